This design comes from an exercise in tuning for small area on the open sky130 flow, not from production work. Function was checked by simulation only, so behaviour that the tests miss may differ from the original. Runs are listed by start time; runs that overlapped did not see each other's results, and the first one shown may already differ from the original design. Some runs may be left out. An edit can pass the tests and still lose a function that they never use. Power is estimated from default activity; no workload was simulated. The flow treats the clock pin as an ideal source, which a real chip does not have.

==> design.v <==
module sync_fifo 
#(
	parameter FIFO_DEPTH = 256,
	parameter DATA_WIDTH =  32,
	parameter WIDTH      = 9
) (
	input                         i_clk            ,  
	input                         i_rst_n          ,  
	input                         i_valid_s        ,  
	input                         i_ready_m        ,  
	input        [WIDTH-1:0]      i_almostempty_lvl,  
	input        [WIDTH-1:0]      i_almostfull_lvl ,  
	input        [DATA_WIDTH-1:0] i_datain         ,  
	output logic                  o_almostfull     ,  
	output logic                  o_full           ,  
	output logic                  o_ready_s        ,  
	output logic                  o_valid_m        ,  
	output logic                  o_almostempty    ,  
	output logic                  o_empty          ,  
	output logic [DATA_WIDTH-1:0] o_dataout           
);
logic [DATA_WIDTH-1:0] fifo [FIFO_DEPTH-1:0];
logic [WIDTH-1:0] ptr;
assign o_dataout = fifo[0];
assign o_almostfull = (ptr >= i_almostfull_lvl);
assign o_full       = (ptr == FIFO_DEPTH);
assign o_valid_m    = !o_empty;
assign o_empty      = (!(|ptr));
assign o_ready_s    = !o_full;
assign o_almostempty= (ptr <= i_almostempty_lvl);
always_ff @(posedge i_clk or negedge i_rst_n) begin
	if(~i_rst_n) begin
		ptr <= 0;
	end else begin
		case ({i_ready_m, i_valid_s})
			2'b01: begin
				ptr <= o_full ? ptr : ptr + 1;
			end
			2'b10: begin 
				ptr <= o_empty ? ptr : ptr - 1;
			end
			2'b11: begin
				ptr <= o_empty ? ptr + 1 : ptr;
			end
			default: begin 
				ptr <= ptr;
			end
		endcase
	end
end
always_ff @(posedge i_clk or negedge i_rst_n) begin
	if(~i_rst_n) begin
		for (int i = 0; i < FIFO_DEPTH; i++) begin
			fifo[i] <= {DATA_WIDTH{1'b0}};
		end
	end else begin
		case ({i_ready_m, i_valid_s})
			2'b01: begin 
				if (o_ready_s) begin
					fifo[ptr] <= i_datain;					
				end
			end
			2'b10: begin 
				fifo[FIFO_DEPTH-1] <= {DATA_WIDTH{1'b0}};
				for (int i = 0; i < FIFO_DEPTH-1; i++) begin
					fifo[i] <= fifo[i+1];
				end				
			end
			2'b11: begin 
				fifo[FIFO_DEPTH-1] <= o_full ? i_datain : {DATA_WIDTH{1'b0}};
				fifo[0] <= (o_empty || (ptr == 1)) ? i_datain : fifo[1];
				for (int i = 1; i < FIFO_DEPTH-1; i++) begin
					if (i == (ptr-1)) begin
						fifo[i] <= i_datain;
					end
					else begin 
						fifo[i] <= fifo[i+1];
					end
				end
			end
		endcase
	end
end
endmodule
==> run.sh <==
#!/bin/bash
# synth_recipe.tcl (not shown) runs the flow's synth.tcl, then flattens the netlist and writes it again
# the make line also repeats each setting of config.mk as NAME=value (left out here)
make -C /OpenROAD-flow-scripts/flow DESIGN_CONFIG=/design/flow/config.mk WORK_HOME=/design/flow/orfs CLKGATE_MAP_FILE= SYNTH_SCRIPT=/design/flow/synth_recipe.tcl finish
==> config.mk <==
export PLATFORM = sky130hd
export DESIGN_NAME = sync_fifo
export DESIGN_NICKNAME = sync_fifo
export VERILOG_FILES = /design/flow/design.v
export SDC_FILE = /design/flow/constraint.sdc
export NUM_CORES = 8
export LEC_CHECK = 0
export CAP_MARGIN = 20
export CORE_MARGIN = 2
export CORE_UTILIZATION = 40
export SLEW_MARGIN = 20
==> constraint.sdc <==
create_clock -name core_clock -period 10.0 [get_ports {i_clk}]
set_input_delay 2.0000 -clock core_clock [delete_from_list [all_inputs] [get_ports {i_clk}]]
set_output_delay 2.0000 -clock core_clock [all_outputs]
set_load 0.01 [all_outputs]
==> results of run 1 <==
## how the worst max path moves through the flow
stage,to,slack [ps],depth (start not counted)
4_1_cts,o_full,2870,8
3_5_place_dp,o_almostempty,3730,10
2_1_floorplan,o_almostempty,4720,8
5_1_grt,o_full,2610,8
6_report,o_full,2610,8
3_3_place_gp,o_almostempty,3490,10
## tightest hold or removal path, cell delays in order (launching register included)
cell and delay, ps:
dfrtp_1 350, a22oi_1 70, o31ai_1 60
## metal layers
metal,global-route usage [%],wire length (microns)
met1,44.90,714500
met5,0.5125,1750
met2,46.57,748800
met4,21.37,132400
met3,10.92,227400
## registers in the layout, indices dropped and copies added (netlist names)
name	cells
fifo	8192
ptr	9
## layout by cell type (no fill, tap or decap), types with 57 or more instances in the layout
cell	count
mux2i_1	1178
a21oi_1	750
a211oi_1	4287
buf_12	123
buf_4	1132
clkbuf_8	242
mux2_2	67
nand3_1	128
o31ai_1	460
clkinv_2	143
a32oi_1	211
nor2_1	1816
a221o_1	2015
a22oi_1	671
o311ai_0	308
nor2_4	145
dfrtp_1	8194
bufinv_16	57
clkbuf_1	214
nand2_1	9107
nor3_2	135
a31oi_1	3837
nor2b_1	2730
nor3_1	1230
o21ai_0	898
diode_2	149
and3_1	904
clkbuf_16	905
## report_power, final
group          switching [mW]  internal [mW]
registers                5.62           39.8
clock network            15.1           19.9
logic                    16.5           7.83
total                    37.3           67.5
## synth_stat cells (all sizes together), types with 21 or more instances
cell type / n / share of area [%]
o311ai: 308 / 0.65
a22oi: 674 / 1.2
ha: 25 / 0.075
mux2i: 1178 / 2.8
o311a: 56 / 0.14
dfrtp: 8201 / 49
nor3: 1381 / 1.7
mux2: 67 / 0.18
and3: 908 / 1.4
a221o: 2015 / 4.9
a211oi: 4291 / 7.8
nor2b: 2734 / 4.1
clkbuf: 4979 / 4.5
or3: 24 / 0.036
nor2: 1990 / 1.8
a32oi: 213 / 0.45
a21oi: 810 / 0.98
a31oi: 3892 / 5.9
o31ai: 478 / 0.87
nor4: 47 / 0.11
inv: 46 / 0.042
nand3: 183 / 0.23
buf: 648 / 0.70
o21ai: 943 / 1.1
o211ai: 21 / 0.040
and2: 21 / 0.032
a22o: 37 / 0.078
nand4: 31 / 0.048
nand2: 9171 / 8.3
## metrics by stage
step	cells	area, sq um	hold slack [ps]
final	56820	459100	460.2
after global routing	56690	458800	496.2
after CTS	56640	457800	466.1
after detailed placement	55000	427400	465.8
after global placement	54980	426700	463.4
after floorplan	45550	414800	449.2
## cells by family after synthesis
kind of cell               count (synthesis)  synth area share [%]
buffers and inverters                   5685                 5.262
adders and majority gates                 25               0.07540
AOI/OAI and AO/OA                      13840                 24.29
xor gates and xnor gates                   7               0.01478
muxes                                   1245                 3.024
and+or+nand+nor                        16540                 17.86
DFF                                     8201                 49.47
## area by class of cell
class / instances / area (sq um) / area share, %
antenna: 149 / 372.9 / 0.08121
clock buffer: 1361 / 26780 / 5.833
clock inverter: 276 / 3691 / 0.8040
inverter: 58 / 465.4 / 0.1014
multi-input combinational: 31660 / 192500 / 41.92
sequential: 8201 / 205200 / 44.70
tap: 13720 / 17170 / 3.740
timing repair buffer: 1388 / 12910 / 2.813
==> implementation parameters, run 1 <==
Parameter                              Value

Detailed routing
  Antenna Violating Nets Remaining    0
  Post-detailed-route wirelength per cell    32.12 microns
  Initial detailed-routing violation count    56,410
  Residual DRC count    0
  DR vias    377,200
  Number of detailed-route iterations in the first pass    8
  Vias per std cell    6.638
  Wire length reported by the detailed router    1,825,000 microns

Hold path
  Cell depth of the worst hold path    2
  Path type of the worst min-delay path    flop to flop
  Worst Hold Launch    fifo[246][25]
  Worst-case hold path end point    fifo[245][25]

Worst setup path
  Cell count of the worst reg-to-reg path    12
  Startpoint of the lowest-slack register-to-register path    ptr[1]
  Largest delay contributor family on the critical path    buffers and inverters
  Max stage delay cell, worst path    inv_1
  Setup slack of the most critical reg-to-reg path    3590 ps
  Critical path cell sequence    inv_1 -> ha_1 -> buf_4 -> nor3b_4 -> buf_4 -> nand3_1 -> inv_1 -> clkdlybuf4s50_1
  Arrival @ worst endpoint    5390 ps
  Start point of the critical path    ptr[0]
  Critical path fanouts, max    21
  Sort of element at the end of the critical path    output pin
  WS Path Type    flop to output pin
  Critical Path Start Type    flop
  Combined buffer and inverter count along the critical path    5
  Capture point of the worst reg-to-reg path    fifo[134][22]
  Critical path required time    8000 ps
  Largest stage delay on the critical path    700 ps

Placed design
  DP HPWL    1,103,000 microns
  Final estimated routing congestion in global placement    1.001
  Buffers added on ports    91
  Worst-case setup slack after placement    3728 ps

Power
  Cell leakage power    182.1 nW
  Final Power    104.8 mW
  Peak supply drop    0.0003126 V
  Power density relative to cell area    228.3 mW/mm^2

STA
  Accumulated negative setup slack    0 ps
  Fmax achieved    0.1353 GHz
  Worst clock skew on the final layout    101.0 ps
  Slew at the pin closest to its max-slew limit    1438 ps
  Final period util    73.92%
  Final Max Tran Viols    0
  Post-layout min period    7392 ps
  PnR worst setup slack    2608 ps
  Final hold violations    0
  RSZ-0062 raised after global routing    no
  Number of setup violations in the final report    0
  Headroom to the max-slew limit    4.134%

Logic synthesis
  Yosys synthesis warning count    2
  Share of the yosys chip area belonging to registers    49.47%
  Number of flops mapped to enable cells by yosys    0
  Dominant synthesized flop cell    dfrtp_1
  Post-Syn Instances    45,550
  Mapped Nets    45,630
  Unique masters post-synth    92
  Synth Area per Inst    9.108 sq um
  Netlist Area Pre-Place    0.4148 sq mm
  Async set or reset register ratio after synthesis    100.0%
  Post-synthesis register bit count    8,201

Clock network
  Number of levels in the clock H-tree    6
  Clock-pin slew on the worst setup and hold paths    60 ps
  Clock buffers created by TritonCTS    899
  Clock tree sinks    8,201
  Maximum buffer depth of the clock tree    5
  Worst skew pair latency    1370 ps
  Master cell of the clock root buffer    clkbuf_16
  Resized Gates After CTS    0
  Quantity of hold-fixing buffers added after cts    0
  Number of post-CTS setup repair buffers    0
  CTS tree    yes

Finish
  Fraction of final layout cells sized beyond drive strength 1    8.432%
  End-of-flow core utilization    44.33%
  Area growth from synthesis to layout    10.67%
  Post-layout net count    42,290
  Fill count    98,040

GRT
  Total congestion overflow after global routing    0
  Global-route wire length before repair    2,613,000 microns
  GRT Total Usage    33.55%
  Initial antenna violation count    166
  Pin count of the biggest net entering global routing    269
  Via count of the first global-routing pass    349,100

Job
  Number of violations of the max-capacitance limit    0

Floorplanning
  Cell row count    374
  Width of the die    1022 microns
  Die area    1.045 sq mm
  Placeable core region    1.036 sq mm
  Height of the die    1022 microns
  Number of I/O pins    92
  Starting Density    40.06%

Outcome
  Outcome    complete, no violations
==> run 2, diff against run 1 <==
==> design.v (replaced) <==
module sync_fifo
#(
	parameter FIFO_DEPTH = 256,
	parameter DATA_WIDTH =  32,
	parameter WIDTH      = 9
) (
	input                         i_clk            ,
	input                         i_rst_n          ,
	input                         i_valid_s        ,
	input                         i_ready_m        ,
	input        [WIDTH-1:0]      i_almostempty_lvl,
	input        [WIDTH-1:0]      i_almostfull_lvl ,
	input        [DATA_WIDTH-1:0] i_datain         ,
	output logic                  o_almostfull     ,
	output logic                  o_full           ,
	output logic                  o_ready_s        ,
	output logic                  o_valid_m        ,
	output logic                  o_almostempty    ,
	output logic                  o_empty          ,
	output logic [DATA_WIDTH-1:0] o_dataout
);
localparam int LB = 3;                  
localparam int L  = 1 << LB;            
localparam int PC = L;                  
localparam int KC = L - 1;              
localparam int NR = (FIFO_DEPTH - PC) / L;  
localparam int RB = 5;                  
localparam int DW = DATA_WIDTH;
logic [WIDTH-1:0] count;
logic [3:0]       pcnt;    
logic [2:0]       kcnt;    
logic [LB-1:0]    phase;
logic [RB-1:0]    ra_r, wa_r;
logic [LB-1:0]    ra_s, wa_s;
assign o_empty       = (count == 0);
assign o_valid_m     = !o_empty;
assign o_full        = (count == FIFO_DEPTH);
assign o_ready_s     = !o_full;
assign o_almostfull  = (count >= i_almostfull_lvl);
assign o_almostempty = (count <= i_almostempty_lvl);
logic pop, push, pfree, s_zero, has_k, rd, src_p, src_s, kout, d2k, pin;
assign pop    = i_ready_m & !o_empty;
assign push   = i_valid_s & (!o_full | i_ready_m);
assign pfree  = !(pcnt == PC) | pop;
assign s_zero = (count == WIDTH'(pcnt) + WIDTH'(kcnt));
assign has_k  = (kcnt != 0);
assign rd     = !s_zero & (ra_s == phase) & pfree;
assign src_p  = s_zero & pfree & (has_k | push);
assign src_s  = !(s_zero & pfree) & (has_k | push) & (s_zero | (wa_s == phase));
assign kout   = has_k & (src_p | src_s);
assign d2k    = push & (has_k | !(src_p | src_s));
assign pin    = rd | src_p;
logic [RB-1:0] ra_rn, wa_rn;
assign ra_rn = (ra_r == NR-1) ? {RB{1'b0}} : ra_r + 1'b1;
assign wa_rn = (wa_r == NR-1) ? {RB{1'b0}} : wa_r + 1'b1;
always_ff @(posedge i_clk or negedge i_rst_n) begin
	if (~i_rst_n) begin
		count <= '0;
		pcnt  <= '0;
		kcnt  <= '0;
		phase <= '0;
		ra_r  <= '0;
		ra_s  <= '0;
		wa_r  <= '0;
		wa_s  <= '0;
	end else begin
		count <= count + WIDTH'(push) - WIDTH'(pop);
		pcnt  <= pcnt - 4'(pop) + 4'(pin);
		kcnt  <= kcnt - 3'(kout) + 3'(d2k);
		phase <= phase + 1'b1;
		if (src_s & s_zero) begin
			ra_r <= wa_r;
			ra_s <= phase;
			wa_s <= phase + 1'b1;
			if (phase == L-1) wa_r <= wa_rn;
		end else begin
			if (rd) begin
				ra_s <= ra_s + 1'b1;
				if (ra_s == L-1) ra_r <= ra_rn;
			end
			if (src_s) begin
				wa_s <= wa_s + 1'b1;
				if (wa_s == L-1) wa_r <= wa_rn;
			end
		end
	end
end
logic [DW-1:0] kq [KC];
logic [DW-1:0] pq [PC];
logic [DW-1:0] ring [NR][L];
logic [DW-1:0] src, ring_out, pin_data;
assign src = has_k ? kq[0] : i_datain;
always_comb begin
	ring_out = ring[0][L-1];
	for (int i = 1; i < NR; i++)
		if (ra_r == i) ring_out = ring[i][L-1];
end
assign pin_data  = rd ? ring_out : src;
assign o_dataout = pq[0];
for (genvar i = 0; i < NR; i++) begin : g_ring
	logic we;
	assign we = src_s & (wa_r == i);
	always_ff @(posedge i_clk) begin
		ring[i][0] <= we ? src : ring[i][L-1];
		for (int j = 1; j < L; j++)
			ring[i][j] <= ring[i][j-1];
	end
end
logic [3:0] pa;
assign pa = pcnt - 4'(pop);
for (genvar i = 0; i < PC; i++) begin : g_p
	always_ff @(posedge i_clk) begin
		if (pin && pa == 4'(i))
			pq[i] <= pin_data;
		else if (pop)
			pq[i] <= (i == PC-1) ? pq[i] : pq[(i+1) % PC];
	end
end
logic [2:0] ka;
assign ka = kcnt - 3'(kout);
for (genvar i = 0; i < KC; i++) begin : g_k
	always_ff @(posedge i_clk) begin
		if (d2k && ka == 3'(i))
			kq[i] <= i_datain;
		else if (kout)
			kq[i] <= (i == KC-1) ? kq[i] : kq[(i+1) % KC];
	end
end
endmodule
==> implementation parameters, run 2 <==
Parameter                              Value

Worst setup path
  Critical path cell sequence    clkdlybuf4s50_1 -> ha_1 -> nand2b_1 -> a21o_1 -> a21o_1 -> a21o_1 -> a211o_1 -> a21oi_1 -> o21ai_0 -> clkdlybuf4s50_1
  Largest stage delay on the critical path    490 ps (-210 ps)
  Critical path fanouts, max    1 (-95%)
  Critical path required time    8000 ps (about the same)
  Sort of element at the end of the critical path    output pin
  Max stage delay cell, worst path    clkdlybuf4s50_1
  Arrival @ worst endpoint    4400 ps (-990 ps)
  Most frequent cell on the critical path    a21o_1
  Critical Path Start Type    primary input
  WS Path Type    primary input to output pin

Clock network
  Quantity of hold-fixing buffers added after cts    0 (unchanged)
  Number of post-CTS setup repair buffers    0 (unchanged)
  Resized Gates After CTS    0 (unchanged)
  Master cell of the clock root buffer    clkbuf_16
  Worst skew pair latency    1070 ps (-300 ps)
  Clock-pin slew on the worst setup and hold paths    60 ps (about the same)
  Clock tree sinks    8,451 (+3.0%)
  CTS tree    yes
  Clock buffers created by TritonCTS    717 (-20%)
  Number of levels in the clock H-tree    6 (unchanged)
  Maximum buffer depth of the clock tree    4 (-1)

Floorplanning
  Placeable core region    0.5062 sq mm (-51%)
  Height of the die    717.3 microns (-30%)
  Number of I/O pins    92 (unchanged)
  Width of the die    717.3 microns (-30%)
  Cell row count    261 (-30%)
  Starting Density    40.21% (+0.15 points)
  Die area    0.5145 sq mm (-51%)

Logic synthesis
  Synth Area per Inst    14.91 sq um (+64%)
  Yosys top cell area share    78.06% (+29 points)
  Yosys synthesis warning count    4 (+2)
  Post-synthesis register bit count    8,451 (+3.0%)
  Netlist Area Pre-Place    0.2035 sq mm (-51%)
  Leading cell types by count after synthesis    dfxtp_1 (7,936), nor2_1 (732), a21oi_1 (707), nand2_1 (707), o21ai_0 (633)
  Leading post-synthesis cells by cell area    dfxtp_1 (78%), edfxtp_1 (7.1%), a21oi_1 (1.7%)
  Dominant synthesized flop cell    dfxtp_1
  Cell with the most instances after synthesis    dfxtp_1
  Number of flops mapped to enable cells by yosys    480 (+480)
  Share of the yosys chip area belonging to registers    85.58% (+36 points)
  Async set or reset register ratio after synthesis    0.4142% (-100 points)
  Unique masters post-synth    94 (+2.2%)
  Mapped Nets    13,760 (-70%)
  Leading area contributor after synthesis    dfxtp_1
  Post-Syn Instances    13,650 (-70%)

Finish
  Fraction of final layout cells sized beyond drive strength 1    11.83% (+3.4 points)
  Flip-flop count of the largest register after layout    7,936 (-3.1%)
  Layout Cell Area excl Fill    0.2372 sq mm (-48%)
  Commonest non-fill, non-tap cell in the layout    dfxtp_1
  Post-layout net count    14,220 (-66%)
  Registers with the most flip-flops    ring x7936, pq x256, kq x224
  Area growth from synthesis to layout    16.57%
  Most flops, register    ring
  Commonest non-fill, non-tap cells in the layout    dfxtp_1 (7,936), clkbuf_16 (743), nor2_1 (725)

GRT
  GRT Total Usage    16.29% (-17 points)
  Pin count of the biggest net entering global routing    65 (-76%)
  Initial antenna violation count    35 (-79%)
  Global-route wire length before repair    625,300 microns (-76%)
  Via count of the first global-routing pass    94,210 (-73%)
  Total congestion overflow after global routing    0 (unchanged)

STA
  PnR worst setup slack    3600 ps (+991.1 ps)
  Fmax achieved    0.1562 GHz (+15%)
  Slew at the pin closest to its max-slew limit    1234 ps (-204.1 ps)
  Final hold violations    0 (unchanged)
  Post-layout min period    6400 ps (-991.1 ps)
  Headroom to the max-slew limit    17.24% (+13 points)
  Accumulated negative setup slack    0 ps (unchanged)
  Final period util    64.00% (-9.9 points)
  Worst clock skew on the final layout    45.76 ps (-55.25 ps)
  Final-layout worst hold slack    292.0 ps (-168.2 ps)
  Final Max Tran Viols    0 (unchanged)
  Number of setup violations in the final report    0 (unchanged)
  RSZ-0062 raised after global routing    no

Outcome
  Outcome    complete, no violations

Detailed routing
  Antenna Violating Nets Remaining    0 (unchanged)
  Number of detailed-route iterations in the first pass    5 (-3)
  Residual DRC count    0 (unchanged)
  Initial detailed-routing violation count    7,043 (-88%)
  Post-detailed-route wirelength per cell    20.11 microns (-37%)
  DR vias    97,160 (-74%)
  Vias per std cell    4.537 (-32%)
  Wire length reported by the detailed router    430,600 microns (-76%)

Placed design
  Buffers added on ports    91 (unchanged)
  Worst-case setup slack after placement    3605 ps (-122.4 ps)
  Final estimated routing congestion in global placement    0.7912 (-21%)
  Post-detailed-placement cell area    0.2130 sq mm (-50%)
  DP HPWL    256,300 microns (-77%)

Job
  Number of violations of the max-capacitance limit    0 (unchanged)

Power
  Cell leakage power    92.68 nW (-49%)
  Peak supply drop    0.0002130 V (-32%)
  Power density relative to cell area    314.2 mW/mm^2 (+38%)

Hold path
  Path type of the worst min-delay path    flop to flop
[run 2: cell types whose count changed after synthesis, sizes merged, moves of 1293 or more]
| cell | before | now |
|---|---|---|
| dfxtp | 0 | 7936 |
| nor2b | 2734 | 29 |
| a221o | 2015 | 42 |
| dfrtp | 8201 | 35 |
| clkbuf | 4979 | 450 |
| nor3 | 1381 | 88 |
| a211oi | 4291 | 24 |
| a31oi | 3892 | 28 |
| nand2 | 9171 | 707 |
[run 2: final timing paths]
| kind | startpoint | endpoint | slack (ps) | cells past startpoint |
|---|---|---|---|---|
| max reg2reg | kcnt[0] | kq[1][24] | 4340 | 16 |
| max | i_almostfull_lvl[0] | o_almostfull | 3600 | 10 |
| max in group asynchronous | i_rst_n | ra_r[2] | 8180 | 1 |
| min in group asynchronous | i_rst_n | count[3] | 1090 | 1 |
| min | ring[13][5] | ring[14][5] | 290 | 0 |
| min reg2reg | ring[13][5] | ring[14][5] | 290 | 0 |
[run 2: power breakdown]
group | switching, mW | internal (mW)
clock network | 12.0 | 16.0
registers | 0.658 | 36.1
logic | 7.29 | 2.52
[run 2: through the flow]
stage          power [mW]  instances  utilization (%)
6_report            74.54      21420            46.87
5_1_grt             77.06      21400            46.86
4_1_cts             75.12      21400            46.86
3_5_place_dp        47.35      20100            42.07
3_3_place_gp        47.19      20090            42.06
2_1_floorplan       41.81      13650                -
[run 2: kinds of logic (layout without fill, tap and decap cells)]
logic type	Yosys count	count (layout)	share of synthesized area (%)
flops	8451	8451	85.58
compound gates	2056	2056	6.070
simple gates	1926	1926	4.316
buf+inv	721	1770	1.405
mux	409	409	2.144
fa+ha+maj	59	59	0.3701
xor+xnor	26	26	0.1193
other cells	0	13	0
[run 2: final cells by class]
cell class,count,area (sq um)
clock inverters,247,2848
inverters,140,525.5
multi-input cells,4476,27210
fillers,43500,268900
flip-flops and latches,8451,174200
well taps,6706,8391
diodes,13,32.53
repair buffers,325,2660
clock buffers,1058,21400
[run 2: worst max-delay path: cells and delay by family]
kind	cells	cell delay [ps]
compound gates	6	1090
buf+inv	2	900
fa+ha+maj	1	280
simple gates	1	140
[run 2: layer usage]
| metal | global-route usage [%] | share of wire (%) |
|---|---|---|
| met1 | 24.28 | 50 |
| met2 | 24.24 | 43 |
| met3 | 2.497 | 4.6 |
| met4 | 5.274 | 2.8 |
| met5 | 0 | 0.0026 |
==> run 3, diff against run 2 <==
==> design.v (replaced) <==
module sync_fifo
#(
	parameter FIFO_DEPTH = 256,
	parameter DATA_WIDTH =  32,
	parameter WIDTH      = 9
) (
	input                         i_clk            ,
	input                         i_rst_n          ,
	input                         i_valid_s        ,
	input                         i_ready_m        ,
	input        [WIDTH-1:0]      i_almostempty_lvl,
	input        [WIDTH-1:0]      i_almostfull_lvl ,
	input        [DATA_WIDTH-1:0] i_datain         ,
	output logic                  o_almostfull     ,
	output logic                  o_full           ,
	output logic                  o_ready_s        ,
	output logic                  o_valid_m        ,
	output logic                  o_almostempty    ,
	output logic                  o_empty          ,
	output logic [DATA_WIDTH-1:0] o_dataout
);
localparam int LB = 3;                       
localparam int L  = 1 << LB;                 
localparam int KC = L - 1;                   
localparam int NR = (FIFO_DEPTH - L) / L;    
localparam int RB = 5;                       
localparam int DW = DATA_WIDTH;
logic [WIDTH-1:0] count;   
logic [LB:0]      pcnt;    
logic [2:0]       kcnt;    
logic [LB-1:0]    phase;
logic [LB-1:0]    rp;      
logic [RB-1:0]    ra_r, wa_r;  
logic [LB-1:0]    ra_s, wa_s;
assign o_empty       = (count == 0);
assign o_valid_m     = !o_empty;
assign o_full        = (count == FIFO_DEPTH);
assign o_ready_s     = !o_full;
assign o_almostfull  = (count >= i_almostfull_lvl);
assign o_almostempty = (count <= i_almostempty_lvl);
logic pop, push;
logic [LB:0] pa;
logic pfull, s_zero, realign, has_k, rd, wr, wr_p, wr_s, kout, d2k, pin;
assign pop     = i_ready_m & !o_empty;
assign push    = i_valid_s & (!o_full | i_ready_m);
assign pa      = pcnt - pop;
assign pfull   = pa[LB];
assign s_zero  = (count == pcnt + kcnt);
assign realign = s_zero & (pa == 0);
assign has_k   = (kcnt != 0);
assign rd      = !s_zero & (ra_s == phase) & !pfull;
assign wr      = (has_k | push) & (realign | (wa_s == phase));
assign wr_p    = wr & s_zero & !pfull;
assign wr_s    = wr & !(s_zero & !pfull);
assign kout    = has_k & wr;
assign d2k     = push & (has_k | !wr);
assign pin     = rd | wr_p;
logic [RB-1:0] ra_rn, wa_rn;
assign ra_rn = (ra_r == NR-1) ? {RB{1'b0}} : ra_r + 1'b1;
assign wa_rn = (wa_r == NR-1) ? {RB{1'b0}} : wa_r + 1'b1;
always_ff @(posedge i_clk or negedge i_rst_n) begin
	if (~i_rst_n) begin
		count <= '0;
		pcnt  <= '0;
		kcnt  <= '0;
		phase <= '0;
		rp    <= '0;
		ra_r  <= '0;
		ra_s  <= '0;
		wa_r  <= '0;
		wa_s  <= '0;
	end else begin
		count <= count + push - pop;
		pcnt  <= pa + pin;
		kcnt  <= kcnt - kout + d2k;
		phase <= phase + 1'b1;
		if (realign & wr) begin
			rp   <= phase;
			ra_s <= phase + 1'b1;
			wa_s <= phase + 1'b1;
			if (phase == L-1) begin
				ra_r <= wa_rn;
				wa_r <= wa_rn;
			end
		end else begin
			rp <= rp + pop;
			if (pin) begin
				ra_s <= ra_s + 1'b1;
				if (ra_s == L-1) ra_r <= ra_rn;
			end
			if (wr) begin
				wa_s <= wa_s + 1'b1;
				if (wa_s == L-1) wa_r <= wa_rn;
			end
		end
	end
end
logic [DW-1:0] kq [KC];
logic [DW-1:0] pr [L];
logic [DW-1:0] ring [NR][L];
logic [DW-1:0] src, ring_out, pin_data;
assign src = has_k ? kq[0] : i_datain;
always_comb begin
	ring_out = ring[0][L-1];
	for (int i = 1; i < NR; i++)
		if (ra_r == i) ring_out = ring[i][L-1];
end
assign pin_data = rd ? ring_out : src;
for (genvar i = 0; i < NR; i++) begin : g_ring
	logic we;
	assign we = wr_s & (wa_r == i);
	always_ff @(posedge i_clk) begin
		ring[i][0] <= we ? src : ring[i][L-1];
		for (int j = 1; j < L; j++)
			ring[i][j] <= ring[i][j-1];
	end
end
always_ff @(posedge i_clk) begin
	pr[0] <= pin ? pin_data : pr[L-1];
	for (int j = 1; j < L; j++)
		pr[j] <= pr[j-1];
end
logic [LB-1:0] hsel;
assign hsel = phase - rp - 1'b1;
assign o_dataout = pr[hsel];
logic [2:0] ka;
assign ka = kcnt - kout;
for (genvar i = 0; i < KC; i++) begin : g_k
	always_ff @(posedge i_clk) begin
		if (d2k && ka == i)
			kq[i] <= i_datain;
		else if (kout)
			kq[i] <= (i == KC-1) ? kq[i] : kq[(i+1) % KC];
	end
end
endmodule
==> implementation parameters, run 3 <==
Parameter                              Value

Outcome
  Outcome    complete, no violations

Clock network
  Master cell of the clock root buffer    clkbuf_16
  CTS tree    yes
  Clock buffers created by TritonCTS    718 (+0.14%)
  Number of post-CTS setup repair buffers    0 (unchanged)
  Number of levels in the clock H-tree    6 (unchanged)
  Maximum buffer depth of the clock tree    4 (unchanged)
  Resized Gates After CTS    0 (unchanged)
  Clock tree sinks    8,454 (+0.035%)
  Clock-pin slew on the worst setup and hold paths    70 ps (about the same)
  Quantity of hold-fixing buffers added after cts    0 (unchanged)
  Worst skew pair latency    1090 ps (+20 ps)

GRT
  Total congestion overflow after global routing    0 (unchanged)
  Via count of the first global-routing pass    92,080 (-2.3%)
  Initial antenna violation count    49 (+40%)
  GRT Total Usage    15.77% (-0.52 points)
  Pin count of the biggest net entering global routing    75 (+15%)
  Global-route wire length before repair    597,100 microns (-4.5%)

Detailed routing
  Antenna Violating Nets Remaining    0 (unchanged)
  Routed wire length on met2    170,100 microns (-7.0%)
  Number of detailed-route iterations in the first pass    5 (unchanged)
  Top routing layer in use    met5
  DR vias    93,600 (-3.7%)
  Vias per std cell    4.445 (-2.0%)
  Residual DRC count    0 (unchanged)
  Post-detailed-route wirelength per cell    19.29 microns (-4.0%)
  Wire length the detailed router placed on met1    205,600 microns (-4.7%)
  Wire length on met3    19,060 microns (-3.9%)
  Initial detailed-routing violation count    6,274 (-11%)
  Wire length reported by the detailed router    406,300 microns (-5.6%)

Worst setup path
  Critical path fanouts, max    53 (+52)
  Startpoint of the lowest-slack register-to-register path    ra_r[0]
  Critical path required time    8000 ps (about the same)
  Max stage delay cell, worst path    nor2_1
  Sort of element at the end of the critical path    output pin
  Setup slack of the most critical reg-to-reg path    4230 ps (-110 ps)
  Arrival @ worst endpoint    5860 ps (+1460 ps)
  Largest stage delay on the critical path    790 ps (+300 ps)
  Critical Path Start Type    flop
  WS Path Type    flop to output pin
  Capture point of the worst reg-to-reg path    pr[0][21]
  Cell count of the worst reg-to-reg path    11 (-5)
  Critical path cell sequence    ha_4 -> inv_1 -> fa_4 -> xnor2_1 -> xor2_4 -> buf_4 -> nand3b_1 -> buf_4 -> nor2_1 -> nor2_1 -> clkdlybuf4s50_1

Finish
  Post-layout net count    13,900 (-2.3%)
  Post-Layout Cell Count    21,060 (-1.7%)
  Area growth from synthesis to layout    17.05%
  Commonest non-fill, non-tap cell in the layout    dfxtp_1
  Fill count    42,640 (-2.0%)
  Registers with the most flip-flops    ring x7936, pr x256, kq x224
  Flip-flop count of the largest register after layout    7,936 (unchanged)
  Commonest non-fill, non-tap cells in the layout    dfxtp_1 (8,192), o21ai_0 (780), clkbuf_16 (731)
  Most flops, register    ring
  Fraction of final layout cells sized beyond drive strength 1    11.78% (-0.050 points)

Job
  Number of violations of the max-capacitance limit    0 (unchanged)

Logic synthesis
  Dominant synthesized flop cell    dfxtp_1
  Async set or reset register ratio after synthesis    0.4495% (+0.035 points)
  Netlist Area Pre-Place    0.1992 sq mm (-2.1%)
  Yosys top cell area share    82.35% (+4.3 points)
  Synth Area per Inst    14.92 sq um (about the same)
  Cell with the most instances after synthesis    dfxtp_1
  Number of flops mapped to enable cells by yosys    224 (-53%)
  Post-Syn Instances    13,350 (-2.2%)
  Yosys synthesis warning count    4 (unchanged)
  Leading cell types by count after synthesis    dfxtp_1 (8,192), o21ai_0 (781), nor2_1 (707)
  Share of the yosys chip area belonging to registers    86.20% (+0.63 points)
  Leading post-synthesis cells by cell area    dfxtp_1 (82%), edfxtp_1 (3.4%), o21ai_0 (2.0%)
  Post-synthesis register bit count    8,454 (+0.035%)
  Mapped Nets    13,470 (-2.1%)
  Leading area contributor after synthesis    dfxtp_1
  Unique masters post-synth    89 (-5.3%)

Placed design
  DP HPWL    243,700 microns (-4.9%)
  Worst-case setup slack after placement    3065 ps (-540.8 ps)
  Placed cell count    19,710 (-1.9%)
  Final estimated routing congestion in global placement    0.7718 (-2.5%)
  Buffers added on ports    91 (unchanged)

STA
  Slew at the pin closest to its max-slew limit    1245 ps (+11.32 ps)
  RSZ-0062 raised after global routing    no
  Number of setup violations in the final report    0 (unchanged)
  Post-layout min period    7856 ps (+1455 ps)
  Accumulated negative setup slack    0 ps (unchanged)
  Final Max Tran Viols    0 (unchanged)
  Worst clock skew on the final layout    46.62 ps (+0.8603 ps)
  Fmax achieved    0.1273 GHz (-19%)
  PnR worst setup slack    2144 ps (-1455 ps)
  Final hold violations    0 (unchanged)
  Final period util    78.56% (+15 points)
  Headroom to the max-slew limit    16.98% (-0.26 points)

Floorplanning
  Placeable core region    0.4968 sq mm (-1.9%)
  Number of I/O pins    92 (unchanged)
  Die area    0.5035 sq mm (-2.1%)
  Width of the die    709.6 microns (-1.1%)
  Cell row count    259 (-0.77%)
  Height of the die    709.6 microns (-1.1%)
  Starting Density    40.09% (-0.12 points)

Power
  Peak supply drop    0.0002977 V (+40%)
  Power density relative to cell area    318.3 mW/mm^2 (+1.3%)
  Cell leakage power    90.94 nW (-1.9%)

Hold path
  Cell depth of the worst hold path    0 (unchanged)
  Worst Hold Launch    ring[211][17]
  Worst-case hold path end point    ring[212][17]
  Path type of the worst min-delay path    flop to flop
==> run 3: worst max path at each step <==
stage	from	to	slack, ps	cells past startpoint
floorplan	i_ready_m	kq[0][0]	2780	15
CTS	phase[0]	o_dataout[5]	1950	11
finish	phase[0]	o_dataout[5]	2140	11
detailed placement	i_ready_m	kq[1][19]	3060	19
global placement	i_ready_m	kq[1][1]	2980	19
global route	phase[0]	o_dataout[5]	1960	11
==> run 3: cell families after synthesis <==
family / share of synthesized area, %
mux: 1.909
compound gates: 6.184
fa+ha+maj: 0.4071
xor+xnor: 0.1527
simple gates: 3.832
flops: 86.20
buf+inv: 1.312
==> run 3: cell type report <==
cell class,instances,area [sq um],area share [%]
flip-flops and latches,8454,171700,73.65
multi-input cells,4258,25560,10.97
clock buffers,1063,21340,9.156
well taps,6655,8327,3.572
clock inverters,263,3567,1.530
repair buffers,280,2327,0.9984
inverters,68,255.2,0.1095
diodes,18,45.04,0.01932
==> run 3: per-stage QoR <==
stage	total power, mW	hold slack, ps	util (%)	instance area, sq um
floorplan	41.59	309.6	-	199200
global placement	46.33	309.5	41.89	208100
detailed placement	46.40	312.1	41.90	208100
CTS	74.75	295.4	46.91	233000
global route	76.78	300.6	46.91	233100
finish	74.19	291.0	46.92	233100
==> run 3: where the power goes <==
group / switching [mW] / internal, mW
combinational: 6.22 / 2.77
sequential: 0.762 / 35.9
clock: 12.1 / 16.4
total: 19.1 / 55.1
==> run 3: worst max-delay path, delay by kind of cell, from the launching register on <==
kind	cells	cell delay (ps)
XOR/XNOR	2	670
AND/OR/NAND/NOR	3	1410
adder cells (fa/ha/maj)	2	580
flip-flops	1	490
buffers and inverters	4	1450
==> run 3: per-layer routing <==
metal / global-route usage [%] / up-vias
met2: 23.32 / 2049
met5: 0 / -
met3: 2.576 / 685
met1: 23.52 / 45650
li1: - / 45200
met4: 5.087 / 8
==> run 4, diff against run 3 <==
--- a/config.mk
+++ b/config.mk
@@ -9,3 +9,6 @@
 export CORE_MARGIN = 2
 export CORE_UTILIZATION = 40
+export CTS_BUF_LIST = sky130_fd_sc_hd__clkbuf_16
+export CTS_CLUSTER_DIAMETER = 80
+export CTS_CLUSTER_SIZE = 28
 export SLEW_MARGIN = 20
==> implementation parameters, run 4 <==
Parameter                              Value

Power
  Cell leakage power    83.29 nW (-8.4%)
  Power density relative to cell area    283.5 mW/mm^2 (-11%)
  Peak supply drop    0.0002488 V (-16%)
  Final Power    61.67 mW (-17%)

Logic synthesis
  Leading area contributor after synthesis    dfxtp_1
  Share of the yosys chip area belonging to registers    86.20% (unchanged)
  Post-Syn Instances    13,350 (unchanged)
  Number of flops mapped to enable cells by yosys    224 (unchanged)
  Post-synthesis register bit count    8,454 (unchanged)
  Async set or reset register ratio after synthesis    0.4495% (unchanged)
  Dominant synthesized flop cell    dfxtp_1
  Yosys top cell area share    82.35% (unchanged)
  Synth Area per Inst    14.92 sq um (unchanged)
  Netlist Area Pre-Place    0.1992 sq mm (unchanged)
  Leading post-synthesis cells by cell area    dfxtp_1 (82%), edfxtp_1 (3.4%), o21ai_0 (2.0%)
  Cell with the most instances after synthesis    dfxtp_1
  Unique masters post-synth    89 (unchanged)
  Mapped Nets    13,470 (unchanged)
  Yosys synthesis warning count    4 (unchanged)
  Leading cell types by count after synthesis    dfxtp_1 (8,192), o21ai_0 (781), nor2_1 (707)

GRT
  Pin count of the biggest net entering global routing    75 (unchanged)
  Via count of the first global-routing pass    86,920 (-5.6%)
  GRT Total Usage    15.28% (-0.50 points)
  Initial antenna violation count    43 (-12%)
  Total congestion overflow after global routing    0 (unchanged)
  Global-route wire length before repair    575,800 microns (-3.6%)

Worst setup path
  Critical Path Start Type    flop
  Critical path fanouts, max    54 (+1.9%)
  Largest stage delay on the critical path    730 ps (-60 ps)
  WS Path Type    flop to output pin
  Arrival @ worst endpoint    5760 ps (-100 ps)
  Critical path cell sequence    inv_1 -> ha_4 -> inv_1 -> fa_4 -> xnor2_1 -> xor2_4 -> buf_4 -> nand3b_1 -> buf_4 -> nor2_1 -> nor2_1 -> clkdlybuf4s50_1
  Critical path required time    8000 ps (about the same)
  Sort of element at the end of the critical path    output pin
  Max stage delay cell, worst path    nor2_1

Clock network
  Resized Gates After CTS    0 (unchanged)
  Quantity of hold-fixing buffers added after cts    0 (unchanged)
  Clock buffers created by TritonCTS    345 (-52%)
  Number of levels in the clock H-tree    5 (-1)
  CTS tree    yes
  Master cell of the clock root buffer    clkbuf_16
  Number of post-CTS setup repair buffers    0 (unchanged)
  Maximum buffer depth of the clock tree    4 (unchanged)
  Clock-pin slew on the worst setup and hold paths    110 ps (+40 ps)
  Worst skew pair latency    1000 ps (-90 ps)
  Clock tree sinks    8,454 (unchanged)

Floorplanning
  Die area    0.5035 sq mm (unchanged)
  Starting Density    40.09% (unchanged)
  Number of I/O pins    92 (unchanged)
  Placeable core region    0.4968 sq mm (unchanged)
  Width of the die    709.6 microns (unchanged)
  Cell row count    259 (unchanged)
  Height of the die    709.6 microns (unchanged)

Finish
  Flip-flop count of the largest register after layout    7,936 (unchanged)
  Area growth from synthesis to layout    9.214%
  Commonest non-fill, non-tap cell in the layout    dfxtp_1
  Post-layout net count    13,520 (-2.7%)
  Registers with the most flip-flops    ring x7936, pr x256, kq x224
  Commonest non-fill, non-tap cells in the layout    dfxtp_1 (8,192), o21ai_0 (780), nand2_1 (703)
  Most flops, register    ring
  Fill count    44,070 (+3.4%)
  Fraction of final layout cells sized beyond drive strength 1    6.701% (-5.1 points)

Detailed routing
  Antenna Violating Nets Remaining    0 (unchanged)
  Residual DRC count    0 (unchanged)
  DR vias    90,240 (-3.6%)
  Initial detailed-routing violation count    6,679 (+6.5%)
  Post-detailed-route wirelength per cell    19.55 microns (+1.3%)
  Vias per std cell    4.481 (+0.83%)
  Number of detailed-route iterations in the first pass    6 (+1)
  Wire length reported by the detailed router    393,700 microns (-3.1%)

STA
  Post-layout min period    7764 ps (-91.38 ps)
  Accumulated negative setup slack    0 ps (unchanged)
  Fmax achieved    0.1288 GHz (+1.2%)
  Final hold violations    0 (unchanged)
  RSZ-0062 raised after global routing    no
  Number of setup violations in the final report    0 (unchanged)
  Final period util    77.64% (-0.91 points)
  Final Max Tran Viols    0 (unchanged)
  Slew at the pin closest to its max-slew limit    1366 ps (+120.5 ps)
  Worst clock skew on the final layout    48.56 ps (+1.944 ps)
  Headroom to the max-slew limit    8.949% (-8.0 points)

Placed design
  Final estimated routing congestion in global placement    0.7718 (unchanged)
  Buffers added on ports    91 (unchanged)
  DP HPWL    243,700 microns (unchanged)

Hold path
  Path type of the worst min-delay path    flop to flop

Job
  Number of violations of the max-capacitance limit    0 (unchanged)

Outcome
  Outcome    complete, no violations
## run 4: cell counts after synthesis
Identical to the previous run, type by type.
## run 4: final timing paths
path,from,to,slack (ps),depth (start not counted)
worst min-delay path,ring[240][25],ring[241][25],310,0
worst min register to register,ring[240][25],ring[241][25],310,0
worst max register to register,count[4],kq[1][29],4270,22
worst max-delay path,rp[0],o_dataout[5],2240,12
max in group asynchronous,i_rst_n,ra_r[2],8460,2
min in group asynchronous,i_rst_n,count[0],1060,2
## run 4: final cells by class
cell class / instances / area (sq um) / share of cell area (%)
antenna: 21 / 52.55 / 0.02416
clock buffer: 352 / 8808 / 4.050
clock inverter: 49 / 501.7 / 0.2307
inverter: 68 / 255.2 / 0.1174
multi-input combinational: 4258 / 25560 / 11.75
sequential: 8454 / 171700 / 78.93
tap: 6655 / 8327 / 3.828
timing repair buffer: 279 / 2320 / 1.067
## run 4: metal layers
| metal | routed length, microns | vias to the layer above | GRT usage (%) |
|---|---|---|---|
| met5 | 46 | - | 0 |
| met4 | 10810 | 6 | 4.267 |
| met3 | 17470 | 586 | 2.022 |
| met2 | 164100 | 1578 | 22.77 |
| met1 | 201300 | 44200 | 23.18 |
| li1 | - | 43870 | - |
## run 4: worst max-delay path, delay by kind of cell, from the launching register on
kind | cells | cell delay (ps)
buf+inv | 5 | 1570
xor+xnor | 2 | 700
simple gates | 3 | 1370
flops | 1 | 410
fa+ha+maj | 2 | 550
## run 4: logic make-up after synthesis
| family | share of synthesized area [%] |
|---|---|
| fa+ha+maj | 0.4071 |
| mux | 1.909 |
| flops | 86.20 |
| xor+xnor | 0.1527 |
| buf+inv | 1.312 |
| simple gates | 3.832 |
| compound gates | 6.184 |
## run 4: through the flow
stage / area [sq um] / hold WS [ps] / worst slack [ps] / utilization, % / std cells
3_5_place_dp: 208100 / 312.1 / 3065 / 41.90 / 19710
6_report: 217500 / 307.3 / 2236 / 43.78 / 20140
4_1_cts: 217400 / 306.3 / 2015 / 43.77 / 20110
5_1_grt: 217500 / 312.4 / 2007 / 43.77 / 20120
2_1_floorplan: 199200 / 309.6 / 2779 / - / 13350
3_3_place_gp: 208100 / 309.5 / 2983 / 41.89 / 19710
## run 4: report_power, final
group | total [mW] | internal [mW] | switching, mW | leakage [nW]
sequential | 36.7 | 35.9 | 0.757 | 68.7
clock | 16.1 | 6.44 | 9.63 | 4.63
combinational | 8.93 | 2.76 | 6.17 | 9.98
total | 61.7 | 45.1 | 16.6 | 83.3
==> run 5, diff against run 4 <==
--- a/design.v
+++ b/design.v
@@ -100,5 +100,5 @@
 logic [DW-1:0] ring [NR][L];
 logic [DW-1:0] src, ring_out, pin_data;
-assign src = has_k ? kq[0] : i_datain;
+assign src = has_k ? kq[kr] : i_datain;
 always_comb begin
 	ring_out = ring[0][L-1];
@@ -124,12 +124,16 @@
 assign hsel = phase - rp - 1'b1;
 assign o_dataout = pr[hsel];
-logic [2:0] ka;
-assign ka = kcnt - kout;
+logic [2:0] kr, kw;
+assign kw = (kr + kcnt >= KC) ? kr + kcnt - KC : kr + kcnt;
+always_ff @(posedge i_clk or negedge i_rst_n) begin
+	if (~i_rst_n)
+		kr <= '0;
+	else if (kout)
+		kr <= (kr == KC-1) ? 3'd0 : kr + 1'b1;
+end
 for (genvar i = 0; i < KC; i++) begin : g_k
 	always_ff @(posedge i_clk) begin
-		if (d2k && ka == i)
+		if (d2k && kw == i)
 			kq[i] <= i_datain;
-		else if (kout)
-			kq[i] <= (i == KC-1) ? kq[i] : kq[(i+1) % KC];
 	end
 end
--- a/config.mk
+++ b/config.mk
@@ -8,7 +8,7 @@
 export CAP_MARGIN = 20
 export CORE_MARGIN = 2
-export CORE_UTILIZATION = 40
+export CORE_UTILIZATION = 80
 export CTS_BUF_LIST = sky130_fd_sc_hd__clkbuf_16
 export CTS_CLUSTER_DIAMETER = 80
-export CTS_CLUSTER_SIZE = 28
+export CTS_CLUSTER_SIZE = 32
 export SLEW_MARGIN = 20
==> implementation parameters, run 5 <==
Parameter                              Value

Outcome
  Outcome    complete, no violations

GRT
  Pin count of the biggest net entering global routing    69 (-8.0%)
  Initial antenna violation count    35 (-19%)
  Via count of the first global-routing pass    103,800 (+19%)
  GRT Total Usage    37.47% (+22 points)
  Total congestion overflow after global routing    0 (unchanged)
  Global-route wire length before repair    687,000 microns (+19%)

Clock network
  Master cell of the clock root buffer    clkbuf_16
  Number of levels in the clock H-tree    5 (unchanged)
  Maximum buffer depth of the clock tree    4 (unchanged)
  Resized Gates After CTS    0 (unchanged)
  Clock buffers created by TritonCTS    315 (-8.7%)
  Clock tree sinks    8,457 (+0.035%)
  CTS tree    yes
  Number of post-CTS setup repair buffers    0 (unchanged)
  Worst skew pair latency    1010 ps (about the same)
  Quantity of hold-fixing buffers added after cts    0 (unchanged)
  Clock-pin slew on the worst setup and hold paths    110 ps (about the same)

Logic synthesis
  Mapped Nets    13,580 (+0.79%)
  Cell with the most instances after synthesis    dfxtp_1
  Leading post-synthesis cells by cell area    dfxtp_1 (83%), edfxtp_1 (3.4%), o21ai_0 (3.1%)
  Leading cell types by count after synthesis    dfxtp_1 (8,192), nand2_1 (1,300), o21ai_0 (1,216)
  Synth Area per Inst    14.76 sq um (-1.1%)
  Netlist Area Pre-Place    0.1985 sq mm (-0.32%)
  Async set or reset register ratio after synthesis    0.4848% (+0.035 points)
  Share of the yosys chip area belonging to registers    86.51% (+0.31 points)
  Leading area contributor after synthesis    dfxtp_1
  Yosys top cell area share    82.61% (+0.26 points)
  Unique masters post-synth    97 (+9.0%)
  Dominant synthesized flop cell    dfxtp_1
  Yosys synthesis warning count    4 (unchanged)
  Number of flops mapped to enable cells by yosys    224 (unchanged)
  Post-synthesis register bit count    8,457 (+0.035%)
  Post-Syn Instances    13,450 (+0.76%)

Worst setup path
  Capture point of the worst reg-to-reg path    pr[0][4]
  Critical path required time    8000 ps (about the same)
  Start point of the critical path    phase[0]
  Critical path fanouts, max    68 (+26%)
  Startpoint of the lowest-slack register-to-register path    ra_r[1]
  Setup slack of the most critical reg-to-reg path    4180 ps (-90 ps)
  Sort of element at the end of the critical path    output pin
  Cell count of the worst reg-to-reg path    12 (-45%)
  Arrival @ worst endpoint    5950 ps (+190 ps)
  Critical Path Start Type    flop
  WS Path Type    flop to output pin

Placed design
  Buffers added on ports    91 (unchanged)
  DP HPWL    271,000 microns (+11%)
  Final estimated routing congestion in global placement    0.8623 (+12%)

Finish
  Most flops, register    ring
  Post-layout net count    13,620 (+0.73%)
  Commonest non-fill, non-tap cells in the layout    dfxtp_1 (8,192), nand2_1 (1,299), o21ai_0 (1,183)
  Flip-flop count of the largest register after layout    7,936 (unchanged)
  Area growth from synthesis to layout    6.661%
  Registers with the most flip-flops    ring x7936, pr x256, kq x224
  Fraction of final layout cells sized beyond drive strength 1    5.256% (-1.4 points)
  End-of-flow core utilization    85.94% (+42 points)
  Commonest non-fill, non-tap cell in the layout    dfxtp_1
  Fill count    10,630 (-76%)
  Reg area    0.1718 sq mm (about the same)
  Area taken by multi-input logic gates    0.02473 sq mm (-3.3%)

Power
  Power density relative to cell area    316.6 mW/mm^2 (+12%)
  Cell leakage power    82.26 nW (-1.2%)
  Comb power frac    19.5% (+5.0 points)
  Switching component of the power    21.02 mW (+27%)
  Peak supply drop    0.0005182 V (+110%)
  Switching power share of the total    31.36% (+4.5 points)
  Part of the power in the clock network    23.0% (-3.1 points)
  Internal Power    46.02 mW (+2.0%)
  Fraction of power consumed by sequential logic    57.5% (-2.0 points)

Hold path
  Worst Hold Launch    ring[44][29]
  Cell depth of the worst hold path    0 (unchanged)
  Worst-case hold path end point    ring[45][29]
  Path type of the worst min-delay path    flop to flop

Floorplanning
  Starting Density    80.57% (+40 points)
  Height of the die    502.2 microns (-29%)
  Width of the die    502.2 microns (-29%)
  Number of I/O pins    92 (unchanged)
  Cell row count    182 (-30%)
  Die area    0.2522 sq mm (-50%)
  Placeable core region    0.2464 sq mm (-50%)

Detailed routing
  Number of detailed-route iterations in the first pass    12 (+6)
  Antenna Violating Nets Remaining    0 (unchanged)
  Initial detailed-routing violation count    11,160 (+67%)
  Post-detailed-route wirelength per cell    28.20 microns (+44%)
  Vias per std cell    6.016 (+34%)
  Residual DRC count    0 (unchanged)
  DR vias    101,400 (+12%)
  Wire length reported by the detailed router    475,500 microns (+21%)

STA
  Number of setup violations in the final report    0 (unchanged)
  Fmax achieved    0.1258 GHz (-2.4%)
  Headroom to the max-slew limit    15.90% (+6.9 points)
  Post-layout min period    7952 ps (+187.8 ps)
  Final Max Tran Viols    0 (unchanged)
  Final period util    79.52% (+1.9 points)
  Worst clock skew on the final layout    87.37 ps (+38.81 ps)
  RSZ-0062 raised after global routing    no
  Final hold violations    0 (unchanged)
  Slew at the pin closest to its max-slew limit    1248 ps (-117.4 ps)
  Accumulated negative setup slack    0 ps (unchanged)

Job
  Number of violations of the max-capacitance limit    0 (unchanged)
-- run 5: cell count changes in the layout (fill, tap and decap cells not counted), sizes merged, moves of 25 or more --
cell    delta
a21oi    -335
a22o      +46
a31oi     +31
and3      -27
buf       +25
clkbuf    -32
mux2     -195
mux2i     -48
nand2    +596
nand4     +27
nor2     -478
o21ai    +435
o22ai     +44
o311ai    -37
-- run 5: through the flow --
stage / setup slack (ps) / hold slack, ps / cells / cell area, sq um / total power [mW]
global placement: 3225 / 309.5 / 16490 / 203300 / 50.95
floorplan: 3688 / 309.6 / 13450 / 198500 / 43.87
global route: 1898 / 302.9 / 16840 / 211700 / 68.42
CTS: 2103 / 295.5 / 16840 / 211700 / 66.51
finish: 2048 / 293.1 / 16860 / 211700 / 67.05
detailed placement: 3166 / 312.1 / 16500 / 203500 / 51.48
-- run 5: how the worst max path moves through the flow --
stage	slack, ps	end
floorplan	3690	kq[3][0]
global placement	3230	o_dataout[9]
detailed placement	3170	o_dataout[4]
CTS	2100	o_dataout[4]
global route	1900	o_dataout[9]
finish	2050	o_dataout[4]
-- run 5: logic make-up after synthesis --
group / after synthesis / share of synthesized area, %
buffers and inverters: 642 / 1.419
muxes: 65 / 0.4538
AOI/OAI and AO/OA: 2267 / 6.812
xor gates and xnor gates: 35 / 0.1613
and+or+nand+nor: 1919 / 4.192
DFF: 8457 / 86.51
adders and majority gates: 68 / 0.4475
-- run 5: layout make-up --
class / instances / share of cell area, %
sequential: 8457 / 81.11
clock buffer: 320 / 3.782
multi-input combinational: 4354 / 11.68
antenna: 22 / 0.02600
tap: 3312 / 1.957
clock inverter: 25 / 0.1005
timing repair buffer: 304 / 1.223
inverter: 68 / 0.1205
-- run 5: metal layers --
layer / vias to the layer above / wire length [microns] / global-route usage (%)
met1: 51010 / 192000 / 50.64
li1: 44240 / - / -
met4: 16 / 25640 / 18.40
met3: 1254 / 37810 / 6.567
met5: - / 109 / 0
met2: 4923 / 220000 / 59.39
-- run 5: critical path, cell delays in order, from the launching register on --
cell and delay (ps):
dfrtp_1 510, ha_2 230, inv_1 50, fa_2 330
xnor2_1 710, xor2_4 280, buf_4 630, nand2_1 840
o22ai_1 530, a21oi_1 230, clkdlybuf4s50_1 580
-- run 5: power by group through the flow --
stage	combinational, mW	sequential (mW)	clock (mW)
3_5_place_dp	12.3	39.2	0
2_1_floorplan	5.32	38.6	0
6_report	13.1	38.6	15.4
3_3_place_gp	12.0	38.9	0
4_1_cts	12.6	38.5	15.4
5_1_grt	13.2	38.8	16.4
==> run 6, diff against run 5 <==
==> flow/run.sh (new file) <==
#!/bin/bash
# The standard layout (standard.sh: standard synthesis and ORFS), with two changes:
#  - clock tree synthesis without dummy loads (same buffer list and clustering as config.mk);
#  - port buffers use the smallest buffer cell.
# make's full output goes to standard.log; each ORFS step logs under orfs/logs.
set -euo pipefail
CTS="-sink_clustering_enable -repair_clock_nets -buf_list sky130_fd_sc_hd__clkbuf_16 -sink_clustering_size 32 -sink_clustering_max_diameter 80 -dont_use_dummy_load"
bash standard.sh "CTS_ARGS=$CTS" "BUFFER_PORTS_ARGS=-buffer_cell sky130_fd_sc_hd__buf_1" finish > standard.log 2>&1
==> standard.sh (new file) <==
#!/bin/bash
# synth_recipe.tcl (not shown) runs the flow's synth.tcl, then flattens the netlist and writes it again
# the make line also repeats each setting of config.mk as NAME=value (left out here)
make -C /OpenROAD-flow-scripts/flow DESIGN_CONFIG=/design/flow/config.mk WORK_HOME=/design/flow/orfs CLKGATE_MAP_FILE= SYNTH_SCRIPT=/design/flow/synth_recipe.tcl "${@:-finish}"
removed: run.sh
==> implementation parameters, run 6 <==
Parameter                              Value

Floorplanning
  Cell row count    182 (unchanged)
  Placeable core region    0.2464 sq mm (unchanged)
  Die area    0.2522 sq mm (unchanged)
  Width of the die    502.2 microns (unchanged)
  Starting Density    80.57% (unchanged)
  Number of I/O pins    92 (unchanged)
  Height of the die    502.2 microns (unchanged)

Worst setup path
  Critical path fanouts, max    94 (+38%)
  WS Path Type    flop to output pin
  Sort of element at the end of the critical path    output pin
  Critical path required time    8000 ps (about the same)
  Critical Path Start Type    flop
  Arrival @ worst endpoint    5510 ps (-440 ps)

Clock network
  Number of post-CTS setup repair buffers    0 (unchanged)
  Worst skew pair latency    1000 ps (about the same)
  Clock buffers created by TritonCTS    314 (-0.32%)
  Quantity of hold-fixing buffers added after cts    0 (unchanged)
  Clock tree sinks    8,457 (unchanged)
  CTS tree    yes
  Clock-pin slew on the worst setup and hold paths    110 ps (about the same)
  Resized Gates After CTS    0 (unchanged)
  Maximum buffer depth of the clock tree    4 (unchanged)
  Number of levels in the clock H-tree    5 (unchanged)
  Master cell of the clock root buffer    clkbuf_16

STA
  Fmax achieved    0.1331 GHz (+5.8%)
  Worst clock skew on the final layout    82.95 ps (-4.416 ps)
  Post-layout min period    7514 ps (-438.5 ps)
  Headroom to the max-slew limit    16.34% (+0.44 points)
  Slew at the pin closest to its max-slew limit    1242 ps (-6.526 ps)
  RSZ-0062 raised after global routing    no
  Number of setup violations in the final report    0 (unchanged)
  Final hold violations    0 (unchanged)
  Final Max Tran Viols    0 (unchanged)
  Accumulated negative setup slack    0 ps (unchanged)
  Final period util    75.14% (-4.4 points)

Placed design
  Placed cell count    16,490 (-0.048%)
  Buffers added on ports    91 (unchanged)
  Final estimated routing congestion in global placement    0.8891 (+3.1%)
  DP HPWL    274,500 microns (+1.3%)

Logic synthesis
  Leading area contributor after synthesis    dfxtp_1
  Netlist Area Pre-Place    0.1985 sq mm (unchanged)
  Share of the yosys chip area belonging to registers    86.51% (unchanged)
  Unique masters post-synth    97 (unchanged)
  Dominant synthesized flop cell    dfxtp_1
  Mapped Nets    13,580 (unchanged)
  Leading cell types by count after synthesis    dfxtp_1 (8,192), nand2_1 (1,300), o21ai_0 (1,216)
  Async set or reset register ratio after synthesis    0.4848% (unchanged)
  Post-Syn Instances    13,450 (unchanged)
  Leading post-synthesis cells by cell area    dfxtp_1 (83%), edfxtp_1 (3.4%), o21ai_0 (3.1%)
  Post-synthesis register bit count    8,457 (unchanged)
  Number of flops mapped to enable cells by yosys    224 (unchanged)
  Yosys synthesis warning count    4 (unchanged)
  Cell with the most instances after synthesis    dfxtp_1
  Yosys top cell area share    82.61% (unchanged)
  Synth Area per Inst    14.76 sq um (unchanged)

Finish
  Most flops, register    ring
  Fill count    11,020 (+3.7%)
  Fraction of final layout cells sized beyond drive strength 1    5.100% (-0.16 points)
  Post-layout net count    13,620 (-0.051%)
  Commonest non-fill, non-tap cell in the layout    dfxtp_1
  Commonest non-fill, non-tap cells in the layout    dfxtp_1 (8,192), nand2_1 (1,299), o21ai_0 (1,185)
  Registers with the most flip-flops    ring x7936, pr x256, kq x224
  Post-Layout Cell Count    16,830 (-0.21%)
  Area growth from synthesis to layout    6.175%
  Flip-flop count of the largest register after layout    7,936 (unchanged)

Power
  Switching power share of the total    31.24% (-0.11 points)
  Fraction of power consumed by sequential logic    58.3% (+0.8 points)
  Part of the power in the clock network    22.7% (-0.3 points)
  Internal Power    45.56 mW (-1.0%)
  Cell leakage power    81.77 nW (-0.60%)
  Peak supply drop    0.0004343 V (-16%)
  Comb power frac    19.0% (-0.5 points)
  Switching component of the power    20.70 mW (-1.5%)
  Power density relative to cell area    314.4 mW/mm^2 (-0.71%)

Detailed routing
  Vias per std cell    5.963 (-0.89%)
  Residual DRC count    0 (unchanged)
  Number of detailed-route iterations in the first pass    12 (unchanged)
  DR vias    100,300 (-1.1%)
  Post-detailed-route wirelength per cell    27.85 microns (-1.2%)
  Wire length reported by the detailed router    468,600 microns (-1.5%)
  Initial detailed-routing violation count    12,100 (+8.4%)
  Antenna Violating Nets Remaining    1 (+1)

GRT
  Pin count of the biggest net entering global routing    95 (+38%)
  Via count of the first global-routing pass    101,700 (-2.0%)
  GRT Total Usage    36.83% (-0.65 points)
  Total congestion overflow after global routing    0 (unchanged)
  Initial antenna violation count    41 (+17%)
  Global-route wire length before repair    673,500 microns (-2.0%)

Job
  Number of violations of the max-capacitance limit    0 (unchanged)

Outcome
  Layout checks that failed      antenna violations
  Outcome    finished with violations

Hold path
  Path type of the worst min-delay path    flop to flop
run 6: cell type report:
class	count	area, sq um	share of cell area [%]
flip-flops and latches	8457	171800	81.48
multi-input cells	4354	24740	11.74
clock buffers	314	7858	3.728
well taps	3312	4144	1.966
repair buffers	298	1974	0.9367
inverters	68	255.2	0.1211
diodes	24	60.06	0.02849
run 6: per-layer routing:
metal	part of all wire, %	vias up	global-route usage, %
li1	-	44200	-
met1	40	49900	50.92
met2	45	5032	56.98
met3	8.4	1196	6.329
met4	5.8	14	18.65
met5	0.018	-	0
run 6: metrics by stage:
stage	util (%)	hold slack [ps]	area, sq um	power [mW]	worst slack, ps
3_3_place_gp	82.29	309.5	202700	50.61	3794
6_report	85.55	298.4	210800	66.27	2486
2_1_floorplan	-	309.6	198500	43.87	3688
5_1_grt	85.53	300.0	210700	67.69	2339
4_1_cts	85.51	292.1	210700	65.74	2549
3_5_place_dp	82.32	312.1	202800	51.05	3673
run 6: power by group through the flow:
stage	Sequential [mW]	Combinational, mW	Clock, mW
detailed placement	39.2	11.9	0
finish	38.6	12.6	15.1
global placement	39.0	11.6	0
floorplan	38.6	5.32	0
CTS	38.6	12.1	15.1
global route	38.8	12.8	16.1
run 6: worst max-delay path, cell delays in order (launching register included):
cell and delay, ps:
dfrtp_1 530, ha_2 230, inv_1 50, fa_2 330, xnor2_1 930, xor2_4 510
buf_4 860, nor3b_1 120, nor3_1 290, o22ai_1 140, nand2_1 130, o31a_1 190
buf_1 170
run 6: worst paths after layout:
| check | startpoint | to | slack [ps] | depth (start not counted) |
|---|---|---|---|---|
| min in group asynchronous | i_rst_n | rp[2] | 1030 | 1 |
| max in group asynchronous | i_rst_n | ra_r[3] | 8490 | 1 |
| setup / recovery | phase[0] | o_dataout[17] | 2490 | 12 |
| hold / removal | ring[43][14] | ring[44][14] | 300 | 0 |
| hold reg to reg | ring[43][14] | ring[44][14] | 300 | 0 |
| setup reg to reg | ra_r[2] | pr[0][9] | 4340 | 9 |
run 6: kinds of logic (layout without fill, tap and decap cells):
kind of cell    count (synthesis)  after routing  share of synthesized area [%]
mux                            65             65                         0.4538
simple gates                 1919           1919                          4.192
other cells                     0             24                              0
flops                        8457           8457                          86.51
fa+ha+maj                      68             68                         0.4475
xor+xnor                       35             35                         0.1613
compound gates               2267           2267                          6.812
buf+inv                       642            680                          1.419
==> run 7, diff against run 6 <==
--- a/design.v
+++ b/design.v
@@ -30,7 +30,7 @@
 logic [2:0]       kcnt;    
 logic [LB-1:0]    phase;
-logic [LB-1:0]    rp;      
+logic [LB-1:0]    hs;      
 logic [RB-1:0]    ra_r, wa_r;  
-logic [LB-1:0]    ra_s, wa_s;
+logic [LB-1:0]    xr, xw;  
 assign o_empty       = (count == 0);
 assign o_valid_m     = !o_empty;
@@ -49,6 +49,6 @@
 assign realign = s_zero & (pa == 0);
 assign has_k   = (kcnt != 0);
-assign rd      = !s_zero & (ra_s == phase) & !pfull;
-assign wr      = (has_k | push) & (realign | (wa_s == phase));
+assign rd      = !s_zero & (xr == 0) & !pfull;
+assign wr      = (has_k | push) & (realign | (xw == 0));
 assign wr_p    = wr & s_zero & !pfull;
 assign wr_s    = wr & !(s_zero & !pfull);
@@ -65,9 +65,9 @@
 		kcnt  <= '0;
 		phase <= '0;
-		rp    <= '0;
+		hs    <= '0;
 		ra_r  <= '0;
-		ra_s  <= '0;
 		wa_r  <= '0;
-		wa_s  <= '0;
+		xr    <= '0;
+		xw    <= '0;
 	end else begin
 		count <= count + push - pop;
@@ -76,7 +76,7 @@
 		phase <= phase + 1'b1;
 		if (realign & wr) begin
-			rp   <= phase;
-			ra_s <= phase + 1'b1;
-			wa_s <= phase + 1'b1;
+			hs <= '0;
+			xr <= '0;
+			xw <= '0;
 			if (phase == L-1) begin
 				ra_r <= wa_rn;
@@ -84,13 +84,9 @@
 			end
 		end else begin
-			rp <= rp + pop;
-			if (pin) begin
-				ra_s <= ra_s + 1'b1;
-				if (ra_s == L-1) ra_r <= ra_rn;
-			end
-			if (wr) begin
-				wa_s <= wa_s + 1'b1;
-				if (wa_s == L-1) wa_r <= wa_rn;
-			end
+			hs <= hs + !pop;
+			xr <= xr + !pin;
+			xw <= xw + !wr;
+			if (pin && phase == L-1) ra_r <= ra_rn;
+			if (wr && phase == L-1) wa_r <= wa_rn;
 		end
 	end
@@ -111,5 +107,5 @@
 	assign we = wr_s & (wa_r == i);
 	always_ff @(posedge i_clk) begin
-		ring[i][0] <= we ? src : ring[i][L-1];
+		ring[i][0] <= (src & {DW{we}}) | (ring[i][L-1] & ~{DW{we}});
 		for (int j = 1; j < L; j++)
 			ring[i][j] <= ring[i][j-1];
@@ -117,11 +113,9 @@
 end
 always_ff @(posedge i_clk) begin
-	pr[0] <= pin ? pin_data : pr[L-1];
+	pr[0] <= (pin_data & {DW{pin}}) | (pr[L-1] & ~{DW{pin}});
 	for (int j = 1; j < L; j++)
 		pr[j] <= pr[j-1];
 end
-logic [LB-1:0] hsel;
-assign hsel = phase - rp - 1'b1;
-assign o_dataout = pr[hsel];
+assign o_dataout = pr[hs];
 logic [2:0] kr, kw;
 assign kw = (kr + kcnt >= KC) ? kr + kcnt - KC : kr + kcnt;
==> flow/run.sh (replaced) <==
#!/bin/bash
# The standard layout (standard.sh: standard synthesis and ORFS), with these changes:
#  - clock tree synthesis without dummy loads (same buffer list and clustering as config.mk);
#  - port buffers use the smallest buffer cell;
#  - antenna repair after detailed routing, up to 5 rounds.
# make's full output goes to standard.log; each ORFS step logs under orfs/logs.
set -euo pipefail
CTS="-sink_clustering_enable -repair_clock_nets -buf_list sky130_fd_sc_hd__clkbuf_16 -sink_clustering_size 30 -sink_clustering_max_diameter 80 -dont_use_dummy_load"
bash standard.sh "CTS_ARGS=$CTS" "BUFFER_PORTS_ARGS=-buffer_cell sky130_fd_sc_hd__buf_1" "MAX_REPAIR_ANTENNAS_ITER_DRT=5" finish > standard.log 2>&1
--- a/config.mk
+++ b/config.mk
@@ -8,7 +8,7 @@
 export CAP_MARGIN = 20
 export CORE_MARGIN = 2
-export CORE_UTILIZATION = 80
+export CORE_UTILIZATION = 70
 export CTS_BUF_LIST = sky130_fd_sc_hd__clkbuf_16
 export CTS_CLUSTER_DIAMETER = 80
-export CTS_CLUSTER_SIZE = 32
+export CTS_CLUSTER_SIZE = 30
 export SLEW_MARGIN = 20
==> implementation parameters, run 7 <==
Parameter                              Value

Outcome
  Outcome    complete, no violations

Detailed routing
  Post-detailed-route wirelength per cell    25.06 microns (-10%)
  Residual DRC count    0 (unchanged)
  Initial detailed-routing violation count    8,687 (-28%)
  DR vias    93,750 (-6.6%)
  Antenna Violating Nets Remaining    0 (-1)
  Number of detailed-route iterations in the first pass    8 (-4)
  Vias per std cell    5.494 (-7.9%)
  Wire length reported by the detailed router    427,700 microns (-8.7%)

Worst setup path
  Capture point of the worst reg-to-reg path    kcnt[2]
  Cell count of the worst reg-to-reg path    20 (+11)
  Setup slack of the most critical reg-to-reg path    4620 ps (+280 ps)
  Sort of element at the end of the critical path    output pin
  Critical path required time    8000 ps (about the same)
  Max stage delay cell, worst path    nor2_1
  Critical path fanouts, max    29 (-69%)
  Arrival @ worst endpoint    4290 ps (-1220 ps)
  Most frequent cell on the critical path    nor2_1
  WS Path Type    flop to output pin
  Startpoint of the lowest-slack register-to-register path    count[5]
  Critical Path Start Type    flop
  Largest stage delay on the critical path    910 ps (-20 ps)
  Critical path cell sequence    clkinv_1 -> nor2_1 -> a22oi_1 -> nor2_1 -> o22a_1 -> buf_1

GRT
  Initial antenna violation count    33 (-20%)
  Global-route wire length before repair    618,200 microns (-8.2%)
  Via count of the first global-routing pass    92,290 (-9.3%)
  Pin count of the biggest net entering global routing    71 (-25%)
  GRT Total Usage    29.54% (-7.3 points)
  Total congestion overflow after global routing    0 (unchanged)

Power
  Switching component of the power    18.08 mW (-13%)
  Cell leakage power    81.50 nW (-0.33%)
  Switching power share of the total    29.03% (-2.2 points)
  Part of the power in the clock network    24.2% (+1.5 points)
  Power density relative to cell area    295.9 mW/mm^2 (-5.9%)
  Peak supply drop    0.0003657 V (-16%)
  Internal Power    44.20 mW (-3.0%)
  Fraction of power consumed by sequential logic    60.1% (+1.8 points)
  Final Power    62.29 mW (-6.0%)
  Comb power frac    15.7% (-3.3 points)

Hold path
  Worst Hold Launch    ring[245][0]
  Worst-case hold path end point    ring[246][0]
  Path type of the worst min-delay path    flop to flop
  Cell depth of the worst hold path    0 (unchanged)

Finish
  Flip-flop count of the largest register after layout    7,936 (unchanged)
  Area taken by multi-input logic gates    0.02390 sq mm (-3.4%)
  Area growth from synthesis to layout    6.404%
  Fill count    17,510 (+59%)
  Commonest non-fill, non-tap cells in the layout    dfxtp_1 (8,192), o21ai_0 (1,164), nand2_1 (1,160)
  Registers with the most flip-flops    ring x7936, pr x256, kq x224
  Post-layout net count    13,420 (-1.4%)
  Reg area    0.1718 sq mm (about the same)
  Fraction of final layout cells sized beyond drive strength 1    4.856% (-0.24 points)
  Commonest non-fill, non-tap cell in the layout    dfxtp_1
  End-of-flow core utilization    74.70% (-11 points)
  Most flops, register    ring

STA
  Final period util    62.90% (-12 points)
  PnR worst setup slack    3710 ps (+1224 ps)
  Final Max Tran Viols    0 (unchanged)
  Final hold violations    0 (unchanged)
  Post-layout min period    6290 ps (-1224 ps)
  Number of setup violations in the final report    0 (unchanged)
  Headroom to the max-slew limit    9.586% (-6.8 points)
  RSZ-0062 raised after global routing    no
  Slew at the pin closest to its max-slew limit    1356 ps (+114.4 ps)
  Accumulated negative setup slack    0 ps (unchanged)
  Worst clock skew on the final layout    98.17 ps (+15.22 ps)
  Fmax achieved    0.1590 GHz (+19%)
  Final-layout worst hold slack    287.0 ps (-11.35 ps)

Clock network
  Clock-pin slew on the worst setup and hold paths    100 ps (about the same)
  Clock tree sinks    8,457 (unchanged)
  Number of levels in the clock H-tree    5 (unchanged)
  Worst skew pair latency    940 ps (-60 ps)
  Quantity of hold-fixing buffers added after cts    0 (unchanged)
  CTS tree    yes
  Master cell of the clock root buffer    clkbuf_16
  Maximum buffer depth of the clock tree    4 (unchanged)
  Clock buffers created by TritonCTS    321 (+2.2%)
  Resized Gates After CTS    0 (unchanged)
  Number of post-CTS setup repair buffers    0 (unchanged)

Logic synthesis
  Leading post-synthesis cells by cell area    dfxtp_1 (83%), edfxtp_1 (3.4%), o21ai_0 (3.0%)
  Post-synthesis register bit count    8,457 (unchanged)
  Unique masters post-synth    91 (-6.2%)
  Synth Area per Inst    14.89 sq um (+0.94%)
  Number of flops mapped to enable cells by yosys    224 (unchanged)
  Netlist Area Pre-Place    0.1978 sq mm (-0.34%)
  Async set or reset register ratio after synthesis    0.4848% (unchanged)
  Mapped Nets    13,400 (-1.3%)
  Leading cell types by count after synthesis    dfxtp_1 (8,192), o21ai_0 (1,184), nand2_1 (1,162)
  Share of the yosys chip area belonging to registers    86.81% (+0.30 points)
  Yosys synthesis warning count    4 (unchanged)
  Post-Syn Instances    13,280 (-1.3%)
  Cell with the most instances after synthesis    dfxtp_1
  Dominant synthesized flop cell    dfxtp_1
  Leading area contributor after synthesis    dfxtp_1
  Yosys top cell area share    82.89% (+0.28 points)

Job
  Number of violations of the max-capacitance limit    0 (unchanged)

Floorplanning
  Height of the die    535.6 microns (+6.7%)
  Starting Density    70.21% (-10 points)
  Width of the die    535.6 microns (+6.7%)
  Number of I/O pins    92 (unchanged)
  Die area    0.2869 sq mm (+14%)
  Cell row count    195 (+7.1%)
  Placeable core region    0.2818 sq mm (+14%)

Placed design
  Final estimated routing congestion in global placement    0.8970 (+0.89%)
  Worst-case setup slack after placement    3872 ps (+198.8 ps)
  Buffers added on ports    91 (unchanged)
  DP HPWL    264,600 microns (-3.6%)
run 7: cell count changes in the layout (fill, tap and decap cells not counted), sizes merged, moves of 16 or more:
cell,delta
mux2i,+42
o211ai,-31
nand2,-139
a221o,+22
a21oi,-178
a221oi,+33
buf,-29
o21ai,-35
nand4,+19
o22ai,+21
a31oi,-40
o221ai,+16
inv,+39
a211oi,+16
run 7: kinds of logic after synthesis:
logic type      count (synthesis)  share of synthesized area [%]
fa+ha+maj                      66                         0.4326
simple gates                 1862                          4.153
flops                        8457                          86.81
buf+inv                       680                          1.360
mux                           108                         0.6356
compound gates               2086                          6.496
xor+xnor                       24                         0.1132
run 7: per-layer routing:
metal | up-vias | global-route usage (%) | wire (microns)
met1 | 46520 | 43.90 | 196700
met3 | 713 | 4.034 | 26080
met2 | 2848 | 45.02 | 188900
met4 | 2 | 10.21 | 15960
met5 | - | 0 | 14
li1 | 43660 | - | -
run 7: power by group through the flow:
stage | combinational [mW] | clock [mW] | sequential, mW
floorplan | 4.32 | 0 | 37.6
global placement | 9.57 | 0 | 38.1
detailed placement | 9.69 | 0 | 38.2
CTS | 9.72 | 15.2 | 37.5
global route | 10.1 | 16.4 | 37.7
finish | 9.79 | 15.1 | 37.4
run 7: area by class of cell:
class / count / area share, %
sequential: 8457 / 81.59
antenna: 17 / 0.02021
timing repair buffer: 269 / 0.8018
clock buffer: 321 / 3.816
tap: 3743 / 2.225
inverter: 109 / 0.1944
multi-input combinational: 4146 / 11.35
run 7: critical path, delay by kind of cell, from the launching register on:
kind,cells,cell delay (ps)
compound gates,2,390
buf+inv,2,1060
flops,1,880
simple gates,2,1050
run 7: worst max-delay path by stage:
stage / from / endpoint / slack, ps / depth (start not counted)
2_1_floorplan: i_ready_m / kq[3][0] / 2560 / 12
3_3_place_gp: i_ready_m / kcnt[2] / 3830 / 17
3_5_place_dp: i_ready_m / kcnt[2] / 3870 / 17
4_1_cts: hs[0] / o_dataout[24] / 3650 / 6
5_1_grt: hs[0] / o_dataout[24] / 3410 / 6
6_report: hs[0] / o_dataout[11] / 3710 / 6
run 7: through the flow:
stage,area [sq um],instances
6_report,210500,17060
3_3_place_gp,202400,16720
3_5_place_dp,202400,16720
5_1_grt,210500,17050
4_1_cts,210500,17040
2_1_floorplan,197800,13280

==> afterwards: timing with drivers on the ports <==
In the flow no input, the clock included, has a driving cell. The finished layouts below were timed again as built, in two steps.
Step 1 (the two cells are an assumption about what drives the block):
set clk [get_ports {i_clk}]
set_driving_cell -lib_cell sky130_fd_sc_hd__clkbuf_16 $clk
set_driving_cell -lib_cell sky130_fd_sc_hd__buf_2 [delete_from_list [all_inputs] $clk]
Step 2, shift: input delay + t, output delay - t, t = (earliest + latest rising clock arrival at the registers) / 2. This alone moves slack from input paths to output paths.
Three values: ideal ports, drivers, drivers and shift; two values: the first two.
run | t, ns | setup slack, ns | hold slack, ns | worst setup path after step 2 | pins driven straight from the clock port
run 1 | 1.420 | 2.608 / 2.483 / 3.593 | 0.460 / 0.460 / 0.460 | register to register | 1
run 2 | 1.170 | 3.600 / 3.576 / 3.576 | 0.292 / 0.292 / 0.292 | input to output | 1
run 3 | 1.182 | 2.144 / 2.027 / 2.992 | 0.291 / 0.291 / 0.291 | input to register | 1
run 4 | 1.094 | 2.236 / 2.119 / 3.032 | 0.307 / 0.307 / 0.307 | input to register | 1
run 5 | 1.075 | 2.048 / 1.938 / 3.013 | 0.293 / 0.293 / 0.293 | register to output | 1
run 6 | 1.058 | 2.486 / 2.384 / 3.442 | 0.298 / 0.298 / 0.298 | register to output | 1
run 7 | 0.996 | 3.710 / 3.609 / 3.971 | 0.287 / 0.287 / 0.287 | input to register | 1
The setup slack of run 2, which loses most, moves by -0.024 ns with the drivers and by -0.024 ns with both steps.
